Context: an optimization exercise on an open-source flow, tuned for a short achievable clock period and few clock cycles. The choices shown serve that exercise and are no tape-out recipe. At most, simulation tests tie the RTL to the original design; equivalence was not proved. The runs stand in the order in which they began. Some may have run side by side, so a run need not build on the results above it, and the first need not be the original design. The series may have gaps, and a smaller design here may also do less where the tests do not look. No functional check of the RTL was part of runs 2 and 3. Power is estimated from default activity; no workload was simulated.

[design.v]
`timescale 1ns/1ps
module regfile(input             clk, 
               input             we, 
               input      [4:0]  ra1, ra2, wa, 
               input      [31:0] wd, 
               output reg [31:0] rd1, rd2);
	reg [31:0] R1;
	reg [31:0] R2;
	reg [31:0] R3;
	reg [31:0] R4;
	reg [31:0] R5;
	reg [31:0] R6;
	reg [31:0] R7;
	reg [31:0] R8;
	reg [31:0] R9;
	reg [31:0] R10;
	reg [31:0] R11;
	reg [31:0] R12;
	reg [31:0] R13;
	reg [31:0] R14;
	reg [31:0] R15;
	reg [31:0] R16;
	reg [31:0] R17;
	reg [31:0] R18;
	reg [31:0] R19;
	reg [31:0] R20;
	reg [31:0] R21;
	reg [31:0] R22;
	reg [31:0] R23;
	reg [31:0] R24;
	reg [31:0] R25;
	reg [31:0] R26;
	reg [31:0] R27;
	reg [31:0] R28;
	reg [31:0] R29;
	reg [31:0] R30;
	reg [31:0] R31;
	always @(posedge clk)
	begin
  	 if (we) 
	 begin
   		case (wa[4:0])
   		5'd0:   ;
   		5'd1:   R1  <= wd;
   		5'd2:   R2  <= wd;
   		5'd3:   R3  <= wd;
   		5'd4:   R4  <= wd;
   		5'd5:   R5  <= wd;
   		5'd6:   R6  <= wd;
   		5'd7:   R7  <= wd;
   		5'd8:   R8  <= wd;
   		5'd9:   R9  <= wd;
   		5'd10:  R10 <= wd;
   		5'd11:  R11 <= wd;
   		5'd12:  R12 <= wd;
   		5'd13:  R13 <= wd;
   		5'd14:  R14 <= wd;
   		5'd15:  R15 <= wd;
   		5'd16:  R16 <= wd;
   		5'd17:  R17 <= wd;
   		5'd18:  R18 <= wd;
   		5'd19:  R19 <= wd;
   		5'd20:  R20 <= wd;
   		5'd21:  R21 <= wd;
   		5'd22:  R22 <= wd;
   		5'd23:  R23 <= wd;
   		5'd24:  R24 <= wd;
   		5'd25:  R25 <= wd;
   		5'd26:  R26 <= wd;
   		5'd27:  R27 <= wd;
   		5'd28:  R28 <= wd;
   		5'd29:  R29 <= wd;
   		5'd30:  R30 <= wd;
   		5'd31:  R31 <= wd;
   		endcase
     end
	end
	always @(*)
	begin
		case (ra2[4:0])
		5'd0:   rd2 = 32'b0;
		5'd1:   rd2 = R1;
		5'd2:   rd2 = R2;
		5'd3:   rd2 = R3;
		5'd4:   rd2 = R4;
		5'd5:   rd2 = R5;
		5'd6:   rd2 = R6;
		5'd7:   rd2 = R7;
		5'd8:   rd2 = R8;
		5'd9:   rd2 = R9;
		5'd10:  rd2 = R10;
		5'd11:  rd2 = R11;
		5'd12:  rd2 = R12;
		5'd13:  rd2 = R13;
		5'd14:  rd2 = R14;
		5'd15:  rd2 = R15;
		5'd16:  rd2 = R16;
		5'd17:  rd2 = R17;
		5'd18:  rd2 = R18;
		5'd19:  rd2 = R19;
		5'd20:  rd2 = R20;
		5'd21:  rd2 = R21;
		5'd22:  rd2 = R22;
		5'd23:  rd2 = R23;
		5'd24:  rd2 = R24;
		5'd25:  rd2 = R25;
		5'd26:  rd2 = R26;
		5'd27:  rd2 = R27;
		5'd28:  rd2 = R28;
		5'd29:  rd2 = R29;
		5'd30:  rd2 = R30;
		5'd31:  rd2 = R31;
		endcase
	end
	always @(*)
	begin
		case (ra1[4:0])
		5'd0:   rd1 = 32'b0;
		5'd1:   rd1 = R1;
		5'd2:   rd1 = R2;
		5'd3:   rd1 = R3;
		5'd4:   rd1 = R4;
		5'd5:   rd1 = R5;
		5'd6:   rd1 = R6;
		5'd7:   rd1 = R7;
		5'd8:   rd1 = R8;
		5'd9:   rd1 = R9;
		5'd10:  rd1 = R10;
		5'd11:  rd1 = R11;
		5'd12:  rd1 = R12;
		5'd13:  rd1 = R13;
		5'd14:  rd1 = R14;
		5'd15:  rd1 = R15;
		5'd16:  rd1 = R16;
		5'd17:  rd1 = R17;
		5'd18:  rd1 = R18;
		5'd19:  rd1 = R19;
		5'd20:  rd1 = R20;
		5'd21:  rd1 = R21;
		5'd22:  rd1 = R22;
		5'd23:  rd1 = R23;
		5'd24:  rd1 = R24;
		5'd25:  rd1 = R25;
		5'd26:  rd1 = R26;
		5'd27:  rd1 = R27;
		5'd28:  rd1 = R28;
		5'd29:  rd1 = R29;
		5'd30:  rd1 = R30;
		5'd31:  rd1 = R31;
		endcase
	end
endmodule
module alu(input      [31:0] a, b, 
           input      [3:0]  alucont, 
           output reg [31:0] result,
           output            zero);
  wire [31:0] b2, sum, slt;
  wire [32:0] unsignedsum, unsignedb2;
  assign b2 = alucont[2] ? ~b:b;  
  assign unsignedb2 = {alucont[2],b2};
  assign unsignedsum = {1'b0,a} + unsignedb2 + alucont[2];  
  assign sum = a+b2+alucont[2];
  assign slt = alucont[3]? unsignedsum[32]:sum[31];
  always@(*)
    case(alucont[1:0])
      2'b00: result <= a & b;
      2'b01: result <= a | b;
      2'b10: result <= sum;
      2'b11: result <= slt;
    endcase
  assign zero = (result == 32'b0);
endmodule
module adder(input [31:0] a, b,
             output [31:0] y);
  assign y = a + b;
endmodule
module sl2(input  [31:0] a,
           output [31:0] y);
  assign y = {a[29:0], 2'b00};
endmodule
module sign_zero_ext(input      [15:0] a,
                     input             signext,
                     output reg [31:0] y);
   always @(*)
	begin
	   if (signext)  y <= {{16{a[15]}}, a[15:0]};
	   else          y <= {16'b0, a[15:0]};
	end
endmodule
module shift_left_16(input      [31:0] a,
		               input         shiftl16,
                     output reg [31:0] y);
   always @(*)
	begin
	   if (shiftl16) y = {a[15:0],16'b0};
	   else          y = a[31:0];
	end
endmodule
module flopr #(parameter WIDTH = 8)
              (input                  clk, reset,
               input      [WIDTH-1:0] d, 
               output reg [WIDTH-1:0] q);
  always @(posedge clk, posedge reset)
    if (reset) q <= 0;
    else       q <= d;
endmodule
module flopenr #(parameter WIDTH = 8)
                (input                  clk, reset,
                 input                  en,
                 input      [WIDTH-1:0] d, 
                 output reg [WIDTH-1:0] q);
  always @(posedge clk, posedge reset)
    if      (reset) q <= 0;
    else if (en)    q <= d;
endmodule
module mux2 #(parameter WIDTH = 8)
             (input  [WIDTH-1:0] d0, d1, 
              input              s, 
              output [WIDTH-1:0] y);
  assign y = s ? d1 : d0; 
endmodule
module mux4 #(parameter WIDTH = 8)
             (input  [WIDTH-1:0] d0, d1, d2, d3,
              input  [1:0]       s, 
              output reg [WIDTH-1:0] y);
  always @(*)
	case(s[1:0])
      2'b00: y <= d0;
      2'b01: y <= d1;
      2'b10: y <= d2;
      2'b11: y <= d3;
    endcase
endmodule
module iftoid(input					clk, reset,
			  input					stall,
			  input					pcsrc, jump_ex, jrcontrol_ex,
			  input			[31:0]	pcplus4_if,
			  input			[31:0]	instr_if,
			  input			[31:0]	pc_if,
			  output 		[31:0]	pcplus4_id,
			  output 		[31:0]	instr_id,
			  output 		[31:0]	pc_id);
	wire [63:0] iftoid_;
	wire reset_flush = pcsrc | jump_ex | jrcontrol_ex;
	flopenr #(64) flopr(
		.clk	(clk),
		.reset	(reset),
		.en		(stall),
		.d		({pcplus4_if, pc_if}),
		.q		(iftoid_));
	flopenr #(32) flopr2(
		.clk	(clk),
		.reset	(reset),
		.en		(stall | reset_flush),
		.d		(reset_flush ? 32'b0 : instr_if),
		.q		(instr_id));
	assign {pcplus4_id, pc_id} = iftoid_;
endmodule
module idtoex(input					clk, reset,
			  input			[3:0]	alucontrol_id,
			  input					memtoreg_id,
			  input					memwrite_id,
			  input					alusrc_id,
			  input					regdst_id,
			  input					regwrite_id,
			  input			[31:0]	signimm_id,
			  input			[31:0]	pcplus4_id,
			  input			[31:0]	srca_id, writedata_id,
			  input					branch_id, branchnot_id,
			  input					shiftl16_id,
			  input					jump_id,
			  input			[31:0]	pc_id,
			  input			[31:0]	instr_id,
			  input					jrcontrol_id,
			  output 	[3:0]	alucontrol_ex,
			  output 			memtoreg_ex,
			  output 			memwrite_ex,
			  output 			alusrc_ex,
			  output 			regdst_ex,
			  output 			regwrite_ex,
			  output 	[31:0]	signimm_ex,
			  output 	[31:0]	pcplus4_ex,
			  output 	[31:0]	srca_ex, writedata_ex,
			  output 			branch_ex, branchnot_ex,
			  output 			shiftl16_ex,
			  output 			jump_ex,
			  output 	[31:0]	pc_ex,
			  output 	[31:0]	instr_ex,
			  output 			jrcontrol_ex);
	wire [205:0] idtoex_;
		flopr #(206) flopr(
		.clk	(clk),
		.reset	(reset),
		.d		({alucontrol_id, memtoreg_id, memwrite_id, alusrc_id, regdst_id, regwrite_id, signimm_id, pcplus4_id, srca_id, writedata_id, branch_id, branchnot_id, shiftl16_id, jump_id, pc_id, instr_id, jrcontrol_id}),
		.q		(idtoex_));
	assign {alucontrol_ex, memtoreg_ex, memwrite_ex, alusrc_ex, regdst_ex, regwrite_ex, signimm_ex, pcplus4_ex, srca_ex, writedata_ex, branch_ex, branchnot_ex, shiftl16_ex, jump_ex, pc_ex, instr_ex, jrcontrol_ex} = idtoex_;
endmodule
module extoma(input					clk, reset,
			  input					regwrite_ex,
			  input					memtoreg_ex,
			  input					memwrite_ex,
			  input			[31:0]	aluout_ex,
			  input			[31:0]	writedata_ex_fwd,
			  input			[4:0]	writereg_ex,
			  input			[31:0]	pcplus4_ex,
			  input					jump_ex,
			  input			[31:0]	pc_ex,
			  input			[31:0]	instr_ex,
			  output 			regwrite_ma,
			  output 			memtoreg_ma,
			  output 			memwrite_ma,
			  output 	[31:0]	aluout_ma,
			  output 	[31:0]	writedata_ma,
			  output 	[4:0]	writereg_ma,
			  output 	[31:0]	pcplus4_ma,
			  output 			jump_ma,
			  output 	[31:0]	pc_ma,
			  output 	[31:0]	instr_ma);
	wire [168:0] extoma_;
		flopr #(169) flopr(
		.clk	(clk),
		.reset	(reset),
		.d		({regwrite_ex, memtoreg_ex, memwrite_ex, aluout_ex, writedata_ex_fwd, writereg_ex, pcplus4_ex, jump_ex, pc_ex, instr_ex}),
		.q		(extoma_));
	assign {regwrite_ma, memtoreg_ma, memwrite_ma, aluout_ma, writedata_ma, writereg_ma, pcplus4_ma, jump_ma, pc_ma, instr_ma} = extoma_;
endmodule
module matowb(input					clk, reset,
			  input					regwrite_ma,
			  input					memtoreg_ma,
			  input			[31:0]	readdata_ma,
			  input			[31:0]	aluout_ma,
			  input			[31:0]	pcplus4_ma,
			  input					jump_ma,
			  input			[31:0]	pc_ma,
			  input			[31:0]	instr_ma,
			  input			[4:0]	writereg_ma,
			  output 			regwrite_wb,
			  output 			memtoreg_wb,
			  output 	[31:0]	readdata_wb,
			  output 	[31:0]	aluout_wb,
			  output 	[31:0]	pcplus4_wb,
			  output 			jump_wb,
			  output 	[31:0]	pc_wb,
			  output 	[31:0]	instr_wb,
			  output	[4:0]	writereg_wb);
	wire [167:0] matowb_;
		flopr #(168) flopr(
		.clk	(clk),
		.reset	(reset),
		.d		({regwrite_ma, memtoreg_ma, readdata_ma, aluout_ma, pcplus4_ma, jump_ma, pc_ma, instr_ma, writereg_ma}),
		.q		(matowb_));
	assign {regwrite_wb, memtoreg_wb, readdata_wb, aluout_wb, pcplus4_wb, jump_wb, pc_wb, instr_wb, writereg_wb} = matowb_;		
endmodule
`timescale 1ns/1ps
module mips(input         clk, reset,
            output [31:0] pc,
            input  [31:0] instr,
            output        memwrite,
            output [31:0] memaddr,
            output [31:0] memwritedata,
            input  [31:0] memreaddata);
  datapath dp(
    .clk        (clk),
    .reset      (reset),
    .pc         (pc),
    .instr      (instr),
    .aluout     (memaddr), 
    .writedata  (memwritedata),
	.memwrite	(memwrite),
    .readdata   (memreaddata));
endmodule
module controller(input  [5:0] op, funct,
                  output       signext,
                  output       shiftl16,
                  output       memtoreg, memwrite,
                  output       alusrc,
                  output       regdst, regwrite,
                  output       jump, jrcontrol, branch,branchnot,
                  output [3:0] alucontrol);
  wire [2:0] aluop;
  maindec md(
    .op       (op),
    .signext  (signext),
    .shiftl16 (shiftl16),
    .memtoreg (memtoreg),
    .memwrite (memwrite),
    .branch   (branch),
    .alusrc   (alusrc),
    .regdst   (regdst),
    .regwrite (regwrite),
    .jump     (jump),
	.branchnot(branchnot),
    .aluop    (aluop));
  aludec ad(
    .funct      (funct),  
    .aluop      (aluop),  
    .alucontrol (alucontrol),  
	.jrcontrol  (jrcontrol));  
endmodule
module maindec(input  [5:0] op,
               output       signext,
               output       shiftl16,
               output       memtoreg, memwrite,
               output       branch, alusrc,
               output       regdst, regwrite,
               output       jump,
			   output		branchnot,
               output [2:0] aluop);
  reg [12:0] controls;
  assign {signext, shiftl16, regwrite, regdst, alusrc, branch, branchnot, memwrite,
          memtoreg, jump, aluop} = controls;
  always @(*)
    case(op)
      6'b000000: controls <= 13'b0011000000011;  
      6'b100011: controls <= 13'b1010100010000;  
      6'b101011: controls <= 13'b1000100100000;  
      6'b000100: controls <= 13'b1000010000001;  
	  6'b000101: controls <= 13'b1000011000001;  
      6'b001000, 
      6'b001001: controls <= 13'b1010100000000;  
	  6'b001010: controls <= 13'b1010100000110;  
	  6'b001011: controls <= 13'b1010100000111;  
      6'b001101: controls <= 13'b0010100000010;  
      6'b001111: controls <= 13'b0110100000000;  
      6'b000010: controls <= 13'b0000000001000;  
	  6'b000011: controls <= 13'b0010000001000;  
      default:   controls <= 13'b0000000000000;  
    endcase
endmodule
module aludec(input      [5:0] funct,
              input      [2:0] aluop,
              output reg [3:0] alucontrol,
			  output           jrcontrol);
  always @(*)
    case(aluop)
      3'b000: alucontrol <= 4'b0010;   
      3'b001: alucontrol <= 4'b0110;   
      3'b010: alucontrol <= 4'b0001;   
	  3'b110: alucontrol <= 4'b0111;   
	  3'b111: alucontrol <= 4'b1111;   
      default: case(funct)           
          6'b100000,
          6'b100001: alucontrol <= 4'b0010;  
          6'b100010,
          6'b100011: alucontrol <= 4'b0110;  
          6'b100100: alucontrol <= 4'b0000;  
          6'b100101: alucontrol <= 4'b0001;  
          6'b101010: alucontrol <= 4'b0111;  
		  6'b101011: alucontrol <= 4'b1111;  
		  6'b001000: alucontrol <= 4'b1010;  
          default:   alucontrol <= 4'b0000;  
        endcase
    endcase
	assign jrcontrol = aluop[0]&aluop[1]&(~aluop[2])&funct[3]&(~(funct[0]|funct[1]|funct[2]|funct[4]|funct[5]));
endmodule
module datapath(input         clk, reset,
                output [31:0] pc,
                input  [31:0] instr,
                output [31:0] aluout, writedata,
				output		  memwrite,
                input  [31:0] readdata);
  wire [4:0]  writeregtemp;
  wire [31:0] pcnext, pcnexttemp;
  wire [31:0] resulttemp, result;
  wire        shift;
  wire		  signext, signext_t, zero;
  wire 	[31:0] 	pcplus4_if, pcplus4_id, pcplus4_ex, pcplus4_ma, pcplus4_wb;
  wire	[31:0] 	instr_id, instr_ex, instr_ma, instr_wb;
  wire 	[31:0] 	pc_id, pc_ex, pc_ma, pc_wb;
  wire 			shiftl16_id, shiftl16_ex, shiftl16_t;
  wire 			memtoreg_id, memtoreg_ex, memtoreg_ma, memtoreg_wb, memtoreg_t;
  wire 			memwrite_id, memwrite_ex, memwrite_ma, memwrite_t;
  wire 			alusrc_id, alusrc_ex, alusrc_t;
  wire 			regdst_id, regdst_ex, regdst_t;
  wire 			regwrite_id, regwrite_ex, regwrite_ma, regwrite_wb, regwrite_t;
  wire 			jump_id, jump_ex, jump_ma, jump_wb, jump_t;
  wire 			jrcontrol_id, jrcontrol_ex, jrcontrol_t;
  wire 			branch_id, branch_ex, branch_t;
  wire 			branchnot_id, branchnot_ex, branchnot_t;
  wire 	[3:0] 	alucontrol_id, alucontrol_ex, alucontrol_t;
  wire	[31:0] 	signimm_id, signimm_ex;
  wire	[31:0]	signimmsh_ex;
  wire	[31:0]	srca_t, srca_id, srca_ex, srca_ex_fwd;
  wire	[31:0]	srcb_ex;
  wire	[31:0]	writedata_t, writedata_id, writedata_ex, writedata_ex_fwd, writedata_ma;
  wire	[31:0]	shiftedimm_ex;
  wire  [31:0]  aluout_ex, aluout_ma, aluout_wb;
  wire	[4:0]	writereg_ex, writereg_ma, writereg_wb;
  wire	[31:0]	pcjtarget_ex;
  wire	[31:0]	readdata_ma, readdata_wb;
  wire	[31:0]	pcnextbr_ex, pcbranch_ex;
  wire			hazard, stall;
  wire			forwardA, forwardB;
  wire	[1:0]	forwardAE, forwardBE;
  wire			pcsrc;
  wire	[14:0]	controller_temp, controller_flush;
  assign pcsrc = (branch_ex&(~zero)&branchnot_ex)|(branch_ex&zero&(~branchnot_ex));
  assign pcjtarget_ex = {pcplus4_ex[31:28], instr_ex[25:0], 2'b00};
  assign memwrite = memwrite_ma;
  assign aluout = aluout_ma;
  assign writedata = writedata_ma;
  assign readdata_ma = readdata;
  assign forwardA = regwrite_wb && (writereg_wb != 0) && (writereg_wb == instr_id[25:21]);
  assign forwardB = regwrite_wb && (writereg_wb != 0) && (writereg_wb == instr_id[20:16]);
  assign controller_temp = {signext_t, shiftl16_t, memtoreg_t, memwrite_t, alusrc_t, regdst_t, regwrite_t, jump_t, jrcontrol_t, branch_t, branchnot_t, alucontrol_t};		
  assign {signext, shiftl16_id, memtoreg_id, memwrite_id, alusrc_id, regdst_id, regwrite_id, jump_id, jrcontrol_id, branch_id, branchnot_id, alucontrol_id} = controller_flush;
  flopenr #(32) pcreg( 
    .clk   (clk),
    .reset (reset),
	.en    (stall),
    .d     (pcnext),
    .q     (pc));
  adder pcadd1( 
    .a (pc),
    .b (32'b100),
    .y (pcplus4_if));  
  sl2 immsh( 
    .a (signimm_ex),
    .y (signimmsh_ex));  
  adder pcadd2( 
    .a (pcplus4_ex),
    .b (signimmsh_ex),
    .y (pcbranch_ex));  
  mux2 #(32) pcbrmux( 
    .d0  (pcplus4_if),  
    .d1  (pcbranch_ex),  
    .s   (pcsrc),  
    .y   (pcnextbr_ex));  
  mux2 #(32) pcjrmux( 
	.d0   (pcnextbr_ex),
	.d1   (srca_ex_fwd),  
	.s    (jrcontrol_ex),
	.y    (pcnexttemp));	
  mux2 #(32) pcmux( 
    .d0   (pcnexttemp),
    .d1   (pcjtarget_ex),  
    .s    (jump_ex),  
    .y    (pcnext));  
  regfile rf(
    .clk     (clk),  
    .we      (regwrite_wb),  
    .ra1     (instr_id[25:21]),  
    .ra2     (instr_id[20:16]),  
    .wa      (writereg_wb),  
    .wd      (result),  
    .rd1     (srca_t),  
    .rd2     (writedata_t));  
  mux2 #(32) forwardAmux(
	.d0	(srca_t),
	.d1	(result),
	.s	(forwardA),
	.y	(srca_id));
  mux2 #(32) forwardBmux(
    .d0 (writedata_t),
	.d1 (result),
	.s  (forwardB),
	.y  (writedata_id));
  hazard_unit hazard_unit(
	.regwrite_ma			(regwrite_ma),
	.regwrite_wb			(regwrite_wb),
	.rs_id					(instr_id[25:21]),
	.rt_id					(instr_id[20:16]),
	.rs_ex					(instr_ex[25:21]),
	.rt_ex					(instr_ex[20:16]),
	.writereg_ma			(writereg_ma),
	.writereg_wb			(writereg_wb),
	.forwardAE				(forwardAE),
	.forwardBE				(forwardBE),
	.memtoreg_ex			(memtoreg_ex),
	.hazard					(hazard),
	.stall					(stall),
	.pcsrc					(pcsrc),
	.jump_ex				(jump_ex),
	.jrcontrol_ex			(jrcontrol_ex));
  mux4 #(32) forwardAEmux( 
	.d0  (srca_ex),
	.d1  (aluout_ma),
	.d2  (result),
	.d3  (32'b0),
	.s   (forwardAE),
	.y   (srca_ex_fwd));
  mux4 #(32) forwardBEmux( 
	.d0  (writedata_ex),
	.d1  (aluout_ma),
	.d2  (result),
	.d3  (32'b0),
	.s   (forwardBE),
	.y   (writedata_ex_fwd));
  mux2 #(5) wrmux( 
    .d0  (instr_ex[20:16]),  
    .d1  (instr_ex[15:11]),  
    .s   (regdst_ex),
    .y   (writeregtemp));
  mux2 #(5) jalwrmux( 
	.d0  (writeregtemp),
	.d1  (5'b11111),
	.s   (jump_ex),
	.y   (writereg_ex));
  mux2 #(32) resmux(
    .d0 (aluout_wb),
    .d1 (readdata_wb),
    .s  (memtoreg_wb),
    .y  (resulttemp));
  mux2 #(32) jalresmux(
	.d0 (resulttemp),
	.d1 (pcplus4_wb),
	.s	(jump_wb),
	.y	(result));  
  sign_zero_ext sze( 
    .a       (instr_id[15:0]),  
    .signext (signext),
    .y       (signimm_id[31:0]));
  shift_left_16 sl16( 
    .a         (signimm_ex[31:0]),
    .shiftl16  (shiftl16_ex),  
    .y         (shiftedimm_ex[31:0]));  
  mux2 #(32) srcbmux( 
    .d0 (writedata_ex_fwd),  
    .d1 (shiftedimm_ex[31:0]),  
    .s  (alusrc_ex),
    .y  (srcb_ex));  
  alu alu( 
    .a       (srca_ex_fwd),
    .b       (srcb_ex),
	.alucont (alucontrol_ex),
    .result  (aluout_ex),  
    .zero    (zero));  
  controller c(
    .op         (instr_id[31:26]),  
		.funct      (instr_id[5:0]),  
		.signext    (signext_t),  
		.shiftl16   (shiftl16_t),  
		.memtoreg   (memtoreg_t),  
		.memwrite   (memwrite_t),  
		.alusrc     (alusrc_t),  
		.regdst     (regdst_t),  
		.regwrite   (regwrite_t),  
		.jump       (jump_t),  
		.jrcontrol  (jrcontrol_t),  
		.branch		(branch_t),
		.branchnot	(branchnot_t),
		.alucontrol (alucontrol_t));  
  mux2 #(15) controller_flushmux(
	.d0 (controller_temp),
	.d1	(15'b0),
	.s	(hazard),
	.y	(controller_flush));
  iftoid iftoid(
	.clk			(clk),
	.reset			(reset),
	.stall			(stall),
	.pcsrc			(pcsrc),
	.jump_ex		(jump_ex),
	.jrcontrol_ex	(jrcontrol_ex),
	.pcplus4_if		(pcplus4_if),
	.instr_if		(instr),
	.pc_if			(pc),
	.pcplus4_id		(pcplus4_id),
	.instr_id		(instr_id),
	.pc_id			(pc_id));
  idtoex idtoex(
	.clk			(clk),
	.reset			(reset),
	.alucontrol_id	(alucontrol_id),
	.memtoreg_id	(memtoreg_id),
	.memwrite_id	(memwrite_id),
	.alusrc_id		(alusrc_id),
	.regdst_id		(regdst_id),
	.regwrite_id	(regwrite_id),
	.signimm_id		(signimm_id),
	.pcplus4_id		(pcplus4_id),
	.srca_id		(srca_id),
	.writedata_id	(writedata_id),
	.branch_id		(branch_id),
	.branchnot_id	(branchnot_id),
	.shiftl16_id	(shiftl16_id),
	.jump_id		(jump_id),
	.pc_id			(pc_id),
	.instr_id		(instr_id),
	.jrcontrol_id	(jrcontrol_id),
	.alucontrol_ex	(alucontrol_ex),
	.memtoreg_ex	(memtoreg_ex),
	.memwrite_ex	(memwrite_ex),
	.alusrc_ex		(alusrc_ex),
	.regdst_ex		(regdst_ex),
	.regwrite_ex	(regwrite_ex),
	.signimm_ex		(signimm_ex),
	.pcplus4_ex		(pcplus4_ex),
	.srca_ex		(srca_ex),
	.writedata_ex	(writedata_ex),
	.branch_ex		(branch_ex),
	.branchnot_ex	(branchnot_ex),
	.shiftl16_ex	(shiftl16_ex),
	.jump_ex		(jump_ex),
	.pc_ex			(pc_ex),
	.instr_ex		(instr_ex),
	.jrcontrol_ex	(jrcontrol_ex));
  extoma extoma(
	.clk			(clk),
	.reset			(reset),
	.regwrite_ex	(regwrite_ex),
	.memtoreg_ex	(memtoreg_ex),
	.memwrite_ex	(memwrite_ex),
	.aluout_ex		(aluout_ex),
	.writedata_ex_fwd(writedata_ex_fwd),
	.writereg_ex	(writereg_ex),
	.pcplus4_ex		(pcplus4_ex),
	.jump_ex		(jump_ex),
	.pc_ex			(pc_ex),
	.instr_ex		(instr_ex),
	.regwrite_ma	(regwrite_ma),
	.memtoreg_ma	(memtoreg_ma),
	.memwrite_ma	(memwrite_ma),
	.aluout_ma		(aluout_ma),
	.writedata_ma	(writedata_ma),
	.writereg_ma	(writereg_ma),
	.pcplus4_ma		(pcplus4_ma),
	.jump_ma		(jump_ma),
	.pc_ma			(pc_ma),
	.instr_ma		(instr_ma));
  matowb matowb(
	.clk			(clk),
	.reset			(reset),
	.regwrite_ma	(regwrite_ma),
	.memtoreg_ma	(memtoreg_ma),
	.readdata_ma	(readdata_ma),
	.aluout_ma		(aluout_ma),
	.pcplus4_ma		(pcplus4_ma),
	.jump_ma		(jump_ma),
	.pc_ma			(pc_ma),
	.instr_ma		(instr_ma),
	.writereg_ma	(writereg_ma),
	.regwrite_wb	(regwrite_wb),
	.memtoreg_wb	(memtoreg_wb),
	.readdata_wb	(readdata_wb),
	.aluout_wb		(aluout_wb),
	.pcplus4_wb		(pcplus4_wb),
	.jump_wb		(jump_wb),
	.pc_wb			(pc_wb),
	.instr_wb		(instr_wb),
	.writereg_wb	(writereg_wb));
endmodule
module hazard_unit(input				regwrite_ma, regwrite_wb,
				   input		[4:0]	rs_id, rt_id, rs_ex, rt_ex,
				   input		[4:0]	writereg_ma, writereg_wb,
				   output reg	[1:0]	forwardAE, forwardBE,
				   input				memtoreg_ex,
				   output reg			hazard, stall,
				   input				pcsrc, jump_ex, jrcontrol_ex);
  always @(*)
	begin
		if (regwrite_ma && (writereg_ma != 0) && (writereg_ma == rs_ex)) forwardAE = 2'b01;
		else if (regwrite_wb && (writereg_wb != 0) && (writereg_wb == rs_ex)) forwardAE = 2'b10;
		else forwardAE = 2'b00;
		if (regwrite_ma && (writereg_ma != 0) && (writereg_ma == rt_ex)) forwardBE = 2'b01;
		else if (regwrite_wb && (writereg_wb != 0) && (writereg_wb == rt_ex)) forwardBE = 2'b10;
		else forwardBE = 2'b00;		
	end
  always @(*)
    begin
    if (memtoreg_ex && (rt_ex != 0) && ((rt_ex == rs_id) || (rt_ex == rt_id)))
	  begin
	  stall = 1'b0;
	  hazard = (~stall) | pcsrc | jump_ex | jrcontrol_ex;
	  end
	else
	  begin
	  stall = 1'b1;
	  hazard = (~stall) | pcsrc | jump_ex | jrcontrol_ex;
	  end
	end	
endmodule
[run.sh]
#!/bin/bash
# synth_recipe.tcl (not shown) runs the flow's synth.tcl, then flattens the netlist and writes it again
# the make line also repeats each setting of config.mk as NAME=value (left out here)
make -C /OpenROAD-flow-scripts/flow DESIGN_CONFIG=/design/flow/config.mk WORK_HOME=/design/flow/orfs CLKGATE_MAP_FILE= SYNTH_SCRIPT=/design/flow/synth_recipe.tcl finish
[config.mk]
export PLATFORM = sky130hd
export DESIGN_NAME = mips
export DESIGN_NICKNAME = mips
export VERILOG_FILES = /design/flow/design.v
export SDC_FILE = /design/flow/constraint.sdc
export NUM_CORES = 4
export LEC_CHECK = 0
export CAP_MARGIN = 20
export CORE_MARGIN = 2
export CORE_UTILIZATION = 40
export PLACE_DENSITY = 0.6
export SLEW_MARGIN = 20
[constraint.sdc]
create_clock -name core_clock -period 10.0 [get_ports {clk}]
set_input_delay 2.0000 -clock core_clock [delete_from_list [all_inputs] [get_ports {clk}]]
set_output_delay 2.0000 -clock core_clock [all_outputs]
set_load 0.01 [all_outputs]
==> impl_metrics.tcl, run 1 <==
set metrics [dict create \
    outcome "no timing/DRC/antenna violations" \
    finalWorstSetupSlack_ns 1.43 \
    fp.coreArea_mm2 0.158 \
    hold_viol_final 0 \
    synth_area_mm2 0.0637 \
    drive_gt1_share_pct 10.8 \
    rsz0062_at_grt "no" \
    synth_edf_count 992 \
    final_core_util_pct 46.2 \
    worst_pin_slew_ns 1.21 \
    firstDrtPassIters 11 \
    synthCells 4935 \
    p_leak_nw 25.5 \
    numPortBuffers 162 \
    final_max_slew_viol_count 0 \
    cts-buffers-inserted 150 \
    synthArstFlopShare_pct 30.8 \
    top_regs "dp.idtoex.flopr.q (137), dp.extoma.flopr.q (105), dp.matowb.flopr.q (104)" \
    worstPathCellList "or2_1 > o311ai_2 > o21ai_0 > a31o_2 > or3_1 > and2_1 > fa_1 > nor2b_1 > o2111ai_1 > a211oi_1 > nor2_1 > o21ai_0 > xnor2_1 > o221ai_1 > or2_2 > nor4_1 > and4_1 > nand4_1 > o211ai_1 > and2_1 > buf_4 > a31oi_1 > a221o_1" \
    grt_max_degree 176 \
    via_per_inst 7.26 \
    grt_usage_pct 35.7 \
    ys_types 90 \
    power_frac_clock_pct 33.3 \
    antenna_found_initial 9 \
    postCtsHoldBufs 0 \
    postSynthAreaPerCell_um2 12.9 \
    cpMaxStageDelayCell "and2_1" \
    totalWireLength_um 297000 \
    cts_root_buffer "clkbuf_16" \
    regMostFlops "dp.idtoex.flopr.q" \
    critPathMaxStageDelay_ns 0.88 \
    synth_flop_cell "edfxtp_1" \
    cp.required_ns 10.67 \
    setup_tns_ns 0 \
    avgRoutedWirePerCell_um 41.3 \
    final_nets 5126 \
    preCtsSetupSlack_ns 1.69 \
    route.detailed.drc 0 \
    endpoint_kind "register" \
    start_util_pct 40.3 \
    post-cts-setup-buffers 0 \
    gp_congestion 0.986 \
    critPathMaxFanout 22 \
    max_clock_freq_mhz 117 \
    critPathBufInv 1 \
    ys_ff_latch 1434 \
    power.internal_mw 11.7 \
    clock_skew_ns 0.0363 \
    fp.dieH_um 403 \
    cts_resized 0 \
    dp_hpwl_um 170000 \
    die_w_um 403 \
    stdcell_area_mm2 0.0730 \
    peakVddDrop_v 0.000190 \
    power_mw 17.0 \
    drtIter0Drc 9932 \
    cts.sinks 1434 \
    vias 52200 \
    rows 146 \
    finalCriticalPeriod_ns 8.57 \
    clock_latency_ns 0.82 \
    p_sw_mw 5.24 \
    holdCritPathClass "reg2reg" \
    final_cell_mix "edfxtp_1 (992), dfrtp_1 (439), a22oi_1 (386)" \
    p_comb_share_pct 19.9 \
    grt_overflow 0 \
    ios 163 \
    mostFrequentLayoutCell "edfxtp_1" \
    crit_arrival_ns 9.24 \
    path_class "reg2reg" \
    num-fill-cells 13900 \
    drv_cap 0 \
    sequentialPowerShare_pct 46.8 \
    htreeDepth 4 \
    clk_pin_slew_worst_paths_ns 0.06 \
    ys_warn_count 13 \
    dieArea_mm2 0.162 \
    grt_pass1_vias 49300 \
    ant_nets 0 \
    synthToLayoutAreaGrowth_pct 14.6 \
    cts_tree "built" \
    place_area_mm2 0.0681 \
    p_sw_share_pct 30.8 \
    clock_tree.buffer_depth 3 \
    start_kind "register" \
    critPathTopFamily "simple AND/OR/NAND/NOR gates" \
    largest_reg_flops 137 \
    power_density_mw_per_mm2 233 \
    synth_seq_area_share_pct 64.1 \
    finalSetupViolations 0 \
    slew_headroom_pct 18.6 \
    grt_pass1_wl_um 402000 \
    period_share_pct 85.7 \
]
==> final cells by class <==
class                      count  area, um^2  area share (%)
antenna                        5        12.5          0.0171
clock buffer                 187        4060            5.56
clock inverter                86         821            1.12
inverter                      84         319           0.437
multi-input combinational   2981       21300            29.2
sequential                  1434       40900            55.9
tap                         2072        2590            3.55
timing repair buffer         343        3050            4.17
==> Yosys cell counts, types with 12 or more instances <==
library cell  count  area, um^2
a211oi_1         12        90.1
a21o_1           27         203
a21oi_1         162         811
a221o_1          12         120
a221oi_1        271        2370
a222oi_1         64         641
a22o_1          263        2300
a22oi_1         386        2900
a31oi_1          21         131
and2_1           13        81.3
and3_1           37         231
buf_1            22        82.6
buf_4            99         743
clkbuf_1        300        1130
dfrtp_1         442       11100
edfxtp_1        992       29800
ha_1             64         801
inv_1            82         308
maj3_1           22         220
mux2i_1         102        1020
nand2_1         262         983
nand2b_1         22         138
nand3_1         178         891
nand4_1         105         657
nor2_1          255         957
nor3_1           90         450
nor4_1           25         156
o211ai_1         19         143
o21a_1           43         323
o21ai_0         126         631
o21ai_1          14        70.1
o22ai_1          74         463
o31ai_1          12        90.1
or3_1            20         125
xnor2_1          87         762
xor2_1           57         499
==> worst reg2reg max path, cell delays in order (launching register included) <==
cell       delay [ns]
dfrtp_1          0.52
or2_1            0.51
o311ai_2         0.50
o21ai_0          0.23
a31o_2           0.31
or3_1            0.60
and2_1           0.33
fa_1             0.46
nor2b_1          0.19
o2111ai_1        0.20
a211oi_1         0.48
nor2_1           0.14
o21ai_0          0.23
xnor2_1          0.16
o221ai_1         0.17
or2_2            0.35
nor4_1           0.56
and4_1           0.33
nand4_1          0.12
o211ai_1         0.36
and2_1           0.88
buf_4            0.39
a31oi_1          0.12
a221o_1          0.31
==> power groups by stage <==
stage | combinational (mW) | clock [mW] | sequential, mW
after CTS | 3.28 | 5.67 | 7.93
after global placement | 3.26 | 0 | 8.05
final | 3.39 | 5.65 | 7.94
after detailed placement | 3.27 | 0 | 8.04
after global routing | 3.57 | 5.90 | 7.97
after floorplan | 2.06 | 0 | 7.75
==> through the flow <==
| step | instances | hold slack (ns) |
|---|---|---|
| floorplan | 4935 | 0.331 |
| global placement | 6910 | 0.335 |
| detailed placement | 6912 | 0.335 |
| CTS | 7185 | 0.347 |
| global route | 7187 | 0.356 |
| finish | 7192 | 0.347 |
==> per-layer routing <==
layer	routed length (um)	vias up	track usage, %
met1	104000	25700	46.4
met3	48600	1452	14.3
met5	41	-	0.238
met4	23900	6	21.2
met2	121000	5331	49.9
li1	-	19700	-
==> logic make-up after synthesis <==
kind of cell,after synthesis,share of synthesized area [%]
buffers and inverters,520,3.72
adders and majority gates,88,1.67
xor gates and xnor gates,144,1.98
muxes,108,1.73
DFF,1434,64.1
and+or+nand+nor,1069,8.08
AOI/OAI and AO/OA,1572,18.7
==> worst paths after layout <==
check / startpoint / end / slack, ns / cells after the start
min reg2reg: dp.extoma.flopr.q[70] / dp.matowb.flopr.q[75] / 0.35 / 0
max in group asynchronous: reset / dp.idtoex.flopr.q[73] / 6.43 / 4
max: dp.matowb.flopr.q[1] / dp.pcreg.q[5] / 1.43 / 23
min: dp.extoma.flopr.q[70] / dp.matowb.flopr.q[75] / 0.35 / 0
min in group asynchronous: reset / dp.iftoid.flopr.q[62] / 1.64 / 2
max reg2reg: dp.matowb.flopr.q[1] / dp.pcreg.q[5] / 1.43 / 23
Testbench counts, summed over its fixed seeds: cycles 63,548.
==> run 2, diff against run 1 <==
==> design.v (replaced) <==
`timescale 1ns/1ps
module regfile(input             clk,
               input             we,
               input      [4:0]  ra1, ra2, wa,
               input      [31:0] wd,
               output     [31:0] rd1, rd2);
  reg [31:0] rf [1:31];
  always @(posedge clk)
    if (we && wa != 5'd0) rf[wa] <= wd;
  assign rd1 = (ra1 != 5'd0) ? rf[ra1] : 32'b0;
  assign rd2 = (ra2 != 5'd0) ? rf[ra2] : 32'b0;
endmodule
`timescale 1ns/1ps
module mips(input         clk, reset,
            output [31:0] pc,
            input  [31:0] instr,
            output        memwrite,
            output [31:0] memaddr,
            output [31:0] memwritedata,
            input  [31:0] memreaddata);
  reg  [31:0] pc_f;
  reg  [31:0] ras;
  reg         v_d;
  reg  [31:0] instr_d, pc4_d, jrpred_d;
  reg         v_e;
  reg         regwrite_e, memtoreg_e, memwrite_e, alusrc_e;
  reg         branch_e, bne_e, jr_e, jal_e, pred_e;
  reg  [2:0]  aluop_e;               
  reg  [4:0]  wr_e, rt_e;
  reg  [31:0] srca_e, srcb_e, imm_e, pc4_e, btarget_e, jrpred_e;
  reg         fa_m_e, fa_w_e, fb_m_e, fb_w_e;    
  reg         sdfwd_e;               
  reg         regwrite_m, memtoreg_m, memwrite_m, sdfwd_m;
  reg  [4:0]  wr_m;
  reg  [31:0] aluout_m, writedata_m;
  reg         regwrite_w, memtoreg_w;
  reg  [4:0]  wr_w;
  reg  [31:0] aluout_w, readdata_w;
  wire [31:0] result_w = memtoreg_w ? readdata_w : aluout_w;
  wire [5:0] op_d    = instr_d[31:26];
  wire [4:0] rs_d    = instr_d[25:21];
  wire [4:0] rt_d    = instr_d[20:16];
  wire [4:0] rd_d    = instr_d[15:11];
  wire [5:0] funct_d = instr_d[5:0];
  wire [15:0] imm16_d = instr_d[15:0];
  reg        regwrite_d, regdst_d, alusrc_d, memtoreg_d, memwrite_d;
  reg        branch_d, bne_d, jal_d, jr_d, signext_d, lui_d;
  reg [2:0]  aluop_d;
  always @(*) begin
    regwrite_d = 1'b0; regdst_d = 1'b0; alusrc_d = 1'b0; memtoreg_d = 1'b0;
    memwrite_d = 1'b0; branch_d = 1'b0; bne_d = 1'b0; jal_d = 1'b0;
    jr_d = 1'b0; signext_d = 1'b0; lui_d = 1'b0; aluop_d = 3'd0;
    case (op_d)
      6'b000000: begin                
        regwrite_d = 1'b1; regdst_d = 1'b1;
        case (funct_d)
          6'b100000, 6'b100001: aluop_d = 3'd0;
          6'b100010, 6'b100011: aluop_d = 3'd1;
          6'b100100:            aluop_d = 3'd2;
          6'b100101:            aluop_d = 3'd3;
          6'b101010:            aluop_d = 3'd4;
          6'b101011:            aluop_d = 3'd5;
          6'b001000: begin      aluop_d = 3'd0; jr_d = 1'b1; end
          default:              aluop_d = 3'd2;
        endcase
      end
      6'b100011: begin regwrite_d = 1'b1; alusrc_d = 1'b1; memtoreg_d = 1'b1; signext_d = 1'b1; end  
      6'b101011: begin memwrite_d = 1'b1; alusrc_d = 1'b1; signext_d = 1'b1; end                    
      6'b000100: begin branch_d = 1'b1; signext_d = 1'b1; end                                        
      6'b000101: begin branch_d = 1'b1; bne_d = 1'b1; signext_d = 1'b1; end                          
      6'b001000,
      6'b001001: begin regwrite_d = 1'b1; alusrc_d = 1'b1; signext_d = 1'b1; end                     
      6'b001010: begin regwrite_d = 1'b1; alusrc_d = 1'b1; signext_d = 1'b1; aluop_d = 3'd4; end     
      6'b001011: begin regwrite_d = 1'b1; alusrc_d = 1'b1; signext_d = 1'b1; aluop_d = 3'd5; end     
      6'b001101: begin regwrite_d = 1'b1; alusrc_d = 1'b1; aluop_d = 3'd3; end                       
      6'b001111: begin regwrite_d = 1'b1; alusrc_d = 1'b1; lui_d = 1'b1; end                         
      6'b000011: begin regwrite_d = 1'b1; jal_d = 1'b1; end                                          
      default: ;                                                                                     
    endcase
  end
  wire [4:0] wr_d = jal_d ? 5'd31 : (regdst_d ? rd_d : rt_d);
  wire       regwr_d = regwrite_d && (wr_d != 5'd0);
  wire [31:0] sext_d  = {{16{imm16_d[15]}}, imm16_d};
  wire [31:0] imm_d   = lui_d ? {imm16_d, 16'b0} : (signext_d ? sext_d : {16'b0, imm16_d});
  wire [31:0] btarget_d = pc4_d + {sext_d[29:0], 2'b00};
  wire [31:0] rd1, rd2;
  regfile rf(.clk(clk), .we(regwrite_w), .ra1(rs_d), .ra2(rt_d), .wa(wr_w),
             .wd(result_w), .rd1(rd1), .rd2(rd2));
  wire [31:0] srca_d = (regwrite_w && wr_w == rs_d) ? result_w : rd1;
  wire [31:0] srcb_d = (regwrite_w && wr_w == rt_d) ? result_w : rd2;
  wire ld_e      = v_e && memtoreg_e && regwrite_e;
  wire uses_rs_d = (op_d[5:1] != 5'b00001);           
  wire uses_rt_d = (op_d == 6'b000000) || branch_d;   
  wire stall     = v_d && ld_e &&
                   ((uses_rs_d && rs_d == wr_e) ||
                    (uses_rt_d && rt_d == wr_e));
  wire fa_m_d = v_e && regwrite_e && wr_e == rs_d;
  wire fb_m_d = v_e && regwrite_e && wr_e == rt_d;
  wire fa_w_d = regwrite_m && wr_m == rs_d;
  wire fb_w_d = regwrite_m && wr_m == rt_d;
  wire sdfwd_d = memwrite_d && ld_e && rt_d == wr_e;
  wire [31:0] fwda = fa_m_e ? aluout_m : (fa_w_e ? result_w : srca_e);
  wire [31:0] fwdb = fb_m_e ? aluout_m : (fb_w_e ? result_w : srcb_e);
  wire [31:0] alub = alusrc_e ? imm_e : fwdb;
  wire [31:0] sum_add = fwda + alub;
  wire [32:0] dif     = {1'b0, fwda} - {1'b0, alub};
  reg  [31:0] aluout_e;
  always @(*) begin
    case (aluop_e)
      3'd0:    aluout_e = sum_add;
      3'd1:    aluout_e = dif[31:0];
      3'd2:    aluout_e = fwda & alub;
      3'd3:    aluout_e = fwda | alub;
      3'd4:    aluout_e = {31'b0, dif[31]};
      3'd5:    aluout_e = {31'b0, dif[32]};
      default: aluout_e = sum_add;
    endcase
    if (jal_e) aluout_e = pc4_e;
  end
  wire eq_e     = (fwda == fwdb);
  wire taken_e  = eq_e ^ bne_e;
  wire misbr_e  = v_e && branch_e && (taken_e != pred_e);
  wire misjr_e  = v_e && jr_e && (fwda != jrpred_e);
  wire redir_e  = misbr_e || misjr_e;
  wire [31:0] tgt_e = jr_e ? fwda : (taken_e ? btarget_e : pc4_e);
  wire predtk_d = branch_d && imm16_d[15];
  wire redir_d  = v_d && predtk_d && !stall && !redir_e;
  wire [31:0] pc4_f = pc_f + 32'd4;
  wire        isj_f  = (instr[31:27] == 5'b00001);
  wire        isjr_f = (instr[31:26] == 6'b000000) && (instr[5:0] == 6'b001000);
  wire [31:0] jtgt_f = {pc4_f[31:28], instr[25:0], 2'b00};
  wire        over_f = redir_e || redir_d;
  wire [31:0] over_tgt = redir_e ? tgt_e : btarget_d;
  wire [31:0] npc = over_f ? over_tgt :
                    isj_f  ? jtgt_f :
                    isjr_f ? ras : pc4_f;
  assign pc = pc_f;
  always @(posedge clk, posedge reset)
    if (reset) pc_f <= 32'b0;
    else if (!stall || redir_e) pc_f <= npc;
  always @(posedge clk, posedge reset)
    if (reset) ras <= 32'b0;
    else if (v_e && jal_e) ras <= pc4_e;
  always @(posedge clk, posedge reset)
    if (reset) begin
      v_d <= 1'b0; instr_d <= 32'b0; pc4_d <= 32'b0; jrpred_d <= 32'b0;
    end else if (!stall) begin
      v_d <= !over_f;
      instr_d <= instr; pc4_d <= pc4_f; jrpred_d <= ras;
    end
  always @(posedge clk, posedge reset)
    if (reset) begin
      v_e <= 1'b0; regwrite_e <= 1'b0; memtoreg_e <= 1'b0; memwrite_e <= 1'b0;
      alusrc_e <= 1'b0; branch_e <= 1'b0; bne_e <= 1'b0; jr_e <= 1'b0;
      jal_e <= 1'b0; pred_e <= 1'b0; aluop_e <= 3'd0; wr_e <= 5'd0; rt_e <= 5'd0;
      srca_e <= 32'b0; srcb_e <= 32'b0; imm_e <= 32'b0; pc4_e <= 32'b0;
      btarget_e <= 32'b0; jrpred_e <= 32'b0;
      fa_m_e <= 1'b0; fa_w_e <= 1'b0; fb_m_e <= 1'b0; fb_w_e <= 1'b0; sdfwd_e <= 1'b0;
    end else begin
      v_e <= v_d && !stall && !redir_e;
      regwrite_e <= regwr_d; memtoreg_e <= memtoreg_d; memwrite_e <= memwrite_d;
      alusrc_e <= alusrc_d; branch_e <= branch_d; bne_e <= bne_d; jr_e <= jr_d;
      jal_e <= jal_d; pred_e <= predtk_d; aluop_e <= aluop_d; wr_e <= wr_d; rt_e <= rt_d;
      srca_e <= srca_d; srcb_e <= srcb_d; imm_e <= imm_d; pc4_e <= pc4_d;
      btarget_e <= btarget_d; jrpred_e <= jrpred_d;
      fa_m_e <= fa_m_d; fa_w_e <= fa_w_d; fb_m_e <= fb_m_d; fb_w_e <= fb_w_d;
      sdfwd_e <= sdfwd_d;
    end
  always @(posedge clk, posedge reset)
    if (reset) begin
      regwrite_m <= 1'b0; memtoreg_m <= 1'b0; memwrite_m <= 1'b0; sdfwd_m <= 1'b0;
      wr_m <= 5'd0; aluout_m <= 32'b0; writedata_m <= 32'b0;
    end else begin
      regwrite_m <= v_e && regwrite_e;
      memtoreg_m <= memtoreg_e;
      memwrite_m <= v_e && memwrite_e;
      sdfwd_m <= sdfwd_e;
      wr_m <= wr_e; aluout_m <= aluout_e; writedata_m <= fwdb;
    end
  assign memwrite     = memwrite_m;
  assign memaddr      = aluout_m;
  assign memwritedata = sdfwd_m ? readdata_w : writedata_m;
  always @(posedge clk, posedge reset)
    if (reset) begin
      regwrite_w <= 1'b0; memtoreg_w <= 1'b0; wr_w <= 5'd0;
      aluout_w <= 32'b0; readdata_w <= 32'b0;
    end else begin
      regwrite_w <= regwrite_m; memtoreg_w <= memtoreg_m; wr_w <= wr_m;
      aluout_w <= aluout_m; readdata_w <= memreaddata;
    end
endmodule
--- a/config.mk
+++ b/config.mk
@@ -5,8 +5,10 @@
 export SDC_FILE = /design/flow/constraint.sdc
 export NUM_CORES = 4
 export LEC_CHECK = 0
+export ABC_CLOCK_PERIOD_IN_PS = 2500
 export CAP_MARGIN = 20
 export CORE_MARGIN = 2
 export CORE_UTILIZATION = 40
 export PLACE_DENSITY = 0.6
+export SETUP_SLACK_MARGIN = 5
 export SLEW_MARGIN = 20
==> run 2 against run 1 <==
Die area rose by 17%. Highest routed layer unchanged. Routed wire length down 12%. Critical path depth shrank 6. Utilization shrank 0.095 points. Via count is 2.2% lower. Fmax grew 75%. Largest power group unchanged.
==> impl_metrics.tcl, run 2 <==
set metrics [dict create \
    synthCells 5334 \
    r2r_end "aluout_m[30]" \
    htreeDepth 4 \
    vias 51100 \
    period_share_pct 49.0 \
    synth_seq_area_share_pct 57.4 \
    ys_ff_latch 1510 \
    die_w_um 435 \
    final_cell_mix "edfxtp_1 (992), dfrtp_1 (499), mux4_2 (430)" \
    peakVddDrop_v 0.000208 \
    clock_latency_ns 0.87 \
    power_density_mw_per_mm2 219 \
    cts.sinks 1510 \
    synthToLayoutAreaGrowth_pct 14.6 \
    outcome "no timing/DRC/antenna violations" \
    crit_arrival_ns 5.61 \
    final_max_slew_viol_count 0 \
    fp.dieH_um 435 \
    finalCriticalPeriod_ns 4.90 \
    numPortBuffers 162 \
    grt_pass1_vias 50000 \
    setup_tns_ns 0 \
    antenna_found_initial 14 \
    r2r-start "memtoreg_w" \
    rows 158 \
    cp.required_ns 10.71 \
    final_nets 5641 \
    regMostFlops "rf.rf" \
    totalWireLength_um 261000 \
    finalWorstSetupSlack_ns 5.10 \
    firstDrtPassIters 6 \
    ys_warn_count 2 \
    synth_flop_cell "edfxtp_1" \
    path_class "reg2reg" \
    avgRoutedWirePerCell_um 32.4 \
    holdCritPathClass "reg2reg" \
    grt_usage_pct 26.9 \
    postSynthAreaPerCell_um2 14.0 \
    gp_congestion 0.964 \
    synth_area_leaders "edfxtp_1 (40%), dfrtp_1 (17%), mux4_2 (13%), mux2i_1 (3.8%), a21oi_1 (2.2%)" \
    grt_pass1_wl_um 368000 \
    finalSetupViolations 0 \
    slew_headroom_pct 23.1 \
    rrSetupSlack_ns 5.10 \
    max_clock_freq_mhz 204 \
    postCtsHoldBufs 0 \
    critPathMaxFanout 15 \
    startpoint "memtoreg_w" \
    start_kind "register" \
    cts_root_buffer "clkbuf_16" \
    endpoint_kind "register" \
    drv_cap 0 \
    hold_viol_final 0 \
    dp_hpwl_um 166000 \
    clock_tree.buffer_depth 3 \
    largest_reg_flops 992 \
    ios 163 \
    synthArstFlopShare_pct 34.3 \
    grt_max_degree 158 \
    rsz0062_at_grt "no" \
    worstSetupEndpoint "aluout_m[30]" \
    route.detailed.drc 0 \
    p_leak_nw 30.7 \
    mostFrequentLayoutCell "edfxtp_1" \
    dieArea_mm2 0.190 \
    preCtsSetupSlack_ns 3.68 \
    drtIter0Drc 6667 \
    via_per_inst 6.33 \
    clk_pin_slew_worst_paths_ns 0.06 \
    yosys.area.top_type "edfxtp_1" \
    ant_nets 0 \
    clock_skew_ns 0.0783 \
    worst_pin_slew_ns 1.15 \
    synth_edf_count 992 \
    ys_types 85 \
    yosysTopAreaCellShare_pct 40.0 \
    drive_gt1_share_pct 20.5 \
    grt_overflow 0 \
    ys_top_cells_by_count "edfxtp_1 (992), dfrtp_1 (518), mux4_2 (430)" \
    r2r_cells 17 \
    cts_tree "built" \
    fp.coreArea_mm2 0.185 \
    synth_most_common_cell "edfxtp_1" \
    start_util_pct 40.2 \
    cts-buffers-inserted 164 \
    synth_area_mm2 0.0744 \
]
==> run 2: cell types whose count changed after synthesis, moves of 114 or more <==
| cell | previous run | this run |
|---|---|---|
| a21oi_1 | 162 | 330 |
| mux2i_1 | 102 | 280 |
| nand2_1 | 262 | 376 |
| a221oi_1 | 271 | 85 |
| nand3_1 | 178 | 40 |
| o21ai_0 | 126 | 263 |
| a22oi_1 | 386 | 72 |
| a22o_1 | 263 | 4 |
| mux4_2 | 0 | 430 |
| mux2_2 | 3 | 136 |
==> run 2: critical path: stages, from the launching register on <==
cell and delay (ns):
dfrtp_2 0.37, buf_12 0.15, buf_16 0.21, mux2i_4 0.44
a21oi_1 0.16, mux2_2 0.32, mux2i_2 0.41, ha_4 0.30
and2_1 0.20, nand4_1 0.27, nor4_2 0.45, o31ai_1 0.25
and4_1 0.29, nor3_4 0.24, a21o_1 0.16, nand2_1 0.05
mux2_2 0.28, a22o_1 0.19
==> run 2: repair_timing <==
action / CTS / global route
pin swaps: 2 / 11
hold endpoints to repair: 0 / 0
setup buffers: 4 / 20
resized for setup: 59 / 68
endpoints found under the setup margin: 63 / 54
cloned: 2 / 2
==> run 2: cell families (layout without fill, tap and decap cells) <==
family,after synthesis,in the layout,synth area share [%]
buffers and inverters,539,784,2.84
xor gates and xnor gates,147,147,1.73
DFF,1510,1510,57.4
and+or+nand+nor,930,931,5.59
adders and majority gates,130,130,2.22
muxes,881,881,19.6
other,0,6,0
AOI/OAI and AO/OA,1197,1197,10.6
==> run 2: report_power, final <==
group	switching (mW)	internal [mW]	total (mW)
Combinational	2.55	1.52	4.06
Clock	2.65	3.43	6.08
Sequential	0.714	7.82	8.54
Total	5.91	12.8	18.7
==> run 2: how the worst min path moves through the flow <==
stage	start	endpoint	slack, ns	cells after the start
detailed placement	sdfwd_e	sdfwd_m	0.34	0
finish	sdfwd_e	sdfwd_m	0.35	0
global route	sdfwd_e	sdfwd_m	0.35	0
CTS	jrpred_d[9]	jrpred_e[9]	0.34	0
global placement	sdfwd_e	sdfwd_m	0.33	0
floorplan	memtoreg_m	memtoreg_w	0.33	0
==> run 2: metrics by stage <==
step | util, % | total power, mW | instances | hold slack (ns) | cell area, um^2
global route | 46.1 | 19.3 | 8061 | 0.349 | 85300
detailed placement | 42.7 | 12.5 | 7730 | 0.336 | 79100
CTS | 45.8 | 18.6 | 8037 | 0.340 | 84800
global placement | 42.7 | 12.4 | 7729 | 0.334 | 79100
floorplan | - | 10.7 | 5334 | 0.331 | 74400
finish | 46.1 | 18.7 | 8066 | 0.345 | 85300
==> run 2: metal layers <==
layer | global-route usage (%) | share of wire (%) | vias up
met1 | 36.3 | 40 | 26600
met3 | 4.73 | 8.8 | 578
li1 | - | - | 21000
met4 | 14.0 | 6.0 | 6
met2 | 41.9 | 46 | 2861
met5 | 0 | 0.018 | -
==> run 2: cell type report <==
class,instances,area [um^2]
fillers,16200,99900
flip-flops and latches,1510,42800
multi-input cells,3286,30400
clock buffers,232,4540
well taps,2480,3100
repair buffers,321,3020
clock inverters,69,831
inverters,160,631
diodes,6,15.0
repair inverters,2,10.0
==> run 3, diff against run 2 <==
==> design.v (replaced) <==
`timescale 1ns/1ps
module regfile(input             clk,
               input             we,
               input      [4:0]  ra1, ra2, wa,
               input      [31:0] wd,
               output     [31:0] rd1, rd2);
  reg [31:0] rf [1:31];
  always @(posedge clk)
    if (we && wa != 5'd0) rf[wa] <= wd;
  assign rd1 = (ra1 != 5'd0) ? rf[ra1] : 32'b0;
  assign rd2 = (ra2 != 5'd0) ? rf[ra2] : 32'b0;
endmodule
`timescale 1ns/1ps
module mips(input         clk, reset,
            output [31:0] pc,
            input  [31:0] instr,
            output        memwrite,
            output [31:0] memaddr,
            output [31:0] memwritedata,
            input  [31:0] memreaddata);
  reg  [31:0] pc_f;
  reg  [31:0] ras;
  reg         v_d;
  reg  [31:0] instr_d, pc_d, pc4_d, ptgt_d;    
  reg         bhit_d, bp_d;                     
  reg         v_e;
  reg         regwrite_e, memtoreg_e, memwrite_e;
  reg         branch_e, jr_e, bhit_e;
  reg         rq_e, rn_e;           
  reg         tkq_e, tkn_e;         
  reg         nbr_e;                
  reg  [31:0] tgtq_e, tgtn_e;       
  reg         s_add_e, s_sub_e, s_and_e, s_or_e, s_slt_e, s_sltu_e, s_link_e;
  reg  [4:0]  wr_e;
  reg  [31:0] srca_e, srcb_e, sd_e, pc_e, pc4_e, btarget_e, ptgt_e;
  reg         eqab_e;               
  reg         fa_e, fb_e;           
  reg         sdm_e, sdl_e;         
  reg         regwrite_m, memtoreg_m, memwrite_m;
  reg  [4:0]  wr_m;
  reg  [31:0] aluout_m, memaddr_q, memwritedata_q;
  reg         regwrite_w, memtoreg_w;
  reg  [4:0]  wr_w;
  reg  [31:0] aluout_w, readdata_w;
  wire [31:0] result_w = memtoreg_w ? readdata_w : aluout_w;
  wire [31:0] result_m = memtoreg_m ? memreaddata : aluout_m;
  wire [5:0] op_d    = instr_d[31:26];
  wire [4:0] rs_d    = instr_d[25:21];
  wire [4:0] rt_d    = instr_d[20:16];
  wire [4:0] rd_d    = instr_d[15:11];
  wire [5:0] funct_d = instr_d[5:0];
  wire [15:0] imm16_d = instr_d[15:0];
  reg        regwrite_d, regdst_d, alusrc_d, memtoreg_d, memwrite_d;
  reg        branch_d, bne_d, jal_d, jr_d, signext_d, lui_d;
  reg [2:0]  aluop_d;               
  always @(*) begin
    regwrite_d = 1'b0; regdst_d = 1'b0; alusrc_d = 1'b0; memtoreg_d = 1'b0;
    memwrite_d = 1'b0; branch_d = 1'b0; bne_d = 1'b0; jal_d = 1'b0;
    jr_d = 1'b0; signext_d = 1'b0; lui_d = 1'b0; aluop_d = 3'd0;
    case (op_d)
      6'b000000: begin                
        regwrite_d = 1'b1; regdst_d = 1'b1;
        case (funct_d)
          6'b100000, 6'b100001: aluop_d = 3'd0;
          6'b100010, 6'b100011: aluop_d = 3'd1;
          6'b100100:            aluop_d = 3'd2;
          6'b100101:            aluop_d = 3'd3;
          6'b101010:            aluop_d = 3'd4;
          6'b101011:            aluop_d = 3'd5;
          6'b001000: begin      aluop_d = 3'd0; jr_d = 1'b1; end
          default:              aluop_d = 3'd2;
        endcase
      end
      6'b100011: begin regwrite_d = 1'b1; alusrc_d = 1'b1; memtoreg_d = 1'b1; signext_d = 1'b1; end  
      6'b101011: begin memwrite_d = 1'b1; alusrc_d = 1'b1; signext_d = 1'b1; end                    
      6'b000100: begin branch_d = 1'b1; signext_d = 1'b1; end                                        
      6'b000101: begin branch_d = 1'b1; bne_d = 1'b1; signext_d = 1'b1; end                          
      6'b001000,
      6'b001001: begin regwrite_d = 1'b1; alusrc_d = 1'b1; signext_d = 1'b1; end                     
      6'b001010: begin regwrite_d = 1'b1; alusrc_d = 1'b1; signext_d = 1'b1; aluop_d = 3'd4; end     
      6'b001011: begin regwrite_d = 1'b1; alusrc_d = 1'b1; signext_d = 1'b1; aluop_d = 3'd5; end     
      6'b001101: begin regwrite_d = 1'b1; alusrc_d = 1'b1; aluop_d = 3'd3; end                       
      6'b001111: begin regwrite_d = 1'b1; alusrc_d = 1'b1; lui_d = 1'b1; end                         
      6'b000011: begin regwrite_d = 1'b1; jal_d = 1'b1; end                                          
      default: ;                                                                                     
    endcase
  end
  wire [4:0] wr_d = jal_d ? 5'd31 : (regdst_d ? rd_d : rt_d);
  wire       regwr_d = regwrite_d && (wr_d != 5'd0);
  wire [31:0] sext_d  = {{16{imm16_d[15]}}, imm16_d};
  wire [31:0] imm_d   = lui_d ? {imm16_d, 16'b0} : (signext_d ? sext_d : {16'b0, imm16_d});
  wire [31:0] btarget_d = pc4_d + {sext_d[29:0], 2'b00};
  wire [31:0] rd1, rd2;
  regfile rf(.clk(clk), .we(regwrite_w), .ra1(rs_d), .ra2(rt_d), .wa(wr_w),
             .wd(result_w), .rd1(rd1), .rd2(rd2));
  wire [31:0] rsval_d = (regwrite_m && wr_m == rs_d) ? result_m :
                        (regwrite_w && wr_w == rs_d) ? result_w : rd1;
  wire [31:0] rtval_d = (regwrite_m && wr_m == rt_d) ? result_m :
                        (regwrite_w && wr_w == rt_d) ? result_w : rd2;
  wire hit_rs_d = v_e && regwrite_e && wr_e == rs_d;
  wire hit_rt_d = v_e && regwrite_e && wr_e == rt_d;
  wire uses_rs_d = (op_d[5:1] != 5'b00001);           
  wire uses_rt_d = (op_d == 6'b000000) || branch_d;   
  wire stall     = v_d && memtoreg_e &&
                   ((uses_rs_d && hit_rs_d) || (uses_rt_d && hit_rt_d));
  wire [31:0] a_e = fa_e ? aluout_m : srca_e;
  wire [31:0] b_e = fb_e ? aluout_m : srcb_e;
  wire [31:0] sum_e = a_e + b_e;
  wire [32:0] dif_e = {1'b0, a_e} - {1'b0, b_e};
  wire [31:0] aluout_e = ({32{s_add_e}}  & sum_e) |
                         ({32{s_sub_e}}  & dif_e[31:0]) |
                         ({32{s_and_e}}  & (a_e & b_e)) |
                         ({32{s_or_e}}   & (a_e | b_e)) |
                         {31'b0, (s_slt_e & dif_e[31]) | (s_sltu_e & dif_e[32])} |
                         ({32{s_link_e}} & pc4_e);
  wire eq_e     = fa_e ? (fb_e ? 1'b1 : (aluout_m == srcb_e))
                       : (fb_e ? (srca_e == aluout_m) : eqab_e);
  wire taken_e  = eq_e ? tkq_e : tkn_e;
  wire jrok_e   = fa_e ? (aluout_m == ptgt_e) : (srca_e == ptgt_e);
  wire misjr_e  = v_e && jr_e && !jrok_e;
  wire redir_e  = (eq_e ? rq_e : rn_e) || nbr_e || misjr_e;
  wire [31:0] tgt_e = jr_e ? a_e : (eq_e ? tgtq_e : tgtn_e);
  wire stk_d    = branch_d && !bhit_d && imm16_d[15];
  wire predtk_d = stk_d || bp_d;
  wire [31:0] bo_d  = {sext_d[29:0], 2'b00};
  wire [31:0] kin_d = pc4_d ^ bo_d ^ ptgt_d;
  wire [31:0] kgen_d = {(pc4_d[30:0] & bo_d[30:0]) | ((pc4_d[30:0] | bo_d[30:0]) & kin_d[30:0]), 1'b0};
  wire tgtbad_d = bp_d && (kin_d != kgen_d);
  wire redir_d  = v_d && stk_d && !stall && !redir_e;
  wire [31:0] pc4_f = pc_f + 32'd4;
  wire        isj_f  = (instr[31:27] == 5'b00001);
  wire        isjr_f = (instr[31:26] == 6'b000000) && (instr[5:0] == 6'b001000);
  wire [31:0] jtgt_f = {pc4_f[31:28], instr[25:0], 2'b00};
  wire        over_f = redir_e || redir_d;
  wire [31:0] over_tgt = redir_e ? tgt_e : btarget_d;
  reg         btb_v   [0:31];
  reg         btb_tk  [0:31];
  reg  [9:0]  btb_tag [0:31];
  reg  [29:0] btb_tgt [0:31];
  reg  [4:0]  bidx_f;
  wire        bhit_f  = btb_v[bidx_f] && (btb_tag[bidx_f] == pc_f[16:7]);
  wire        btk_f   = bhit_f && btb_tk[bidx_f];
  wire [31:0] btgt_f  = {btb_tgt[bidx_f], 2'b00};
  wire [31:0] npc = over_f ? over_tgt :
                    isj_f  ? jtgt_f :
                    isjr_f ? ras :
                    btk_f  ? btgt_f : pc4_f;
  reg  [31:0] bw_we;                
  reg         bw_tk;
  reg  [9:0]  bw_tag;
  reg  [29:0] bw_tgt;
  wire        bupd_e = v_e && branch_e && (taken_e || bhit_e);
  integer i;
  always @(posedge clk, posedge reset)
    if (reset) bw_we <= 32'b0;
    else for (i = 0; i < 32; i = i + 1) bw_we[i] <= bupd_e && (pc_e[6:2] == i);
  always @(posedge clk) begin
    bw_tk  <= taken_e;
    bw_tag <= pc_e[16:7];
    bw_tgt <= btarget_e[31:2];
  end
  always @(posedge clk, posedge reset)
    if (reset) begin
      for (i = 0; i < 32; i = i + 1) btb_v[i] <= 1'b0;
    end else begin
      for (i = 0; i < 32; i = i + 1)
        if (bw_we[i] && bw_tk) btb_v[i] <= 1'b1;
    end
  always @(posedge clk)
    for (i = 0; i < 32; i = i + 1)
      if (bw_we[i]) begin
        btb_tk[i] <= bw_tk;
        if (bw_tk) begin
          btb_tag[i] <= bw_tag;
          btb_tgt[i] <= bw_tgt;
        end
      end
  assign pc = pc_f;
  always @(posedge clk, posedge reset)
    if (reset)                  pc_f <= 32'b0;
    else if (!stall || redir_e) pc_f <= npc;
  always @(posedge clk, posedge reset)
    if (reset)                  bidx_f <= 5'b11111;
    else if (!stall || redir_e) bidx_f <= npc[6:2];
  always @(posedge clk, posedge reset)
    if (reset)                 ras <= 32'b0;
    else if (v_e && s_link_e)  ras <= pc4_e;
  always @(posedge clk, posedge reset)
    if (reset)        v_d <= 1'b0;
    else if (!stall)  v_d <= !over_f;
  always @(posedge clk)
    if (!stall) begin
      instr_d <= instr; pc_d <= pc_f; pc4_d <= pc4_f;
      ptgt_d <= isjr_f ? ras : btgt_f;
      bhit_d <= bhit_f && !isj_f && !isjr_f;
      bp_d   <= btk_f && !isj_f && !isjr_f;
    end
  wire ve_next = v_d && !stall && !redir_e;
  always @(posedge clk, posedge reset)
    if (reset) v_e <= 1'b0;
    else       v_e <= ve_next;
  always @(posedge clk) begin
    regwrite_e <= regwr_d; memtoreg_e <= memtoreg_d; memwrite_e <= memwrite_d;
    branch_e <= branch_d; jr_e <= jr_d; bhit_e <= bhit_d;
    tkq_e  <= !bne_d;
    tkn_e  <= bne_d;
    rq_e   <= ve_next && branch_d && ((!bne_d != predtk_d) || (!bne_d && tgtbad_d));
    rn_e   <= ve_next && branch_d && (( bne_d != predtk_d) || ( bne_d && tgtbad_d));
    nbr_e  <= ve_next && !branch_d && predtk_d;
    tgtq_e <= bne_d ? pc4_d : btarget_d;
    tgtn_e <= bne_d ? btarget_d : pc4_d;
    eqab_e <= (rsval_d == rtval_d);
    s_add_e  <= !jal_d && aluop_d == 3'd0;
    s_sub_e  <= !jal_d && aluop_d == 3'd1;
    s_and_e  <= !jal_d && aluop_d == 3'd2;
    s_or_e   <= !jal_d && aluop_d == 3'd3;
    s_slt_e  <= !jal_d && aluop_d == 3'd4;
    s_sltu_e <= !jal_d && aluop_d == 3'd5;
    s_link_e <= jal_d;
    wr_e <= wr_d; pc_e <= pc_d; pc4_e <= pc4_d;
    btarget_e <= btarget_d; ptgt_e <= ptgt_d;
    srca_e <= rsval_d;
    srcb_e <= alusrc_d ? imm_d : rtval_d;
    sd_e   <= rtval_d;
    fa_e   <= hit_rs_d;
    fb_e   <= hit_rt_d && !alusrc_d;
    sdm_e  <= hit_rt_d && !memtoreg_e;
    sdl_e  <= hit_rt_d && memtoreg_e;
  end
  always @(posedge clk, posedge reset)
    if (reset) begin
      regwrite_m <= 1'b0; memwrite_m <= 1'b0;
    end else begin
      regwrite_m <= v_e && regwrite_e;
      memwrite_m <= v_e && memwrite_e;
    end
  always @(posedge clk) begin
    memtoreg_m <= memtoreg_e;
    wr_m <= wr_e; aluout_m <= aluout_e;
  end
  always @(posedge clk) begin
    memaddr_q      <= sum_e;
    memwritedata_q <= sdl_e ? memreaddata : (sdm_e ? aluout_m : sd_e);
  end
  assign memwrite     = memwrite_m;
  assign memaddr      = memaddr_q;
  assign memwritedata = memwritedata_q;
  always @(posedge clk, posedge reset)
    if (reset) regwrite_w <= 1'b0;
    else       regwrite_w <= regwrite_m;
  always @(posedge clk) begin
    memtoreg_w <= memtoreg_m; wr_w <= wr_m;
    aluout_w <= aluout_m; readdata_w <= memreaddata;
  end
endmodule
==> flow/run.sh (new file) <==
#!/bin/bash
# Own layout flow: the standard flow (standard synthesis, floorplan, placement, CTS,
# routing) run whole through standard.sh, with these changes to how timing is repaired:
#  - gate resizing may change a cell's footprint (MATCH_CELL_FOOTPRINT=0);
set -euo pipefail
MARGIN=${OWN_SETUP_MARGIN:-6.8}
bash standard.sh \
  SETUP_SLACK_MARGIN=$MARGIN \
  TNS_END_PERCENT=5 \
  MATCH_CELL_FOOTPRINT=0 \
  "BUFFER_PORTS_ARGS=-buffer_cell sky130_fd_sc_hd__buf_6" \
  finish > make_finish.log 2>&1
==> standard.sh (new file) <==
#!/bin/bash
# synth_recipe.tcl (not shown) runs the flow's synth.tcl, then flattens the netlist and writes it again
# the make line also repeats each setting of config.mk as NAME=value (left out here)
make -C /OpenROAD-flow-scripts/flow DESIGN_CONFIG=/design/flow/config.mk WORK_HOME=/design/flow/orfs CLKGATE_MAP_FILE= SYNTH_SCRIPT=/design/flow/synth_recipe.tcl "${@:-finish}"
--- a/config.mk
+++ b/config.mk
@@ -10,5 +10,4 @@
 export CORE_MARGIN = 2
 export CORE_UTILIZATION = 40
 export PLACE_DENSITY = 0.6
-export SETUP_SLACK_MARGIN = 5
 export SLEW_MARGIN = 20
removed: run.sh
==> run 3 against run 2 <==
Non-clock buffer count increased by 239. Still clean on timing, DRC and antenna. Largest power group unchanged. Fmax increased by 13%. Sequential power increased by 110%. Synthesized area increased by 74%. Via count increased by 67%. Utilization increased by 0.97 points. Synthesized cell count increased by 60%. Largest cell class unchanged.
==> impl_metrics.tcl, run 3 <==
set metrics [dict create \
    ys_types 85 \
    period_share_pct 43.4 \
    outcome "no timing/DRC/antenna violations" \
    vias 85200 \
    ios 163 \
    synthArstFlopShare_pct 4.49 \
    antenna_found_initial 34 \
    synthToLayoutAreaGrowth_pct 17.2 \
    endpoint_kind "register" \
    critPathMaxStageDelay_ns 0.82 \
    yosysTopAreaCellShare_pct 55.9 \
    peakVddDrop_v 0.000294 \
    ant_nets 0 \
    mostFrequentLayoutCell "edfxtp_1" \
    finalCriticalPeriod_ns 4.34 \
    cp.required_ns 10.88 \
    dieArea_mm2 0.329 \
    synthCells 8539 \
    final_max_slew_viol_count 0 \
    finalSetupViolations 0 \
    clock_skew_ns 0.0884 \
    ys_ff_latch 3071 \
    cts-buffers-inserted 328 \
    route.detailed.drc 0 \
    fp.coreArea_mm2 0.323 \
    holdCritPathClass "reg2reg" \
    clock_latency_ns 0.97 \
    avgRoutedWirePerCell_um 35.8 \
    drtIter0Drc 13100 \
    firstDrtPassIters 8 \
    gp_congestion 0.954 \
    synth_most_common_cell "edfxtp_1" \
    path_class "reg2reg" \
    synth_flop_cell "edfxtp_1" \
    final_cell_mix "edfxtp_1 (2417), nand2_1 (613), mux4_2 (549)" \
    cts.sinks 3071 \
    grt_max_degree 69 \
    clock_tree.buffer_depth 4 \
    synth_seq_area_share_pct 66.5 \
    dp_hpwl_um 282000 \
    worst_pin_slew_ns 1.25 \
    worstPathCellList "buf_8 > or3b_4 > nor2_4 > buf_4 > a22oi_1 > nand2_1 > nor4_1 > a21oi_2 > mux2_4 > a2111oi_4 > o22ai_1" \
    clk_pin_slew_worst_paths_ns 0.07 \
    cts_tree "built" \
    grt_pass1_wl_um 661000 \
    ys_top_cells_by_count "edfxtp_1 (2417), nand2_1 (619), mux4_2 (549)" \
    grt_pass1_vias 81700 \
    synth_edf_count 2417 \
    synth_area_leaders "edfxtp_1 (56%), mux4_2 (9.5%), dfxtp_1 (8.0%), a22oi_1 (2.9%), dfrtp_1 (2.6%)" \
    p_leak_nw 52.8 \
    yosys.area.top_type "edfxtp_1" \
    final_nets 9143 \
    via_per_inst 6.31 \
    totalWireLength_um 483000 \
    max_clock_freq_mhz 231 \
    largest_reg_flops 992 \
    regMostFlops "rf.rf" \
    rows 209 \
    postSynthAreaPerCell_um2 15.2 \
    critPathMaxFanout 26 \
    slew_headroom_pct 16.4 \
    start_kind "register" \
    cts_root_buffer "clkbuf_16" \
    start_util_pct 40.1 \
    top_regs "rf.rf (992), btb_tgt (960), btb_tag (320)" \
    grt_usage_pct 28.5 \
    setup_tns_ns 0 \
    final_core_util_pct 47.0 \
    ys_warn_count 6 \
    htreeDepth 5 \
    fp.dieH_um 574 \
    crit_arrival_ns 5.22 \
    hold_viol_final 0 \
    power_density_mw_per_mm2 264 \
    synth_area_mm2 0.130 \
    rsz0062_at_grt "yes" \
    cpMaxStageDelayCell "a21oi_2" \
    drv_cap 0 \
    grt_overflow 0 \
    die_w_um 574 \
    postCtsHoldBufs 0 \
    drive_gt1_share_pct 23.2 \
    numPortBuffers 162 \
]
[run 3: changes by cell type after synthesis, sizes merged, moves of 119 or more]
cell | previous run | this run
dfxtp | 0 | 516
nand3 | 40 | 172
mux4 | 430 | 549
edfxtp | 992 | 2417
nand2 | 376 | 619
dfrtp | 518 | 133
xnor2 | 79 | 228
a22oi | 72 | 503
[run 3: power by group]
| group | leakage [nW] | switching (mW) | internal, mW | total [mW] |
|---|---|---|---|---|
| Sequential | 28.1 | 1.80 | 16.3 | 18.1 |
| Combinational | 19.3 | 6.38 | 3.21 | 9.59 |
| Clock | 5.36 | 5.25 | 7.27 | 12.5 |
| Total | 52.8 | 13.4 | 26.8 | 40.2 |
[run 3: layout make-up]
| cell class | count | area, um^2 |
|---|---|---|
| sequential | 3071 | 86500 |
| tap | 4325 | 5410 |
| clock inverter | 183 | 1940 |
| antenna | 11 | 27.5 |
| inverter | 240 | 905 |
| fill | 27500 | 171000 |
| timing repair buffer | 560 | 5990 |
| multi-input combinational | 4687 | 42400 |
| clock buffer | 418 | 8980 |
[run 3: worst max-delay path: cells and delay by family (launching register included)]
kind / cells / cell delay, ns
AO/OA/AOI/OAI: 4 / 1.29
AND/OR/NAND/NOR: 4 / 1.06
flip-flops: 1 / 0.72
multiplexers: 1 / 0.31
buffers and inverters: 2 / 0.74
[run 3: stage by stage]
step                      total power, mW  hold slack [ns]  setup WS, ns  cells  instance area (um^2)
after floorplan                      21.9            0.310          6.23   8539                130000
after global placement               26.5            0.314          3.40  12700                137000
after detailed placement             26.7            0.312          3.44  12700                137000
after CTS                            39.7            0.322          5.78  13400                151000
after global routing                 41.1            0.330          5.63  13500                152000
final                                40.2            0.319          5.66  13500                152000
[run 3: cells by family (layout without fill, tap and decap cells)]
family / Yosys count / in the layout / synth area share (%)
AOI/OAI and AO/OA: 1558 / 1558 / 8.19
xor gates and xnor gates: 293 / 293 / 1.98
adders and majority gates: 189 / 189 / 2.01
buffers and inverters: 784 / 1401 / 2.42
DFF: 3071 / 3071 / 66.5
muxes: 948 / 948 / 12.7
other: 0 / 11 / 0
and+or+nand+nor: 1696 / 1699 / 6.18
[run 3: final timing paths]
| check | start | to | slack [ns] | cells past startpoint |
|---|---|---|---|---|
| max | bidx_f[3] | pc_f[26] | 5.66 | 11 |
| max reg2reg | bidx_f[3] | pc_f[26] | 5.66 | 11 |
| min | btarget_e[15] | bw_tgt[13] | 0.32 | 0 |
| min reg2reg | btarget_e[15] | bw_tgt[13] | 0.32 | 0 |
| max in group asynchronous | reset | memwrite_m | 7.10 | 3 |
| min in group asynchronous | reset | pc_f[26] | 1.22 | 2 |
[run 3: repair_timing]
item | 4_1_cts | 5_1_grt
setup endpoints to repair | 560 | 550
endpoints found under the hold margin | 0 | 0
gates resized for setup | 315 | 130
buffers inserted | 110 | 54
cloned | 20 | 2
pin swaps | 67 | 49
[run 3: routing by layer]
metal / GRT usage [%] / vias to the layer above / share of wire, %
met5: 0 / - / 0.020
met4: 13.4 / 14 / 5.7
met3: 7.13 / 1143 / 12
met2: 43.8 / 5959 / 45
met1: 38.1 / 44000 / 37
li1: - / 34100 / -
==> run 4, diff against run 3 <==
--- a/design.v
+++ b/design.v
@@ -1,14 +1,11 @@
 `timescale 1ns/1ps
-module regfile(input             clk,
-               input             we,
-               input      [4:0]  ra1, ra2, wa,
-               input      [31:0] wd,
-               output     [31:0] rd1, rd2);
-  reg [31:0] rf [1:31];
-  always @(posedge clk)
-    if (we && wa != 5'd0) rf[wa] <= wd;
-  assign rd1 = (ra1 != 5'd0) ? rf[ra1] : 32'b0;
-  assign rd2 = (ra2 != 5'd0) ? rf[ra2] : 32'b0;
+module add32(input  [31:0] a, b,
+             output [31:0] s);
+  assign s = a + b;
+endmodule
+module sub32(input  [31:0] a, b,
+             output [32:0] d);
+  assign d = {1'b0, a} - {1'b0, b};
 endmodule
 `timescale 1ns/1ps
 module mips(input         clk, reset,
@@ -35,6 +32,7 @@
   reg  [31:0] srca_e, srcb_e, sd_e, pc_e, pc4_e, btarget_e, ptgt_e;
   reg         eqab_e;               
   reg         fa_e, fb_e;           
+  reg         sel_p0_e, sel_pa_e, sel_pb_e, sel_pc_e;    
   reg         sdm_e, sdl_e;         
   reg         regwrite_m, memtoreg_m, memwrite_m;
   reg  [4:0]  wr_m;
@@ -89,10 +87,13 @@
   wire       regwr_d = regwrite_d && (wr_d != 5'd0);
   wire [31:0] sext_d  = {{16{imm16_d[15]}}, imm16_d};
   wire [31:0] imm_d   = lui_d ? {imm16_d, 16'b0} : (signext_d ? sext_d : {16'b0, imm16_d});
-  wire [31:0] btarget_d = pc4_d + {sext_d[29:0], 2'b00};
-  wire [31:0] rd1, rd2;
-  regfile rf(.clk(clk), .we(regwrite_w), .ra1(rs_d), .ra2(rt_d), .wa(wr_w),
-             .wd(result_w), .rd1(rd1), .rd2(rd2));
+  wire [31:0] btarget_d;
+  add32 u_add_bt(.a(pc4_d), .b({sext_d[29:0], 2'b00}), .s(btarget_d));
+  reg  [31:0] rf [1:31];
+  always @(posedge clk)
+    if (regwrite_w) rf[wr_w] <= result_w;
+  wire [31:0] rd1 = (rs_d != 5'd0) ? rf[rs_d] : 32'b0;
+  wire [31:0] rd2 = (rt_d != 5'd0) ? rf[rt_d] : 32'b0;
   wire [31:0] rsval_d = (regwrite_m && wr_m == rs_d) ? result_m :
                         (regwrite_w && wr_w == rs_d) ? result_w : rd1;
   wire [31:0] rtval_d = (regwrite_m && wr_m == rt_d) ? result_m :
@@ -105,13 +106,27 @@
                    ((uses_rs_d && hit_rs_d) || (uses_rt_d && hit_rt_d));
   wire [31:0] a_e = fa_e ? aluout_m : srca_e;
   wire [31:0] b_e = fb_e ? aluout_m : srcb_e;
-  wire [31:0] sum_e = a_e + b_e;
-  wire [32:0] dif_e = {1'b0, a_e} - {1'b0, b_e};
-  wire [31:0] aluout_e = ({32{s_add_e}}  & sum_e) |
-                         ({32{s_sub_e}}  & dif_e[31:0]) |
+  wire [31:0] sum_p0, sum_pa, sum_pb;
+  wire [32:0] dif_p0, dif_pa, dif_pb;
+  wire [31:0] sum_pc = {aluout_m[30:0], 1'b0};
+  add32 u_add_p0(.a(srca_e),   .b(srcb_e),   .s(sum_p0));
+  add32 u_add_pa(.a(aluout_m), .b(srcb_e),   .s(sum_pa));
+  add32 u_add_pb(.a(srca_e),   .b(aluout_m), .s(sum_pb));
+  sub32 u_sub_p0(.a(srca_e),   .b(srcb_e),   .d(dif_p0));
+  sub32 u_sub_pa(.a(aluout_m), .b(srcb_e),   .d(dif_pa));
+  sub32 u_sub_pb(.a(srca_e),   .b(aluout_m), .d(dif_pb));
+  wire [31:0] sum_e = sel_p0_e ? sum_p0 : sel_pa_e ? sum_pa : sel_pb_e ? sum_pb : sum_pc;
+  wire [31:0] arith_e =
+      ({32{sel_p0_e & s_add_e}} & sum_p0) | ({32{sel_p0_e & s_sub_e}} & dif_p0[31:0]) |
+      ({32{sel_pa_e & s_add_e}} & sum_pa) | ({32{sel_pa_e & s_sub_e}} & dif_pa[31:0]) |
+      ({32{sel_pb_e & s_add_e}} & sum_pb) | ({32{sel_pb_e & s_sub_e}} & dif_pb[31:0]) |
+      ({32{sel_pc_e & s_add_e}} & sum_pc) |
+      {31'b0, (sel_p0_e & ((s_slt_e & dif_p0[31]) | (s_sltu_e & dif_p0[32]))) |
+              (sel_pa_e & ((s_slt_e & dif_pa[31]) | (s_sltu_e & dif_pa[32]))) |
+              (sel_pb_e & ((s_slt_e & dif_pb[31]) | (s_sltu_e & dif_pb[32])))};
+  wire [31:0] aluout_e = arith_e |
                          ({32{s_and_e}}  & (a_e & b_e)) |
                          ({32{s_or_e}}   & (a_e | b_e)) |
-                         {31'b0, (s_slt_e & dif_e[31]) | (s_sltu_e & dif_e[32])} |
                          ({32{s_link_e}} & pc4_e);
   wire eq_e     = fa_e ? (fb_e ? 1'b1 : (aluout_m == srcb_e))
                        : (fb_e ? (srca_e == aluout_m) : eqab_e);
@@ -127,7 +142,8 @@
   wire [31:0] kgen_d = {(pc4_d[30:0] & bo_d[30:0]) | ((pc4_d[30:0] | bo_d[30:0]) & kin_d[30:0]), 1'b0};
   wire tgtbad_d = bp_d && (kin_d != kgen_d);
   wire redir_d  = v_d && stk_d && !stall && !redir_e;
-  wire [31:0] pc4_f = pc_f + 32'd4;
+  wire [31:0] pc4_f;
+  add32 u_add_pc4(.a(pc_f), .b(32'd4), .s(pc4_f));
   wire        isj_f  = (instr[31:27] == 5'b00001);
   wire        isjr_f = (instr[31:26] == 6'b000000) && (instr[5:0] == 6'b001000);
   wire [31:0] jtgt_f = {pc4_f[31:28], instr[25:0], 2'b00};
@@ -137,7 +153,8 @@
   reg         btb_tk  [0:31];
   reg  [9:0]  btb_tag [0:31];
   reg  [29:0] btb_tgt [0:31];
-  reg  [4:0]  bidx_f;
+  reg  [4:0]  bidx_nf;
+  wire [4:0]  bidx_f  = ~bidx_nf;
   wire        bhit_f  = btb_v[bidx_f] && (btb_tag[bidx_f] == pc_f[16:7]);
   wire        btk_f   = bhit_f && btb_tk[bidx_f];
   wire [31:0] btgt_f  = {btb_tgt[bidx_f], 2'b00};
@@ -180,8 +197,8 @@
     if (reset)                  pc_f <= 32'b0;
     else if (!stall || redir_e) pc_f <= npc;
   always @(posedge clk, posedge reset)
-    if (reset)                  bidx_f <= 5'b11111;
-    else if (!stall || redir_e) bidx_f <= npc[6:2];
+    if (reset)                  bidx_nf <= 5'b00000;
+    else if (!stall || redir_e) bidx_nf <= ~npc[6:2];
   always @(posedge clk, posedge reset)
     if (reset)                 ras <= 32'b0;
     else if (v_e && s_link_e)  ras <= pc4_e;
@@ -224,6 +241,10 @@
     sd_e   <= rtval_d;
     fa_e   <= hit_rs_d;
     fb_e   <= hit_rt_d && !alusrc_d;
+    sel_p0_e <= !hit_rs_d && !(hit_rt_d && !alusrc_d);
+    sel_pa_e <=  hit_rs_d && !(hit_rt_d && !alusrc_d);
+    sel_pb_e <= !hit_rs_d &&  (hit_rt_d && !alusrc_d);
+    sel_pc_e <=  hit_rs_d &&  (hit_rt_d && !alusrc_d);
     sdm_e  <= hit_rt_d && !memtoreg_e;
     sdl_e  <= hit_rt_d && memtoreg_e;
   end
==> config.mk (replaced) <==
export PLATFORM = sky130hd
export DESIGN_NAME = mips
export DESIGN_NICKNAME = mips
export VERILOG_FILES = /design/flow/design.v
export SDC_FILE = /design/flow/constraint.sdc
export NUM_CORES = 4
export LEC_CHECK = 0
export CAP_MARGIN = 20
export CORE_MARGIN = 2
export CORE_UTILIZATION = 60
export PLACE_DENSITY = 0.7
export SLEW_MARGIN = 20
export SYNTH_HIERARCHICAL = 1
==> run 4 against run 3 <==
Hold slack gained 0.0014 ns. Synthesized area rose by 8.8%. Highest routed layer unchanged. Critical path depth up 6. Synthesized cell count increased by 18%. Die area down 27%. Power grew 21%. Global-route usage increased by 17 points.
==> impl_metrics.tcl, run 4 <==
set metrics [dict create \
    grt_pass1_wl_um 750000 \
    grt_overflow 0 \
    start_util_pct 60.2 \
    dieArea_mm2 0.239 \
    start_kind "register" \
    clock_latency_ns 1.02 \
    path_class "reg2reg" \
    power_frac_clock_pct 25.3 \
    rows 178 \
    cts.sinks 3079 \
    hp-start "btarget_e[28]" \
    synthArstFlopShare_pct 4.48 \
    grt_pass1_vias 97400 \
    p_comb_share_pct 36.3 \
    top_regs "rf (992), btb_tgt (960), btb_tag (320)" \
    finalCriticalPeriod_ns 4.06 \
    ys_top_cells_by_count "edfxtp_1 (2417), nand2_1 (726), mux4_2 (552)" \
    sequentialPowerShare_pct 38.4 \
    crit_arrival_ns 4.86 \
    final_cell_mix "edfxtp_1 (2417), nand2_1 (718), mux4_2 (552)" \
    holdCritPathClass "reg2reg" \
    synthCells 10000 \
    ys_warn_count 11 \
    synth_edf_count 2417 \
    wl_met3_um 92400 \
    ant_nets 0 \
    r2r_end "pc_f[28]" \
    numPortBuffers 162 \
    r2r_cells 17 \
    ios 163 \
    yosys.area.top_type "edfxtp_1" \
    slew_headroom_pct 15.0 \
    r2r-start "bidx_nf[2]" \
    cts_root_buffer "clkbuf_16" \
    drtIter0Drc 18300 \
    fp.coreArea_mm2 0.235 \
    antenna_found_initial 37 \
    cts-buffers-inserted 329 \
    rsz0062_at_grt "yes" \
    drive_gt1_share_pct 24.8 \
    grt_usage_pct 45.1 \
    regMostFlops "rf" \
    top_layer "met5" \
    hold_viol_final 0 \
    period_share_pct 40.6 \
    vias 103000 \
    worst_pin_slew_ns 1.28 \
    ys_types 104 \
    postSynthAreaPerCell_um2 14.1 \
    synth_most_common_cell "edfxtp_1" \
    firstDrtPassIters 12 \
    dp_hpwl_um 318000 \
    clock_tree.buffer_depth 4 \
    mostFrequentLayoutCell "edfxtp_1" \
    max_clock_freq_mhz 246 \
    clk_pin_slew_worst_paths_ns 0.06 \
    postCtsHoldBufs 0 \
    synth_flop_cell "edfxtp_1" \
    endpoint_kind "register" \
    synth_area_mm2 0.141 \
    whs_path_depth 0 \
    die_w_um 489 \
    fp.dieH_um 489 \
    synth_seq_area_share_pct 61.3 \
    final_max_slew_viol_count 0 \
    via_per_inst 7.41 \
    cp.required_ns 10.81 \
    cts_tree "built" \
    grt_max_degree 85 \
    gp_congestion 1.04 \
    ys_ff_latch 3079 \
    final_nets 10900 \
    yosysTopAreaCellShare_pct 51.4 \
    dp_cells 13000 \
    clock_skew_ns 0.117 \
    synth_area_leaders "edfxtp_1 (51%), mux4_2 (8.8%), dfxtp_1 (7.4%), a22oi_1 (2.5%), dfrtp_1 (2.4%)" \
    route.detailed.drc 0 \
    outcome "no timing/DRC/antenna violations" \
    power.internal_mw 29.7 \
    finalSetupViolations 0 \
    holdWs_ns 0.320 \
    p_sw_share_pct 38.7 \
    synthToLayoutAreaGrowth_pct 16.9 \
    met2WireLength_um 227000 \
    p_leak_nw 58.8 \
    htreeDepth 5 \
    avgRoutedWirePerCell_um 39.3 \
    final_core_util_pct 70.4 \
    power_density_mw_per_mm2 293 \
    p_sw_mw 18.7 \
    wl_met1_um 192000 \
    hold_end "bw_tgt[26]" \
    drv_cap 0 \
    finalNonFillerCells 14000 \
    rrSetupSlack_ns 5.94 \
    largest_reg_flops 992 \
    totalWireLength_um 549000 \
    setup_tns_ns 0 \
    peakVddDrop_v 0.000284 \
    critPathMaxFanout 9 \
]
==> run 4: Yosys stat by module, one instance, submodules excluded <==
module	area [um^2]	cells	copies in the design	flip-flops and latches
mips	127000	7929	1	3079
add32	1740	241	5	0
sub32	1980	301	3	0
==> run 4: per-stage QoR <==
step | power (mW) | area, um^2 | setup slack [ns]
final | 48.4 | 165000 | 5.94
after global routing | 49.4 | 165000 | 6.01
after CTS | 46.7 | 163000 | 6.28
after detailed placement | 33.2 | 147000 | 3.92
after global placement | 33.0 | 147000 | 3.92
after floorplan | 26.3 | 141000 | 6.23
==> run 4: cell type report <==
type                            count  area [um^2]
Antenna cell                       14         35.0
Multi-Input combinational cell   6144        54200
Tap cell                         3150         3940
Sequential cell                  3079        86800
Fill cell                       15400        69600
Clock buffer                      413         8940
Timing Repair Buffer              743         8650
Inverter                          243          936
Clock inverter                    167         1700
==> run 4: critical path: stages, from the launching register on <==
cell and delay, ns:
dfrtp_4 0.56, buf_8 0.19, buf_4 0.15, clkbuf_16 0.16, buf_4 0.20, nand3b_1 0.16
a21oi_1 0.54, a221oi_1 0.10, and4_1 0.23, a31oi_4 0.24, xor2_2 0.15, nor4b_4 0.30
buf_6 0.17, and2_4 0.15, buf_12 0.13, buf_12 0.13, nor3_1 0.05, o31ai_1 0.28
==> run 4: logic make-up after synthesis <==
group | share of synthesized area [%]
AND/OR/NAND/NOR | 7.22
buffers and inverters | 2.40
flip-flops | 61.3
other | 0.00532
adder cells (fa/ha/maj) | 2.77
AO/OA/AOI/OAI | 11.1
multiplexers | 12.7
XOR/XNOR | 2.54
==> run 4: power by group through the flow <==
stage	clock [mW]	combinational (mW)	sequential (mW)
2_1_floorplan	0	8.69	17.6
4_1_cts	12.2	16.0	18.5
5_1_grt	12.7	18.1	18.6
3_3_place_gp	0	14.3	18.7
6_report	12.3	17.6	18.6
3_5_place_dp	0	14.5	18.8
==> run 4: timing repair <==
action	4_1_cts	5_1_grt
hold endpoints to repair	0	0
pin swaps	103	66
setup buffers	212	72
setup endpoints to repair	591	413
gates cloned	57	5
resized for setup	558	227
==> run 4: worst max path at each step <==
stage	startpoint	endpoint	depth (start not counted)
final	bidx_nf[2]	pc_f[28]	17
after global routing	bidx_nf[0]	pc_f[28]	17
after CTS	instr_d[23]	eqab_e	11
after detailed placement	bidx_nf[1]	bidx_nf[3]	13
after global placement	bidx_nf[1]	bidx_nf[3]	13
after floorplan	instr[29]	pc_f[6]	8
==> run 4: metal layers <==
layer | GRT usage, % | vias up
li1 | - | 40500
met1 | 61.2 | 51400
met2 | 62.7 | 9364
met3 | 17.7 | 2028
met4 | 23.9 | 32
met5 | 0.262 | -
Testbench counts for the RTL of run 4, summed over its fixed seeds: cycles 52,583.
==> run 5, diff against run 4 <==
--- a/design.v
+++ b/design.v
@@ -6,6 +6,32 @@
 module sub32(input  [31:0] a, b,
              output [32:0] d);
   assign d = {1'b0, a} - {1'b0, b};
+endmodule
+module jdec(input  [31:0] w,
+            output        isj, isjr);
+  assign isj  = (w[31:27] == 5'b00001);
+  assign isjr = (w[31:26] == 6'b000000) && (w[5:0] == 6'b001000);
+endmodule
+module npcsel(input         fix, isj, isjr,
+              input  [31:0] fix_pc, ras, seq,
+              input  [3:0]  jhi,
+              input  [25:0] jlo,
+              output [31:0] npc);
+  assign npc = fix  ? fix_pc :
+               isj  ? {jhi, jlo, 2'b00} :
+               isjr ? ras : seq;
+endmodule
+module eq32(input  [31:0] a, b,
+            output        eq);
+  assign eq = (a == b);
+endmodule
+module and4x(input a, b, c, d, output y);
+  assign y = a & b & c & d;
+endmodule
+module mux32(input         s,
+             input  [31:0] d0, d1,
+             output [31:0] y);
+  assign y = s ? d1 : d0;
 endmodule
 `timescale 1ns/1ps
 module mips(input         clk, reset,
@@ -30,7 +56,7 @@
   reg         s_add_e, s_sub_e, s_and_e, s_or_e, s_slt_e, s_sltu_e, s_link_e;
   reg  [4:0]  wr_e;
   reg  [31:0] srca_e, srcb_e, sd_e, pc_e, pc4_e, btarget_e, ptgt_e;
-  reg         eqab_e;               
+  reg  [31:0] xab_e;                
   reg         fa_e, fb_e;           
   reg         sel_p0_e, sel_pa_e, sel_pb_e, sel_pc_e;    
   reg         sdm_e, sdl_e;         
@@ -128,10 +154,15 @@
                          ({32{s_and_e}}  & (a_e & b_e)) |
                          ({32{s_or_e}}   & (a_e | b_e)) |
                          ({32{s_link_e}} & pc4_e);
-  wire eq_e     = fa_e ? (fb_e ? 1'b1 : (aluout_m == srcb_e))
-                       : (fb_e ? (srca_e == aluout_m) : eqab_e);
+  wire eq_mb, eq_am, eq_mp, eq_ap;
+  eq32 u_eq_mb(.a(aluout_m), .b(srcb_e), .eq(eq_mb));
+  eq32 u_eq_am(.a(srca_e),   .b(aluout_m), .eq(eq_am));
+  eq32 u_eq_mp(.a(aluout_m), .b(ptgt_e), .eq(eq_mp));
+  eq32 u_eq_ap(.a(srca_e),   .b(ptgt_e), .eq(eq_ap));
+  wire eq_e     = fa_e ? (fb_e ? 1'b1 : eq_mb)
+                       : (fb_e ? eq_am : ~|xab_e);
   wire taken_e  = eq_e ? tkq_e : tkn_e;
-  wire jrok_e   = fa_e ? (aluout_m == ptgt_e) : (srca_e == ptgt_e);
+  wire jrok_e   = fa_e ? eq_mp : eq_ap;
   wire misjr_e  = v_e && jr_e && !jrok_e;
   wire redir_e  = (eq_e ? rq_e : rn_e) || nbr_e || misjr_e;
   wire [31:0] tgt_e = jr_e ? a_e : (eq_e ? tgtq_e : tgtn_e);
@@ -144,30 +175,42 @@
   wire redir_d  = v_d && stk_d && !stall && !redir_e;
   wire [31:0] pc4_f;
   add32 u_add_pc4(.a(pc_f), .b(32'd4), .s(pc4_f));
-  wire        isj_f  = (instr[31:27] == 5'b00001);
-  wire        isjr_f = (instr[31:26] == 6'b000000) && (instr[5:0] == 6'b001000);
-  wire [31:0] jtgt_f = {pc4_f[31:28], instr[25:0], 2'b00};
+  wire        isj_f, isjr_f;
+  jdec u_jdec(.w(instr), .isj(isj_f), .isjr(isjr_f));
   wire        over_f = redir_e || redir_d;
   wire [31:0] over_tgt = redir_e ? tgt_e : btarget_d;
+  integer i;
   reg         btb_v   [0:31];
   reg         btb_tk  [0:31];
   reg  [9:0]  btb_tag [0:31];
   reg  [29:0] btb_tgt [0:31];
   reg  [4:0]  bidx_nf;
   wire [4:0]  bidx_f  = ~bidx_nf;
-  wire        bhit_f  = btb_v[bidx_f] && (btb_tag[bidx_f] == pc_f[16:7]);
-  wire        btk_f   = bhit_f && btb_tk[bidx_f];
+  reg  [31:0] bsel_f, bmatch_f;
+  always @(*)
+    for (i = 0; i < 32; i = i + 1) begin
+      bsel_f[i]   = (bidx_f == i);
+      bmatch_f[i] = btb_v[i] && (btb_tag[i] == pc_f[16:7]);
+    end
+  wire        bhit_f  = |(bsel_f & bmatch_f);
+  reg  [31:0] btkv;
+  always @(*)
+    for (i = 0; i < 32; i = i + 1) btkv[i] = btb_tk[i];
+  wire        btk_f   = |(bsel_f & bmatch_f & btkv);
   wire [31:0] btgt_f  = {btb_tgt[bidx_f], 2'b00};
-  wire [31:0] npc = over_f ? over_tgt :
-                    isj_f  ? jtgt_f :
-                    isjr_f ? ras :
-                    btk_f  ? btgt_f : pc4_f;
+  wire        fix_f  = over_f || stall;
+  wire [31:0] fix_pc = redir_e ? tgt_e : (redir_d ? btarget_d : pc_f);
+  wire [31:0] npc_nb, npc;
+  wire        takeb_f;
+  npcsel u_npcsel(.fix(fix_f), .isj(isj_f), .isjr(isjr_f), .fix_pc(fix_pc), .ras(ras),
+                  .seq(pc4_f), .jhi(pc4_f[31:28]), .jlo(instr[25:0]), .npc(npc_nb));
+  and4x u_takeb(.a(btk_f), .b(!fix_f), .c(!isj_f), .d(!isjr_f), .y(takeb_f));
+  mux32 u_npcmux(.s(takeb_f), .d0(npc_nb), .d1(btgt_f), .y(npc));
   reg  [31:0] bw_we;                
   reg         bw_tk;
   reg  [9:0]  bw_tag;
   reg  [29:0] bw_tgt;
   wire        bupd_e = v_e && branch_e && (taken_e || bhit_e);
-  integer i;
   always @(posedge clk, posedge reset)
     if (reset) bw_we <= 32'b0;
     else for (i = 0; i < 32; i = i + 1) bw_we[i] <= bupd_e && (pc_e[6:2] == i);
@@ -195,10 +238,10 @@
   assign pc = pc_f;
   always @(posedge clk, posedge reset)
     if (reset)                  pc_f <= 32'b0;
-    else if (!stall || redir_e) pc_f <= npc;
+    else                        pc_f <= npc;
   always @(posedge clk, posedge reset)
     if (reset)                  bidx_nf <= 5'b00000;
-    else if (!stall || redir_e) bidx_nf <= ~npc[6:2];
+    else                        bidx_nf <= ~npc[6:2];
   always @(posedge clk, posedge reset)
     if (reset)                 ras <= 32'b0;
     else if (v_e && s_link_e)  ras <= pc4_e;
@@ -226,7 +269,7 @@
     nbr_e  <= ve_next && !branch_d && predtk_d;
     tgtq_e <= bne_d ? pc4_d : btarget_d;
     tgtn_e <= bne_d ? btarget_d : pc4_d;
-    eqab_e <= (rsval_d == rtval_d);
+    xab_e  <= rsval_d ^ rtval_d;
     s_add_e  <= !jal_d && aluop_d == 3'd0;
     s_sub_e  <= !jal_d && aluop_d == 3'd1;
     s_and_e  <= !jal_d && aluop_d == 3'd2;
--- a/flow/run.sh
+++ b/flow/run.sh
@@ -6,7 +6,7 @@
 MARGIN=${OWN_SETUP_MARGIN:-6.8}
 bash standard.sh \
   SETUP_SLACK_MARGIN=$MARGIN \
-  TNS_END_PERCENT=5 \
+  TNS_END_PERCENT=25 \
   MATCH_CELL_FOOTPRINT=0 \
   "BUFFER_PORTS_ARGS=-buffer_cell sky130_fd_sc_hd__buf_6" \
   finish > make_finish.log 2>&1
==> run 5 against run 4 <==
Still clean on timing, DRC and antenna. Via count is 3.6% higher. Register-to-register slack better by 0.35 ns. Hold slack worse by 0.035 ns. Non-clock buffer count is 55 higher. Power is 8.3% higher. Combinational power is about 20% higher. Cell area is 2.9% higher. Die area is 2.5% higher. Largest cell class unchanged.
==> impl_metrics.tcl, run 5 <==
set metrics [dict create \
    worst_pin_slew_ns 1.43 \
    drive_gt1_share_pct 26.7 \
    fp.coreArea_mm2 0.240 \
    synthToLayoutAreaGrowth_pct 17.4 \
    ios 163 \
    synthAdderAreaFrac_pct 2.70 \
    htreeDepth 5 \
    final_max_slew_viol_count 0 \
    grt_usage_pct 46.6 \
    finalNonFillerCells 14500 \
    fp.dieH_um 495 \
    max_clock_freq_mhz 263 \
    cp.required_ns 8.00 \
    drtIter0Drc 18900 \
    grt_pass1_wl_um 793000 \
    met2WireLength_um 239000 \
    synth_area_mm2 0.145 \
    synth_mux_area_share_pct 11.9 \
    dieArea_mm2 0.245 \
    start_util_pct 60.3 \
    p_sw_mw 21.0 \
    ant_nets 0 \
    grt_overflow 0 \
    r2r-start "aluout_m[1]" \
    p_sw_share_pct 40.1 \
    worstSetupEndpoint "pc[13]" \
    route.detailed.drc 0 \
    cts.sinks 3110 \
    die_w_um 495 \
    cts_root_buffer "clkbuf_16" \
    setup_tns_ns 0 \
    clock_skew_ns 0.122 \
    finalSetupViolations 0 \
    cts_tree "built" \
    yosys.area_share.simple_pct 8.81 \
    cts-buffers-inserted 332 \
    gp_congestion 1.09 \
    power_density_mw_per_mm2 309 \
    rsz0062_at_grt "yes" \
    final_nets 11300 \
    rows 180 \
    sequentialPowerShare_pct 36.1 \
    synth_most_common_cell "edfxtp_1" \
    peakVddDrop_v 0.000230 \
    outcome "no timing/DRC/antenna violations" \
    synth_xor_area_share_pct 4.57 \
    synth_seq_area_share_pct 60.2 \
    synthArstFlopShare_pct 4.44 \
    clock_latency_ns 1.04 \
    synthCells 10500 \
    postCtsHoldBufs 0 \
    yosys.area.top_type "edfxtp_1" \
    regMostFlops "rf" \
    numPortBuffers 162 \
    via_per_inst 7.41 \
    holdCritPathClass "reg2reg" \
    rrSetupSlack_ns 6.29 \
    critPathMaxFanout 2 \
    p_comb_share_pct 40.5 \
    mostFrequentLayoutCell "edfxtp_1" \
    largest_reg_flops 992 \
    startpoint "pc_f[13]" \
    p_leak_nw 59.9 \
    top_regs "rf (992), btb_tgt (960), btb_tag (320)" \
    ys_warn_count 11 \
    top_layer "met5" \
    hold_viol_final 0 \
    clk_pin_slew_worst_paths_ns 0.06 \
    synth-compound-area-share_pct 9.20 \
    dp_hpwl_um 365000 \
    ys_types 112 \
    final_cell_mix "edfxtp_1 (2417), nand3_1 (555), xnor2_1 (480)" \
    holdWs_ns 0.286 \
    ys_top_cells_by_count "edfxtp_1 (2417), nand3_1 (561), dfxtp_1 (555)" \
    synth_flop_cell "edfxtp_1" \
    synth_area_leaders "edfxtp_1 (50%), dfxtp_1 (7.7%), mux4_2 (6.8%), xnor2_1 (3.0%), mux2i_1 (2.8%)" \
    power.internal_mw 31.4 \
    slew_headroom_pct 3.51 \
    drv_cap 0 \
    dp_cells 13500 \
    synth_edf_count 2417 \
    period_share_pct 38.1 \
    postSynthAreaPerCell_um2 13.8 \
    r2r_end "aluout_m[27]" \
    yosysTopAreaCellShare_pct 50.1 \
    clock_tree.buffer_depth 4 \
    start_kind "register" \
    synth_top_family_by_area "multiplexers" \
    endpoint_kind "output port" \
    r2r_cells 15 \
    totalWireLength_um 579000 \
    antenna_found_initial 52 \
    crit_arrival_ns 1.81 \
    power_frac_clock_pct 23.4 \
    wl_met3_um 92300 \
    wl_met1_um 202000 \
    finalCriticalPeriod_ns 3.81 \
    avgRoutedWirePerCell_um 40.1 \
    ys_ff_latch 3110 \
    firstDrtPassIters 9 \
    grt_max_degree 139 \
    grt_pass1_vias 102000 \
    path_class "reg2out" \
    vias 107000 \
]
run 5: cell count changes after synthesis, moves of 99 or more:
cell,change
mux4_2,-112
xnor2_1,+293
nand3_1,+364
o22ai_1,+107
nand4_1,+161
nand2_1,-342
and3_1,+99
a22oi_1,-285
mux2i_1,+112
run 5: critical path, cell delays in order (launching register included):
cell	delay [ns]
dfrtp_4	0.52
buf_16	0.15
buf_6	0.11
run 5: routing by layer:
layer  global-route usage (%)  up-vias
met4                     29.2       34
met5                    0.509        -
li1                         -    41900
met2                     64.6     9937
met3                     17.2     2171
met1                     62.0    53100
run 5: timing repair:
action,CTS,global route
pin swaps,204,68
gates resized for setup,1038,148
setup buffers,284,52
hold endpoints to repair,0,0
cloned,35,1
endpoints found under the setup margin,558,296
run 5: power by group through the flow:
stage               combinational (mW)  clock, mW  sequential (mW)
global placement                  16.4          0             19.2
CTS                               19.7       12.2             18.8
floorplan                         9.69          0             18.0
global route                      21.6       12.7             19.0
finish                            21.2       12.3             18.9
detailed placement                16.4          0             19.2
run 5: modules after synthesis, one instance, submodules excluded:
module / flip-flops and latches / cells / area (um^2) / copies in the design
mux32: 0 / 36 / 544 / 1
sub32: 0 / 301 / 1980 / 3
and4x: 0 / 1 / 8.76 / 1
eq32: 0 / 43 / 347 / 4
npcsel: 0 / 142 / 1270 / 1
add32: 0 / 241 / 1740 / 5
jdec: 0 / 5 / 41.3 / 1
mips: 3110 / 7994 / 127000 / 1
run 5: worst min-delay path by stage:
stage,from,to,slack (ns),depth (start not counted)
floorplan,pc_e[7],bw_tag[0],0.31,0
global placement,btarget_e[11],bw_tgt[9],0.31,0
detailed placement,pc_e[11],bw_tag[4],0.31,0
CTS,pc_e[13],bw_tag[6],0.28,0
global route,pc_e[13],bw_tag[6],0.29,0
finish,pc_e[13],bw_tag[6],0.29,0
run 5: cell families (layout without fill, tap and decap cells):
kind of cell / Yosys count / after routing
compound gates: 1856 / 1858
xor+xnor: 756 / 756
fa+ha+maj: 290 / 290
buf+inv: 891 / 1632
flops: 3110 / 3110
mux: 1126 / 1126
other cells: 2 / 66
simple gates: 2427 / 2429
run 5: stage by stage:
| stage | area [um^2] | util, % | power [mW] | worst slack, ns |
|---|---|---|---|---|
| CTS | 169000 | 70.2 | 50.7 | 6.17 |
| finish | 170000 | 70.7 | 52.5 | 6.19 |
| global route | 170000 | 70.7 | 53.3 | 6.18 |
| global placement | 150000 | 62.6 | 35.5 | 4.44 |
| floorplan | 145000 | - | 27.7 | 6.28 |
| detailed placement | 150000 | 62.6 | 35.7 | 4.42 |
run 5: final cells by class:
type,instances,area [um^2]
Clock buffer,432,9120
Clock inverter,159,1500
Tap cell,3185,3990
Timing Repair Buffer,798,8380
Antenna cell,28,70.1
Sequential cell,3110,87500
Fill cell,15400,70300
Multi-Input combinational cell,6497,58500
Inverter,243,921
Testbench counts for the RTL of run 5, summed over its fixed seeds: cycles 52,583.

[afterwards: timing with drivers on the ports]
In the flow no input, the clock included, has a driving cell. The finished layouts below were timed again as built, in two steps. Step 1 assumes that a clkbuf_16 drives the clock port and a buf_2 every other input. Step 2 moves the port delays by t, midway between the first and last clock arrival at a register: inputs arrive t later, outputs are due t later. That takes back most of the time a late clock gives input paths. Three values: ideal ports, drivers, drivers and shift; two values: the first two.
| run | shift t [ns] | slack for setup (ns) | worst hold slack (ns) | worst setup path at the end |
|---|---|---|---|---|
| run 1 | 0.879 | 1.429 / 1.429 / 1.429 | 0.347 / 0.347 / 0.347 | register to register |
| run 2 | 0.911 | 5.101 / 5.101 / 4.339 | 0.345 / 0.345 / 0.345 | input to register |
| run 3 | 1.014 | 5.662 / 5.662 / 5.124 | 0.319 / 0.319 / 0.319 | input to register |
| run 4 | 1.050 | 5.942 / 5.942 / 5.182 | 0.320 / 0.320 / 0.320 | input to register |
| run 5 | 1.087 | 6.195 / 6.082 / 5.662 | 0.286 / 0.286 / 0.286 | input to register |
After both steps every run listed still meets setup and hold. For run 2, which loses most, drivers alone change the setup slack by 0.000 ns; drivers and shift together by -0.762 ns.
